Source: an optimization exercise on an open RTL-to-GDS flow (aim: small area). Production flows keep margins and buffers that such runs may drop.
RTL that was checked went through simulation tests only; none was proved equivalent to the original.
Order is by start time. A run may have started before the one above it ended, and the first run may already hold edits.
Some runs may be left out. An edit can pass the tests and still lose a function that they never use.
No functional check of the RTL was part of runs 3 and 4.
No activity file was given, so power comes from the tool's default toggle rates.

[flow/run.sh]
#!/bin/bash
# synth_recipe.tcl (not shown) runs the flow's synth.tcl, then flattens the netlist and writes it again
# the make line also repeats each setting of config.mk as NAME=value (left out here)
make -C /OpenROAD-flow-scripts/flow DESIGN_CONFIG=/design/flow/config.mk WORK_HOME=/design/flow/orfs CLKGATE_MAP_FILE= SYNTH_SCRIPT=/design/flow/synth_recipe.tcl finish
[flow/config.mk]
export PLATFORM = sky130hd
export DESIGN_NAME = axi_lite_pwm_motor
export DESIGN_NICKNAME = axi_lite_pwm_motor
export VERILOG_FILES = /design/flow/design.v
export SDC_FILE = /design/flow/constraint.sdc
export NUM_CORES = 4
export LEC_CHECK = 0
export CAP_MARGIN = 20
export CORE_MARGIN = 2
export CORE_UTILIZATION = 40
export SLEW_MARGIN = 20
[flow/constraint.sdc]
create_clock -name core_clock -period 12.0 [get_ports {clk}]
set_input_delay 2.4000 -clock core_clock [delete_from_list [all_inputs] [get_ports {clk}]]
set_output_delay 2.4000 -clock core_clock [all_outputs]
set_load 0.01 [all_outputs]
[flow/design.v]
module pwm_compare #(
	parameter int unsigned CNT_WIDTH = 32
	)
	(
	input	logic							enable,
	input		logic	[CNT_WIDTH-1:0]	cnt,
	input		logic	[CNT_WIDTH-1:0]	period_cycles_eff,
	input		logic	[CNT_WIDTH-1:0]	duty_cycles,
	output	logic							pwm_o);
	logic	[CNT_WIDTH-1:0] duty_eff;
	assign duty_eff = (duty_cycles >= period_cycles_eff) ? period_cycles_eff : duty_cycles;
	assign pwm_o = (!enable) ? 1'b0 : (cnt < duty_eff);
endmodule
module pwm_timebase #(
	parameter	int	unsigned					CNT_WIDTH					=	32,
	parameter	logic		[CNT_WIDTH-1:0]	DEFAULT_PERIOD_CYCLES	=	5_000,
	parameter	int								RST_CNT_WHEN_DISABLED	=	1'b1
	)
	(
	input		logic clk,
	input		logic rst_n,
	input		logic	enable,
	input		logic	[CNT_WIDTH-1:0]	period_cycles,
	output		logic	[CNT_WIDTH-1:0]	cnt,
	output		logic					period_start,
	output		logic					period_end,
	output		logic	[CNT_WIDTH-1:0]	period_cycles_eff
	);
	logic [CNT_WIDTH-1:0] period_cycles_candidate;
	assign period_cycles_candidate		=	(period_cycles == '0)			? DEFAULT_PERIOD_CYCLES		:	period_cycles;
	assign period_cycles_eff			=	(period_cycles_candidate < CNT_WIDTH'(2)) ? CNT_WIDTH'(2)	:	period_cycles_candidate;
	assign period_start	=	enable && (cnt == 0);
	assign period_end	= 	enable && (cnt == (period_cycles_eff - CNT_WIDTH'(1)));
	always_ff @(posedge clk or negedge rst_n)
	begin
		if(!rst_n)
			cnt	<= '0;
		else
		begin
			if(!enable)
				begin
					if(RST_CNT_WHEN_DISABLED)
						cnt <= '0;
					else
						cnt <= cnt;
				end
			else
				begin
					if(cnt >= (period_cycles_eff - CNT_WIDTH'(1)))
						cnt <= '0;
					else
						cnt <= cnt + 1'b1;
				end
		end
	end
endmodule
module pwm_core_ip #(
    parameter int unsigned CNT_WIDTH                =   32,
    parameter int unsigned CHANNELS                 =   4,
    parameter int unsigned DEFAULT_PERIOD_CYCLES    =   32'd5_000)
(
   input    logic               clk,
   input    logic               rst_n,
   input    logic               enable,
   input    logic   [CHANNELS-1:0]  ch_enable_i,
   input    logic   [CNT_WIDTH-1:0] period_cycles_i,
   input    logic   [CHANNELS-1:0][CNT_WIDTH-1:0] duty_cycles_i,
   output   logic   [CNT_WIDTH-1:0] cnt,
   output   logic                   period_end,
   output   logic   [CHANNELS-1:0]  pwm_o);
logic   [CNT_WIDTH-1:0] period_active;
logic   [CNT_WIDTH-1:0] period_cycles_eff;
logic   [CHANNELS-1:0]  ch_enable_eff;
assign  period_active   = (period_cycles_i == '0)
                        ? CNT_WIDTH'(DEFAULT_PERIOD_CYCLES)
                        : period_cycles_i;
assign  ch_enable_eff   =   {CHANNELS{enable}}  & ch_enable_i;
pwm_timebase    #(
        .CNT_WIDTH(CNT_WIDTH),
        .DEFAULT_PERIOD_CYCLES(CNT_WIDTH'(DEFAULT_PERIOD_CYCLES)),
        .RST_CNT_WHEN_DISABLED(1)
    )
    u_timebase(
        .clk(clk),
        .rst_n(rst_n),
        .enable(enable),
        .period_cycles(period_active),
        .cnt(cnt),
        .period_start(),
        .period_end(period_end),
        .period_cycles_eff(period_cycles_eff)
    );
genvar  i;
generate
    for(i=0; i<CHANNELS; i++)
    begin   :   g_pwm_compare
        pwm_compare     #(
            .CNT_WIDTH(CNT_WIDTH)
        )
        u_pwmcompare(
            .enable(ch_enable_eff[i]),
            .cnt(cnt),
            .period_cycles_eff(period_cycles_eff),
            .duty_cycles(duty_cycles_i[i]),
            .pwm_o(pwm_o[i])
        );
    end
endgenerate
endmodule
module pwm_hbridge_adapter (
    input   logic   direction_i,
    input   logic   brake_i,
    input   logic   coast_i,
    input   logic   pwm_i,
    output  logic   pwm_o,
    output  logic   in1_o,
    output  logic   in2_o);
    always_comb
    begin
        pwm_o = pwm_i;
        in1_o = direction_i;
        in2_o = ~direction_i;
        if(brake_i)
        begin
            pwm_o = 1'b1;
            in1_o = 1'b1;
            in2_o = 1'b1;
        end
        else if(coast_i)
        begin
            pwm_o = 1'b1;
            in1_o = 1'b0;
            in2_o = 1'b0;
        end
    end
endmodule
module pwm_regs_common #(
    parameter   int unsigned    ADDR_W      =   12,
    parameter   int unsigned    DATA_W      =   32,
    parameter   int unsigned    CNT_W       =   32,
    parameter   int unsigned    CHANNELS    =   4,
    parameter   bit APPLY_ON_PERIOD_END =   1'b1)
(
    input   logic                       clk,
    input   logic                       rst_n,
    input   logic                       req_valid,
    output  logic                       req_ready,
    input   logic                       req_write,       
    input   logic   [ADDR_W-1:0]        req_addr,        
    input   logic   [DATA_W-1:0]        req_wdata,
    input   logic   [(DATA_W/8)-1:0]    req_wstrb,
    output  logic                       rsp_valid,
    input   logic                       rsp_ready,
    output  logic   [DATA_W-1:0]        rsp_rdata,
    output  logic                       rsp_err,         
    input   logic                       period_end_i,    
    input   logic   [CNT_W-1:0]         cnt_i,           
    output  logic                       enable_o,
    output  logic   [CHANNELS-1:0]      ch_enable_o,
    output  logic   [CNT_W-1:0]         period_cycles_o,
    output  logic   [CHANNELS-1:0][CNT_W-1:0] duty_cycles_o,
    output logic apply_commit_o);
    initial 
    begin
        if (CHANNELS > DATA_W)
        begin
            $error("pwm_regs_common: CHANNELS (%0d) must be <= DATA_W (%0d)", CHANNELS, DATA_W);
        end
    end
    localparam  logic   [ADDR_W-1:0]    REG_CTRL        =   'h00;
    localparam  logic   [ADDR_W-1:0]    REG_PERIOD      =   'h04;
    localparam  logic   [ADDR_W-1:0]    REG_APPLY       =   'h08;
    localparam  logic   [ADDR_W-1:0]    REG_CH_ENABLE   =   'h0C;
    localparam  logic   [ADDR_W-1:0]    REG_STATUS      =   'h10;
    localparam  logic   [ADDR_W-1:0]    REG_CNT         =   'h14;
    localparam  logic   [ADDR_W-1:0]    REG_DUTY_BASE   =   'h20;
	logic   [DATA_W-1:0]    ctrl_shadow;
    logic   [CNT_W-1:0]     period_shadow;
    logic   [CNT_W-1:0]     duty_shadow[CHANNELS];
    logic   [CHANNELS-1:0]  ch_enable_shadow;
	logic   [DATA_W-1:0]    ctrl_active;
    logic   [CNT_W-1:0]     period_active;
    logic   [CNT_W-1:0]     duty_active[CHANNELS];
    logic   [CHANNELS-1:0]  ch_enable_active;
    logic                   apply_pulse;          
    logic                   apply_pending;        
    logic                   safe_to_delay_apply;  
    logic                   apply_commit_now;     
    logic                   req_fire;
    logic   [DATA_W-1:0]    rdata_next;
    logic                   err_next;
    logic                   rsp_fire;
    logic           duty_addr_hit;  
    int unsigned    duty_idx;        
    assign  rsp_fire    =   rsp_valid && rsp_ready;
    assign  req_ready   =   (!rsp_valid) || (rsp_fire);
    assign  req_fire    =   req_valid && req_ready;
    logic   [DATA_W-1:0]    ch_enable_merged;
    function automatic logic [DATA_W-1:0] merge_wstrb(
        input   logic   [DATA_W-1:0]        old_val,
        input   logic   [DATA_W-1:0]        new_val,
        input   logic   [(DATA_W/8)-1:0]    strb);
        logic [DATA_W-1:0] write_mask;
        begin
            write_mask = {
                {8{strb[3]}},
                {8{strb[2]}},
                {8{strb[1]}},
                {8{strb[0]}}
            };
            merge_wstrb = (old_val & ~write_mask) | (new_val & write_mask);
        end
    endfunction
    always_comb
    begin
        duty_addr_hit   =   1'b0;
        duty_idx        =   0;
        if( (req_addr >= REG_DUTY_BASE) &&
            (req_addr <  (REG_DUTY_BASE + CHANNELS*4)) &&
            (req_addr[1:0]  ==  2'b00))
        begin
            duty_addr_hit   =   1'b1;
            duty_idx        =   (req_addr   -   REG_DUTY_BASE) >> 2;
        end
    end
    always_comb 
	begin
        rdata_next = '0;
        err_next   = 1'b0;
        if(duty_addr_hit)
        begin
            rdata_next  =   duty_shadow[duty_idx];
        end
        else
        begin
            unique case (req_addr)
                REG_CTRL:
                begin
                    rdata_next = ctrl_shadow;  
                end
                REG_PERIOD:
                begin
                    rdata_next = period_shadow;
                end
                REG_CH_ENABLE:
                begin
                    rdata_next  =   '0;  
                    rdata_next[CHANNELS-1:0]    =   ch_enable_shadow;
                end
                REG_APPLY:
                begin
                    rdata_next = '0;
                end
                REG_STATUS:
                begin
                    rdata_next[0] = period_end_i;
                    rdata_next[1] = apply_pending;
                    rdata_next[2] = ctrl_active[0];  
                end
                REG_CNT:
                begin
                    rdata_next = cnt_i;
                end
                default:
                begin
                    rdata_next = '0;
                    err_next   = 1'b1;
                end
            endcase
        end
    end
    always_comb
	begin
        apply_pulse = 1'b0;
        if(req_fire && req_write && (req_addr == REG_APPLY))
		begin
            if(req_wstrb[0] && req_wdata[0])
                apply_pulse = 1'b1;
        end
    end
    always_comb
	begin
        safe_to_delay_apply = ctrl_active[0] && (period_active != '0);
        apply_commit_now = 1'b0;
        if(APPLY_ON_PERIOD_END)
		begin
            if(apply_pulse || apply_pending)
			begin
                if(!safe_to_delay_apply)
                    apply_commit_now = 1'b1;    
                else if(period_end_i)
                    apply_commit_now = 1'b1;    
            end
        end
        else
		begin
            apply_commit_now = apply_pulse;     
        end
    end
    always_comb
    begin
        ch_enable_merged    = merge_wstrb(
            {{(DATA_W-CHANNELS){1'b0}},ch_enable_shadow},
            req_wdata,
            req_wstrb);
    end
    integer k;
    always_ff @(posedge clk or negedge rst_n)
	begin
        if(!rst_n)
		begin
            ctrl_shadow		    <=  '0;
            ch_enable_shadow    <=  '0;
            period_shadow	    <=  '0;
            for(k=0; k<CHANNELS; k++)
            begin
                duty_shadow[k]  <=  '0;
                duty_active[k]  <=  '0;
            end
            ctrl_active		    <=  '0;
            ch_enable_active    <=  '0;
            period_active	    <=  '0;
            apply_pending	<=  1'b0;
            rsp_valid		<=  1'b0;
            rsp_rdata		<=  '0;
            rsp_err			<=  1'b0;
        end
        else
		begin
            if (rsp_fire)
            begin
                rsp_valid <= 1'b0;
            end
            if(apply_commit_now)
			begin
                ctrl_active		    <=  ctrl_shadow;
                ch_enable_active    <=  ch_enable_shadow;
                period_active	    <=  period_shadow;
                for(k=0;k<CHANNELS;k++)
                begin
                    duty_active[k] <= duty_shadow[k];
                end
                apply_pending	    <=  1'b0;
            end
            else if(apply_pulse && APPLY_ON_PERIOD_END && safe_to_delay_apply)
            begin
                apply_pending   <=   1'b1;
            end
            if (req_fire)
			begin
                rsp_valid <= 1'b1;
                rsp_err   <= err_next;
                rsp_rdata <= rdata_next;
                if (req_write)
				begin
                    if(duty_addr_hit)
                    begin
                        duty_shadow[duty_idx]   <=  merge_wstrb(
                            duty_shadow[duty_idx],
                            req_wdata,
                            req_wstrb);
                    end
                    else
                    begin
                        unique case (req_addr)
                            REG_CTRL:
                            begin
                                ctrl_shadow <= merge_wstrb(ctrl_shadow, req_wdata, req_wstrb);
                            end
                            REG_PERIOD:
                            begin
                                period_shadow <= merge_wstrb(period_shadow, req_wdata, req_wstrb);
                            end
                            REG_CH_ENABLE:
                            begin
                                ch_enable_shadow    <=  ch_enable_merged[CHANNELS-1:0];
                            end
                            REG_APPLY:
                            begin
                            end
                            default:
                            begin
                            end
                        endcase
                    end
                end
            end
        end
    end
    assign  enable_o            =   ctrl_active[0];  
    assign  ch_enable_o         =   ch_enable_active;
    assign  period_cycles_o     =   period_active;
    assign apply_commit_o       =   apply_commit_now;
    genvar idx;
    generate
        for(idx=0; idx<CHANNELS;idx++) begin : g_duty_out
            assign  duty_cycles_o[idx]  =   duty_active[idx];
        end
    endgenerate
endmodule
module pwm_regs_hbridge_ext #(
    parameter int unsigned ADDR_W   = 12,
    parameter int unsigned DATA_W   = 32,
    parameter int unsigned CHANNELS = 4)
    (
    input  logic                    clk,
    input  logic                    rst_n,
    input  logic                    wr_en,
    input  logic [ADDR_W-1:0]       addr,
    input  logic [DATA_W-1:0]       wdata,
    input  logic [(DATA_W/8)-1:0]   wstrb,
    input  logic                    apply_commit_i,
    output logic                    reg_hit_o,
    output logic [DATA_W-1:0]       rdata_o,
    output logic [CHANNELS-1:0]     dir_mask_o,
    output logic [CHANNELS-1:0]     brake_mask_o,
    output logic [CHANNELS-1:0]     coast_mask_o);
        initial
        begin
            if (CHANNELS > DATA_W) begin
                $error("pwm_regs_hbridge_ext: CHANNELS (%0d) must be <= DATA_W (%0d)",
                    CHANNELS, DATA_W);
        end
    end
    localparam logic [ADDR_W-1:0] REG_DIR_MASK   = 'h40;
    localparam logic [ADDR_W-1:0] REG_BRAKE_MASK = 'h44;
    localparam logic [ADDR_W-1:0] REG_COAST_MASK = 'h48;
    logic [CHANNELS-1:0] dir_shadow;
    logic [CHANNELS-1:0] brake_shadow;
    logic [CHANNELS-1:0] coast_shadow;
    logic [CHANNELS-1:0] dir_active;
    logic [CHANNELS-1:0] brake_active;
    logic [CHANNELS-1:0] coast_active;
    logic [DATA_W-1:0] dir_merged;
    logic [DATA_W-1:0] brake_merged;
    logic [DATA_W-1:0] coast_merged;
    function automatic logic [DATA_W-1:0] merge_wstrb(
        input logic [DATA_W-1:0]        old_val,
        input logic [DATA_W-1:0]        new_val,
        input logic [(DATA_W/8)-1:0]    strb
    );
        logic [DATA_W-1:0] write_mask;
        begin
            write_mask = {
                {8{strb[3]}},
                {8{strb[2]}},
                {8{strb[1]}},
                {8{strb[0]}}
            };
            merge_wstrb = (old_val & ~write_mask) | (new_val & write_mask);
        end
    endfunction
    always_comb
    begin
        dir_merged = merge_wstrb(
            {{(DATA_W-CHANNELS){1'b0}}, dir_shadow},
            wdata,
            wstrb
        );
        brake_merged = merge_wstrb(
            {{(DATA_W-CHANNELS){1'b0}}, brake_shadow},
            wdata,
            wstrb
        );
        coast_merged = merge_wstrb(
            {{(DATA_W-CHANNELS){1'b0}}, coast_shadow},
            wdata,
            wstrb
        );
    end
    always_comb
    begin
        reg_hit_o = 1'b0;
        rdata_o   = '0;
        unique case (addr)
            REG_DIR_MASK:
            begin
                reg_hit_o = 1'b1;
                rdata_o   = '0;
                rdata_o[CHANNELS-1:0] = dir_shadow;
            end
            REG_BRAKE_MASK:
            begin
                reg_hit_o = 1'b1;
                rdata_o   = '0;
                rdata_o[CHANNELS-1:0] = brake_shadow;
            end
            REG_COAST_MASK:
            begin
                reg_hit_o = 1'b1;
                rdata_o   = '0;
                rdata_o[CHANNELS-1:0] = coast_shadow;
            end
            default:
            begin
                reg_hit_o = 1'b0;
                rdata_o   = '0;
            end
        endcase
    end
    always_ff @(posedge clk or negedge rst_n)
    begin
        if (!rst_n)
        begin
            dir_shadow   <= '0;
            brake_shadow <= '0;
            coast_shadow <= '0;
            dir_active   <= '0;
            brake_active <= '0;
            coast_active <= '0;
        end
        else
        begin
            if (apply_commit_i)
            begin
                dir_active   <= dir_shadow;
                brake_active <= brake_shadow;
                coast_active <= coast_shadow;
            end
            if (wr_en && reg_hit_o)
            begin
                unique case (addr)
                    REG_DIR_MASK:
                    begin
                        dir_shadow <= dir_merged[CHANNELS-1:0];
                    end
                    REG_BRAKE_MASK:
                    begin
                        brake_shadow <= brake_merged[CHANNELS-1:0];
                    end
                    REG_COAST_MASK:
                    begin
                        coast_shadow <= coast_merged[CHANNELS-1:0];
                    end
                    default:
                    begin
                    end
                endcase
            end
        end
    end
    assign  dir_mask_o      =   dir_active;
    assign  brake_mask_o    =   brake_active;
    assign  coast_mask_o    =   coast_active;
endmodule
module pwm_subsystem_motor #(
    parameter int unsigned ADDR_W       = 12,
    parameter int unsigned DATA_W       = 32,
    parameter int unsigned CNT_W        = 32,
    parameter int unsigned CHANNELS     = 4,
    parameter bit APPLY_ON_PERIOD_END   = 1'b1)
    (
    input   logic                       clk,
    input   logic                       rst_n,
    input   logic                       req_valid,
    output  logic                       req_ready,
    input   logic                       req_write,
    input   logic   [ADDR_W-1:0]        req_addr,
    input   logic   [DATA_W-1:0]        req_wdata,
    input   logic   [(DATA_W/8)-1:0]    req_wstrb,
    output  logic                       rsp_valid,
    input   logic                       rsp_ready,
    output  logic   [DATA_W-1:0]        rsp_rdata,
    output  logic                       rsp_err,
    output  logic   [CNT_W-1:0]         cnt,
    output  logic                       period_end,
    output  logic   [CHANNELS-1:0]      pwm_o,
    output  logic   [CHANNELS-1:0]      in1_o,
    output  logic   [CHANNELS-1:0]      in2_o
);
    logic                               enable;
    logic   [CHANNELS-1:0]              ch_enable;
    logic   [CNT_W-1:0]                 period_cycles;
    logic   [CHANNELS-1:0][CNT_W-1:0]   duty_cycles;
    logic                               apply_commit;
    logic   [CHANNELS-1:0]              dir_mask;
    logic   [CHANNELS-1:0]              brake_mask;
    logic   [CHANNELS-1:0]              coast_mask;
    logic   [CHANNELS-1:0]              pwm_raw;
    logic                               common_req_valid;
    logic                               common_req_ready;
    logic                               common_rsp_valid;
    logic                               common_rsp_ready;
    logic   [DATA_W-1:0]                common_rsp_rdata;
    logic                               common_rsp_err;
    logic                               ext_wr_en;
    logic                               ext_reg_hit;
    logic   [DATA_W-1:0]                ext_rdata;
    logic                               pending_common;
    logic                               ext_rsp_valid_reg;
    logic   [DATA_W-1:0]                ext_rsp_rdata_reg;
    logic                               ext_rsp_err_reg;
    logic                               idle;
    logic                               route_to_ext;
    logic                               req_fire;
    assign  idle         = !pending_common && !ext_rsp_valid_reg;
    assign route_to_ext = ext_reg_hit;
    assign req_ready = idle && (route_to_ext ? 1'b1 : common_req_ready);
    assign req_fire  = req_valid && req_ready;
    assign common_req_valid = req_valid && idle && !route_to_ext;
    assign common_rsp_ready = pending_common && rsp_ready;
    assign ext_wr_en = req_fire && route_to_ext && req_write;
    pwm_regs_common #(
        .ADDR_W(ADDR_W),
        .DATA_W(DATA_W),
        .CNT_W(CNT_W),
        .CHANNELS(CHANNELS),
        .APPLY_ON_PERIOD_END(APPLY_ON_PERIOD_END))
    u_pwm_regs_common(
        .clk(clk),
        .rst_n(rst_n),
        .req_valid(common_req_valid),
        .req_ready(common_req_ready),
        .req_write(req_write),
        .req_addr(req_addr),
        .req_wdata(req_wdata),
        .req_wstrb(req_wstrb),
        .rsp_valid(common_rsp_valid),
        .rsp_ready(common_rsp_ready),
        .rsp_rdata(common_rsp_rdata),
        .rsp_err(common_rsp_err),
        .period_end_i(period_end),
        .cnt_i(cnt),
        .enable_o(enable),
        .ch_enable_o(ch_enable),
        .period_cycles_o(period_cycles),
        .duty_cycles_o(duty_cycles),
        .apply_commit_o(apply_commit)
    );
    pwm_regs_hbridge_ext #(
        .ADDR_W(ADDR_W),
        .DATA_W(DATA_W),
        .CHANNELS(CHANNELS))
    u_pwm_regs_hbridge_ext(
        .clk(clk),
        .rst_n(rst_n),
        .wr_en(ext_wr_en),
        .addr(req_addr),
        .wdata(req_wdata),
        .wstrb(req_wstrb),
        .apply_commit_i(apply_commit),
        .reg_hit_o(ext_reg_hit),
        .rdata_o(ext_rdata),
        .dir_mask_o(dir_mask),
        .brake_mask_o(brake_mask),
        .coast_mask_o(coast_mask)
    );
    pwm_core_ip #(
        .CNT_WIDTH(CNT_W),
        .CHANNELS(CHANNELS)
    ) u_pwm_core_ip (
        .clk(clk),
        .rst_n(rst_n),
        .enable(enable),
        .ch_enable_i(ch_enable),
        .period_cycles_i(period_cycles),
        .duty_cycles_i(duty_cycles),
        .cnt(cnt),
        .period_end(period_end),
        .pwm_o(pwm_raw)
    );
    genvar i;
    generate
        for (i = 0; i < CHANNELS; i++)
        begin : g_hbridge
            pwm_hbridge_adapter u_pwm_hbridge_adapter
            (
                .direction_i(dir_mask[i]),
                .brake_i(brake_mask[i]),
                .coast_i(coast_mask[i]),
                .pwm_i(pwm_raw[i]),
                .pwm_o(pwm_o[i]),
                .in1_o(in1_o[i]),
                .in2_o(in2_o[i])
            );
        end
    endgenerate
    always_ff @(posedge clk or negedge rst_n)
    begin
        if (!rst_n)
        begin
            pending_common      <= 1'b0;
            ext_rsp_valid_reg   <= 1'b0;
            ext_rsp_rdata_reg   <= '0;
            ext_rsp_err_reg     <= 1'b0;
        end
        else
        begin
            if (ext_rsp_valid_reg && rsp_ready && !pending_common)
            begin
                ext_rsp_valid_reg <= 1'b0;
            end
            if (req_fire && !route_to_ext)
            begin
                pending_common <= 1'b1;
            end
            else if (pending_common && common_rsp_valid && rsp_ready)
            begin
                pending_common <= 1'b0;
            end
            if (req_fire && route_to_ext)
            begin
                ext_rsp_valid_reg <= 1'b1;
                ext_rsp_rdata_reg <= ext_rdata;
                ext_rsp_err_reg   <= 1'b0;
            end
        end
    end
    assign rsp_valid = pending_common ? common_rsp_valid : ext_rsp_valid_reg;
    assign rsp_rdata = pending_common ? common_rsp_rdata : ext_rsp_rdata_reg;
    assign rsp_err   = pending_common ? common_rsp_err   : ext_rsp_err_reg;
endmodule
module  axi_lite_pwm_motor    #(
    parameter   int unsigned    AXI_ADDR_W              =   12,
    parameter   int unsigned    AXI_DATA_W              =   32,
    parameter   int unsigned    CNT_W                   =   32,
    parameter   int unsigned    CHANNELS                =   4,
    parameter   bit             APPLY_ON_PERIOD_END     =   1'b1)
    (
    input   logic                   clk,
    input   logic                   rst_n,
    input   logic   [AXI_ADDR_W-1:0]            s_axil_awaddr,
    input   logic                               s_axil_awvalid,
    output  logic                               s_axil_awready,
    input   logic   [AXI_DATA_W-1:0]            s_axil_wdata,
    input   logic   [(AXI_DATA_W/8)-1:0]        s_axil_wstrb,
    input   logic                               s_axil_wvalid,
    output  logic                               s_axil_wready,
    output  logic   [1:0]                       s_axil_bresp,
    output  logic                               s_axil_bvalid,
    input   logic                               s_axil_bready,
    input   logic   [AXI_ADDR_W-1:0]            s_axil_araddr,
    input   logic                               s_axil_arvalid,
    output  logic                               s_axil_arready,
    output  logic   [AXI_DATA_W-1:0]            s_axil_rdata,
    output  logic   [1:0]                       s_axil_rresp,
    output  logic                               s_axil_rvalid,
    input   logic                               s_axil_rready,
    output  logic   [CNT_W-1:0]                 cnt,
    output  logic                               period_end,
    output  logic   [CHANNELS-1:0]              pwm_o,
    output  logic   [CHANNELS-1:0]              in1_o,
    output  logic   [CHANNELS-1:0]              in2_o);
    localparam  logic   [1:0]   AXI_RESP_OKAY       =   2'b00;
    localparam  logic   [1:0]   AXI_RESP_SLVERR     =   2'b10;
    logic                           req_valid;
    logic                           req_ready;
    logic                           req_write;
    logic   [AXI_ADDR_W-1:0]        req_addr;
    logic   [AXI_DATA_W-1:0]        req_wdata;
    logic   [(AXI_DATA_W/8)-1:0]    req_wstrb;
    logic                           rsp_valid;
    logic                           rsp_ready;
    logic   [AXI_DATA_W-1:0]        rsp_rdata;
    logic                           rsp_err;   
    typedef enum logic  [3:0]
    {
        IDLE,
        WR_WAIT_DATA,
        WR_WAIT_ADDR,
        WR_ISSUE,
        WR_WAIT_RSP,
        WR_SEND_B,
        RD_ISSUE,
        RD_WAIT_RSP,
        RD_SEND_R
    }   state_t;
    state_t current_state, next_state;
    logic   [AXI_ADDR_W-1:0]        awaddr_reg;
    logic   [AXI_DATA_W-1:0]        wdata_reg;
    logic   [(AXI_DATA_W/8)-1:0]    wstrb_reg;
    logic   [AXI_ADDR_W-1:0]        araddr_reg;
    logic   [1:0]                   bresp_reg;
    logic   [AXI_DATA_W-1:0]        rdata_reg;
    logic   [1:0]                   rresp_reg;
    logic aw_fire, w_fire, ar_fire, b_fire, r_fire;
    assign  aw_fire =   s_axil_awvalid  &&  s_axil_awready;
    assign  w_fire  =   s_axil_wvalid   &&  s_axil_wready;
    assign  ar_fire =   s_axil_arvalid  &&  s_axil_arready;
    assign  b_fire  =   s_axil_bvalid   &&  s_axil_bready;
    assign  r_fire  =   s_axil_rvalid   &&  s_axil_rready;
    logic   req_fire,   rsp_fire;
    assign  req_fire    =   req_valid   &&  req_ready;
    assign  rsp_fire    =   rsp_valid   &&  rsp_ready;
    pwm_subsystem_motor #(
        .ADDR_W(AXI_ADDR_W),
        .DATA_W(AXI_DATA_W),
        .CNT_W(CNT_W),
        .CHANNELS(CHANNELS),
        .APPLY_ON_PERIOD_END(APPLY_ON_PERIOD_END))
        u_pwm_subsystem (
        .clk(clk),
        .rst_n(rst_n),
        .req_valid(req_valid),
        .req_ready(req_ready),
        .req_write(req_write),
        .req_addr(req_addr),
        .req_wdata(req_wdata),
        .req_wstrb(req_wstrb),
        .rsp_valid(rsp_valid),
        .rsp_ready(rsp_ready),
        .rsp_rdata(rsp_rdata),
        .rsp_err(rsp_err),
        .cnt(cnt),
        .period_end(period_end),
        .pwm_o(pwm_o),
        .in1_o(in1_o),
        .in2_o(in2_o));  
    always_ff   @(posedge clk or negedge rst_n)
    begin
        if(!rst_n)
            current_state   <=  IDLE;
        else
            current_state   <=  next_state;
    end
    always_ff   @(posedge   clk or  negedge rst_n)
    begin
        if(!rst_n)
        begin
            awaddr_reg  <=  '0;
            wdata_reg   <=  '0;
            wstrb_reg   <=  '0;
            araddr_reg  <=  '0;
            bresp_reg   <=  AXI_RESP_OKAY;
            rdata_reg   <=  '0;
            rresp_reg   <=  AXI_RESP_OKAY;
        end
        else
        begin
            if(aw_fire)
            begin
                awaddr_reg  <=  s_axil_awaddr;
            end
            if(w_fire)
            begin
                wdata_reg   <=  s_axil_wdata;
                wstrb_reg   <=  s_axil_wstrb;
            end
            if(ar_fire)
            begin
                araddr_reg  <=  s_axil_araddr;
            end
            if((current_state   ==  WR_WAIT_RSP) && rsp_fire)
            begin
                bresp_reg   <=  rsp_err ?   AXI_RESP_SLVERR :   AXI_RESP_OKAY;
            end
            if((current_state   ==  RD_WAIT_RSP)    &&  rsp_fire)
            begin
                rdata_reg   <=  rsp_rdata;
                rresp_reg   <=  rsp_err ?   AXI_RESP_SLVERR :   AXI_RESP_OKAY;
            end
        end
    end
    always_comb
    begin
        next_state  =   current_state;
        unique  case    (current_state)
            IDLE:
            begin
                if(aw_fire  && w_fire)
                    next_state  =   WR_ISSUE;
                else if(aw_fire)
                    next_state  =   WR_WAIT_DATA;
                else if(w_fire)
                    next_state  =   WR_WAIT_ADDR;
                else if(ar_fire)
                    next_state  =   RD_ISSUE;
            end
            WR_WAIT_DATA:
            begin
                if(w_fire)
                    next_state  =   WR_ISSUE;
            end
            WR_WAIT_ADDR:
            begin
                if(aw_fire)
                    next_state  =   WR_ISSUE;
            end
            WR_ISSUE:
            begin
                if(req_fire)
                    next_state  =   WR_WAIT_RSP;
            end
            WR_WAIT_RSP:
            begin
                if(rsp_fire)
                    next_state  =   WR_SEND_B;
            end
            WR_SEND_B:
            begin
                if(b_fire)
                    next_state  =   IDLE;
            end
            RD_ISSUE:
            begin
                if(req_fire)
                    next_state  =   RD_WAIT_RSP;
            end
            RD_WAIT_RSP:
            begin
                if(rsp_fire)
                    next_state  =   RD_SEND_R;
            end
            RD_SEND_R:
            begin
                if(r_fire)
                    next_state  =   IDLE;
            end
            default:
            begin
                next_state  =   IDLE;
            end
        endcase
    end
    always_comb
    begin
        s_axil_awready  =   1'b0;
        s_axil_wready   =   1'b0;
        s_axil_arready  =   1'b0;
        s_axil_bvalid   =   1'b0;
        s_axil_bresp    =   bresp_reg;
        s_axil_rvalid   =   1'b0;
        s_axil_rdata    =   rdata_reg;
        s_axil_rresp    =   rresp_reg;
        req_valid       =   1'b0;
        req_write       =   1'b0;
        req_addr        =   '0;
        req_wdata       =   '0;
        req_wstrb       =   '0;
        rsp_ready       =   1'b0;
        unique case (current_state)
            IDLE: 
            begin
                s_axil_awready  =   1'b1;
                s_axil_wready   =   1'b1;
                s_axil_arready  =   1'b1;
            end
            WR_WAIT_DATA:
            begin
                s_axil_wready   =   1'b1;
            end
            WR_WAIT_ADDR:
            begin
                s_axil_awready  =   1'b1;
            end
            WR_ISSUE:
            begin
                req_valid   =   1'b1;
                req_write   =   1'b1;
                req_addr    =   awaddr_reg;
                req_wdata   =   wdata_reg;
                req_wstrb   =   wstrb_reg;
            end
            WR_WAIT_RSP:
            begin
                rsp_ready   =   1'b1;
            end
            WR_SEND_B:
            begin
                s_axil_bvalid   =   1'b1;
                s_axil_bresp    =   bresp_reg;
            end
            RD_ISSUE:
            begin
                req_valid   =   1'b1;
                req_write   =   1'b0;
                req_addr    =   araddr_reg;
            end
            RD_WAIT_RSP:
            begin
                rsp_ready   =   1'b1;
            end
            RD_SEND_R:
            begin
                s_axil_rvalid   =   1'b1;
                s_axil_rdata    =   rdata_reg;
                s_axil_rresp    =   rresp_reg;
            end
            default:
            begin
            end
        endcase
    end
endmodule
==> results of run 1 <==
[power groups by stage]
stage / registers [mW] / logic (mW) / clock network (mW)
2_1_floorplan: 2.08 / 0.519 / 0
3_3_place_gp: 2.14 / 0.794 / 0
3_5_place_dp: 2.15 / 0.808 / 0
4_1_cts: 2.11 / 0.811 / 1.98
5_1_grt: 2.13 / 0.878 / 2.07
6_report: 2.11 / 0.821 / 1.96
[per-stage QoR]
step / std cells / util (%) / setup slack, ns
floorplan: 2993 / - / 3.56
global placement: 4072 / 43.4 / 1.68
detailed placement: 4072 / 43.4 / 1.59
CTS: 4178 / 46.0 / 0.864
global route: 4179 / 46.0 / 0.390
finish: 4180 / 46.0 / 0.841
[worst max path at each step]
stage / start / cells after the start / to / slack [ns]
after detailed placement: flip-flop / 21 / pwm_o[3] / 1.59
final: flip-flop / 21 / pwm_o[3] / 0.84
after global placement: flip-flop / 21 / pwm_o[3] / 1.68
after CTS: flip-flop / 21 / pwm_o[3] / 0.86
after global routing: flip-flop / 21 / pwm_o[3] / 0.39
after floorplan: flip-flop / 26 / pwm_o[2] / 3.56
[routing by layer]
layer,GRT usage [%],up-vias,wire [µm]
li1,-,11183,-
met1,40.4,13002,52900
met2,41.2,927,49600
met3,4.32,147,8290
met4,6.22,0,2340
met5,0,-,0
[kinds of logic after synthesis]
kind of cell               Yosys count  synth area share (%)
and+or+nand+nor                    781                  11.7
DFF                                556                  42.8
muxes                              545                  18.5
AOI/OAI and AO/OA                  537                  11.0
adders and majority gates          286                  11.0
buffers and inverters              229                  3.34
xor gates and xnor gates            57                  1.54
other                                1                0.0115
[worst max-delay path: cells and delay by family, from the launching register on]
family	cells	cell delay, ns
compound gates	11	3.90
simple gates	4	1.39
buf+inv	3	1.34
fa+ha+maj	2	0.62
flops	1	0.54
mux	1	0.30
[cell usage in the layout (no fill, tap or decap), types with 76 or more instances in the layout]
master | synthesis | routed
a21oi_1 | 118 | 116
clkdlybuf4s50_1 | 0 | 149
dfrtp_1 | 556 | 556
ha_1 | 286 | 286
mux2_1 | 120 | 120
mux2_2 | 286 | 286
mux2i_1 | 129 | 129
nand2_1 | 326 | 326
nor2_1 | 112 | 108
nor3_1 | 78 | 76
o21ai_0 | 118 | 118
[cell type report]
cell class	count	area (µm²)
Fill cell	7422	43400
Multi-Input combinational cell	2208	17600
Sequential cell	556	13900
Timing Repair Buffer	194	1850
Clock buffer	88	1820
Tap cell	1060	1330
Clock inverter	18	262
Inverter	55	206
Antenna cell	1	2.50
==> summary.txt, run 1 <==
Status: complete, no violations
Final Setup Violations: 0
Fmax: 0.0896 GHz
CTS root buf: clkbuf_16
Combinational group share of total power: 16.8%
Layout net count: 3429
R2r setup slk: 3.20 ns
Port Buf Inserts: 150
Row Count: 104
RSZ-0062 raised after global routing: no
Setup TNS: 0 ns
Vias in the first global route: 25484
Synth top area share: 42.8%
Most frequent cell after synthesis: dfrtp_1
Pin slew with the least headroom to its limit: 1.10 ns
Worst Reg-to-Reg Cells: 18
P per Cell Area: 132 nW/µm²
Minimum clock period: 11.16 ns
WP data required: 9.60 ns
H-Tree Depth: 2
Resized Gates After CTS: 0
Max clock buf depth: 3
Pint: 3.42 mW
Area Growth Syn to Fin: 14.0%
Largest net degree at the start of global routing: 167
Crit-path cells: nor4_1, nand4_1, o41ai_2, inv_1, ha_1, nand2b_1, a2111o_1, a21oi_1, o211ai_1, a21oi_4, buf_4, mux2i_1, ha_1, a21o_1, a21o_1, a21oi_1, o21ai_0, o2111ai_1, nand4_1, a221oi_1, clkdlybuf4s50_1
Max-cap violations: 0
Sequential power share: 43.2%
Clock share of power: 40.0%
Post-synthesis average cell area: 10.9 µm²
Top_reg_cell synth: dfrtp_1
I/O pins: 153
Hold WS: 0.470 ns
Vias per std cell: 6.04
Sw Pwr: 1.48 mW
Mapped Cells: 2992
CTS tree: built
Max-slew headroom: 25.8%
Die Wd: 289 µm
Die H: 289 µm
Post-DRT Antenna Nets: 0
Yosys warnings: 8
Seq/Total Area, Yosys: 42.8%
Slowest stage delay, CP: 0.87 ns
Die ar.: 83500 µm²
Top cell type by total area after synthesis: dfrtp_1
Initial drt markers: 2700
Synth unique cells: 86
Critical-path cell with the highest stage delay: o41ai_2
Post-synth top cells: dfrtp_1, nand2_1, ha_1, mux2_2, mux2i_1
Proportion of layout cells with a drive suffix above 1: 15.6%
GR Overflow Total: 0
Worst setup EP type: output port
Clk Latency, worst-skew pair: 0.66 ns
Post-Route WL: 113000 µm
Synth async-reset ratio: 100%
CP Launch Type: flip-flop
CTS clk-pin slew, worst paths: 0.06 ns
Postcts setup bufs: 0
GPL Wtd Cong: 0.965
Post-DP Area: 34900 µm²
First-pass GRT wire length: 170000 µm
Synth area leaders: dfrtp_1, ha_1, mux2_2
Initial antenna violation count: 0
DRC viols: 0
Core ar.: 80400 µm²
Final instance area: 37000 µm²
Setup CP Type: flip-flop to output port
Crit share post-route: 93.0%
CTS buffer count: 61
PnR Total Power: 4.89 mW
Hold path startpoint: rdata_reg[13]
Fin Clk Skew: 0.0247 ns
Mapped Area: 32500 µm²
HP Class: flip-flop to flip-flop
Leak Pwr: 17.9 nW
DP Wirelength: 84500 µm
VDD IR max: 154 µV
Post-CTS Hold Buffers: 0
CP Max Fanout: 18
WHS Path Cells: 2
Post-synth EDFFs: 0
Total GRT Usage: 27.1%
Hold EP: rdata_reg[13]
Worst EP arrival: 8.76 ns
Initial Util: 40.4%
Flops & latches, synth: 556
CTS sink count: 556
Final number of hold-violating endpoints: 0
Fin. max-slew vios: 0
Routed len/inst: 27.1 µm
Drt first pass iters: 9
Via count: 25259
Switching part of the total power: 30.2%
==> run 2, diff against run 1 <==
==> flow/design.v (replaced) <==
module axi_lite_pwm_motor #(
    parameter int unsigned AXI_ADDR_W          = 12,
    parameter int unsigned AXI_DATA_W          = 32,
    parameter int unsigned CNT_W               = 32,
    parameter int unsigned CHANNELS            = 4,
    parameter bit          APPLY_ON_PERIOD_END = 1'b1)
    (
    input   logic                           clk,
    input   logic                           rst_n,
    input   logic   [AXI_ADDR_W-1:0]        s_axil_awaddr,
    input   logic                           s_axil_awvalid,
    output  logic                           s_axil_awready,
    input   logic   [AXI_DATA_W-1:0]        s_axil_wdata,
    input   logic   [(AXI_DATA_W/8)-1:0]    s_axil_wstrb,
    input   logic                           s_axil_wvalid,
    output  logic                           s_axil_wready,
    output  logic   [1:0]                   s_axil_bresp,
    output  logic                           s_axil_bvalid,
    input   logic                           s_axil_bready,
    input   logic   [AXI_ADDR_W-1:0]        s_axil_araddr,
    input   logic                           s_axil_arvalid,
    output  logic                           s_axil_arready,
    output  logic   [AXI_DATA_W-1:0]        s_axil_rdata,
    output  logic   [1:0]                   s_axil_rresp,
    output  logic                           s_axil_rvalid,
    input   logic                           s_axil_rready,
    output  logic   [CNT_W-1:0]             cnt,
    output  logic                           period_end,
    output  logic   [CHANNELS-1:0]          pwm_o,
    output  logic   [CHANNELS-1:0]          in1_o,
    output  logic   [CHANNELS-1:0]          in2_o);
    typedef enum logic [3:0] {
        IDLE      = 4'd0,
        WAIT_DATA = 4'd1,
        WAIT_ADDR = 4'd2,
        WR_ISSUE  = 4'd3,
        WR_RSP    = 4'd4,
        WR_B      = 4'd5,
        RD_ISSUE  = 4'd6,
        RD_RSP    = 4'd7,
        RD_R      = 4'd8
    } state_t;
    state_t state, state_d;
    logic [4:0]  widx;
    logic [31:0] dreg;
    logic [3:0]  sreg;
    function automatic logic [4:0] enc_addr(input logic [11:0] a);
        if (a[11:7] == 5'd0 && a[1:0] == 2'd0)
            enc_addr = a[6:2];
        else
            enc_addr = 5'd7;
    endfunction
    logic [31:0] ctrl_sh, period_sh;
    logic [31:0] duty_sh [4];
    logic [3:0]  chen_sh, dir_sh, brake_sh, coast_sh;
    logic        en_a;
    logic [31:0] period_a;
    logic [31:0] duty_a [4];
    logic [3:0]  chen_a, dir_a, brake_a, coast_a;
    logic        pending;
    logic sel_ctrl, sel_period, sel_apply, sel_chen, sel_status, sel_cnt;
    logic sel_dir, sel_brake, sel_coast;
    logic [3:0] sel_duty;
    logic err;
    always_comb begin
        sel_ctrl   = (widx == 5'd0);
        sel_period = (widx == 5'd1);
        sel_apply  = (widx == 5'd2);
        sel_chen   = (widx == 5'd3);
        sel_status = (widx == 5'd4);
        sel_cnt    = (widx == 5'd5);
        for (int i = 0; i < 4; i++)
            sel_duty[i] = (widx == 5'(8 + i));
        sel_dir    = (widx == 5'd16);
        sel_brake  = (widx == 5'd17);
        sel_coast  = (widx == 5'd18);
        err = !(sel_ctrl | sel_period | sel_apply | sel_chen | sel_status | sel_cnt |
                (|sel_duty) | sel_dir | sel_brake | sel_coast);
    end
    logic wr, rd;
    assign wr = (state == WR_ISSUE);
    assign rd = (state == RD_ISSUE);
    logic        pzero;
    logic [31:0] peff;       
    logic [31:0] cnt_inc;
    logic        at_end, wrap;
    assign pzero   = (period_a == 32'd0);
    assign peff    = pzero ? 32'd5000 : ((period_a == 32'd1) ? 32'd2 : period_a);
    assign cnt_inc = cnt + 32'd1;
    assign at_end  = (cnt_inc == peff);
    assign wrap    = (cnt_inc >= peff);
    assign period_end = en_a && at_end;
    logic apply_pulse, safe, commit;
    assign apply_pulse = wr && sel_apply && sreg[0] && dreg[0];
    assign safe        = en_a && !pzero;
    assign commit      = (apply_pulse || pending) && (!safe || period_end);
    always_ff @(posedge clk or negedge rst_n) begin
        if (!rst_n)
            cnt <= '0;
        else if (!en_a || wrap)
            cnt <= '0;
        else
            cnt <= cnt_inc;
    end
    always_comb begin
        state_d = state;
        case (state)
            IDLE:
                if (s_axil_awvalid && s_axil_wvalid) state_d = WR_ISSUE;
                else if (s_axil_awvalid)             state_d = WAIT_DATA;
                else if (s_axil_wvalid)              state_d = WAIT_ADDR;
                else if (s_axil_arvalid)             state_d = RD_ISSUE;
            WAIT_DATA: if (s_axil_wvalid)  state_d = WR_ISSUE;
            WAIT_ADDR: if (s_axil_awvalid) state_d = WR_ISSUE;
            WR_ISSUE:  state_d = WR_RSP;
            WR_RSP:    state_d = WR_B;
            WR_B:      if (s_axil_bready) state_d = IDLE;
            RD_ISSUE:  state_d = RD_RSP;
            RD_RSP:    state_d = RD_R;
            RD_R:      if (s_axil_rready) state_d = IDLE;
            default:   state_d = IDLE;
        endcase
    end
    always_ff @(posedge clk or negedge rst_n) begin
        if (!rst_n)
            state <= IDLE;
        else
            state <= state_d;
    end
    assign s_axil_awready = (state == IDLE) || (state == WAIT_ADDR);
    assign s_axil_wready  = (state == IDLE) || (state == WAIT_DATA);
    assign s_axil_arready = (state == IDLE);
    assign s_axil_bvalid  = (state == WR_B);
    assign s_axil_rvalid  = (state == RD_R);
    assign s_axil_bresp   = {err, 1'b0};
    assign s_axil_rresp   = {err, 1'b0};
    assign s_axil_rdata   = dreg;
    logic [31:0] rmux;
    always_comb begin
        rmux = '0;
        for (int b = 0; b < 32; b++) begin
            rmux[b] = (sel_ctrl & ctrl_sh[b]) | (sel_period & period_sh[b]) | (sel_cnt & cnt[b]) |
                      (sel_duty[0] & duty_sh[0][b]) | (sel_duty[1] & duty_sh[1][b]) |
                      (sel_duty[2] & duty_sh[2][b]) | (sel_duty[3] & duty_sh[3][b]);
        end
        for (int b = 0; b < 4; b++) begin
            rmux[b] = rmux[b] | (sel_chen & chen_sh[b]) | (sel_dir & dir_sh[b]) |
                      (sel_brake & brake_sh[b]) | (sel_coast & coast_sh[b]);
        end
        rmux[0] = rmux[0] | (sel_status & period_end);
        rmux[1] = rmux[1] | (sel_status & pending);
        rmux[2] = rmux[2] | (sel_status & en_a);
    end
    always_ff @(posedge clk) begin
        if (s_axil_awready)
            widx <= s_axil_awvalid ? enc_addr(s_axil_awaddr) : enc_addr(s_axil_araddr);
        if (s_axil_wready) begin
            dreg <= s_axil_wdata;
            sreg <= s_axil_wstrb;
        end else if (rd) begin
            dreg <= rmux;
        end
    end
    function automatic logic [31:0] merge(input logic [31:0] o, input logic [31:0] n, input logic [3:0] s);
        for (int b = 0; b < 4; b++)
            merge[8*b +: 8] = s[b] ? n[8*b +: 8] : o[8*b +: 8];
    endfunction
    always_ff @(posedge clk or negedge rst_n) begin
        if (!rst_n) begin
            ctrl_sh   <= '0;
            period_sh <= '0;
            chen_sh   <= '0;
            dir_sh    <= '0;
            brake_sh  <= '0;
            coast_sh  <= '0;
            for (int i = 0; i < 4; i++)
                duty_sh[i] <= '0;
        end else if (wr) begin
            if (sel_ctrl)   ctrl_sh   <= merge(ctrl_sh, dreg, sreg);
            if (sel_period) period_sh <= merge(period_sh, dreg, sreg);
            if (sel_chen && sreg[0])  chen_sh  <= dreg[3:0];
            if (sel_dir && sreg[0])   dir_sh   <= dreg[3:0];
            if (sel_brake && sreg[0]) brake_sh <= dreg[3:0];
            if (sel_coast && sreg[0]) coast_sh <= dreg[3:0];
            for (int i = 0; i < 4; i++)
                if (sel_duty[i]) duty_sh[i] <= merge(duty_sh[i], dreg, sreg);
        end
    end
    always_ff @(posedge clk or negedge rst_n) begin
        if (!rst_n) begin
            en_a    <= 1'b0;
            dir_a   <= '0;
            brake_a <= '0;
            coast_a <= '0;
            pending <= 1'b0;
        end else begin
            if (commit) begin
                en_a    <= ctrl_sh[0];
                dir_a   <= dir_sh;
                brake_a <= brake_sh;
                coast_a <= coast_sh;
                pending <= 1'b0;
            end else if (apply_pulse && safe) begin
                pending <= 1'b1;
            end
        end
    end
    always_ff @(posedge clk) begin
        if (commit) begin
            period_a <= period_sh;
            chen_a   <= chen_sh;
            for (int i = 0; i < 4; i++)
                duty_a[i] <= duty_sh[i];
        end
    end
    logic below_p;
    assign below_p = !wrap || at_end;    
    always_comb begin
        for (int i = 0; i < 4; i++) begin
            logic raw;
            raw      = en_a && chen_a[i] && below_p && (cnt < duty_a[i]);
            pwm_o[i] = brake_a[i] | coast_a[i] | raw;
            in1_o[i] = brake_a[i] | (!coast_a[i] & dir_a[i]);
            in2_o[i] = brake_a[i] | (!coast_a[i] & !dir_a[i]);
        end
    end
endmodule
==> summary.txt, run 2 <==
Status: complete, no violations
Post-synth EDFFs: 205 (+205)
WHS Path Cells: 0 (-2)
Final instance area: 26300 µm² (-29%)
CTS root buf: clkbuf_16
Hold EP: duty_a[0][0]
Fmax: 0.126 GHz (+40%)
Synth async-reset ratio: 55.7% (-44 points)
Row Count: 86 (-17%)
Multiplexer share of the synthesized area: 11.3% (-7.2 points)
Post-synth top cells: dfrtp_1, mux2_2, edfxtp_1, inv_1, ha_1
Ant diodes: 0 (-1)
PnR Total Power: 3.99 mW (-18%)
Most frequent cell after synthesis: dfrtp_1
Mapped Area: 22300 µm² (-31%)
CP Max Fanout: 10 (-8)
Fin. max-slew vios: 0 (unchanged)
Most frequent cells in the layout: dfrtp_1, mux2_2, edfxtp_1, inv_1, ha_1
Mapped Cells: 1738 (-42%)
Area Growth Syn to Fin: 18.2%
Final Setup Violations: 0 (unchanged)
Synth unique cells: 73 (-15%)
Pin slew with the least headroom to its limit: 1.00 ns (-0.0980 ns)
Worst setup EP type: output port
Hold path startpoint: duty_sh[0][0]
# fillers: 4967 (-33%)
HP Class: flip-flop to flip-flop
Core ar.: 55100 µm² (-31%)
XOR/XNOR share of the synthesized area: 1.25% (-0.29 points)
Top Registers: duty_a: 128 flops, duty_sh: 128 flops
Post-DP Area: 24600 µm² (-29%)
H-Tree Depth: 2 (unchanged)
Crit share post-route: 66.3% (-27 points)
Top cell type by total area after synthesis: dfrtp_1
Top_reg_cell synth: dfrtp_1
Postcts setup bufs: 0 (unchanged)
Routed len/inst: 23.6 µm (-13%)
Worst EP arrival: 5.56 ns (-3.20 ns)
Seq/Total Area, Yosys: 56.6% (+14 points)
WP data required: 9.60 ns (about the same)
CTS buffer count: 50 (-18%)
Clk Latency, worst-skew pair: 0.60 ns (-0.06 ns)
RSZ-0062 raised after global routing: no
RR Startpoint: cnt[0]
Synth top area share: 29.0% (-14 points)
Max-cap violations: 0 (unchanged)
Post-Synth Simple-Gate Area: 8.42% (-3.3 points)
Max clock buf depth: 3 (unchanged)
Largest family of logic cells by synthesized area: multiplexers
Vias per std cell: 5.58 (-7.6%)
Max-slew headroom: 32.5% (+6.7 points)
Initial drt markers: 1242 (-54%)
Adder-Cell Fraction of Synth Area: 8.82% (-2.2 points)
Vias in the first global route: 15493 (-39%)
I/O pins: 153 (unchanged)
CTS clk-pin slew, worst paths: 0.06 ns (about the same)
Total GRT Usage: 22.6% (-4.5 points)
Most common cell after layout, fill and taps aside: dfrtp_1
Proportion of layout cells with a drive suffix above 1: 17.1% (+1.4 points)
Die ar.: 57600 µm² (-31%)
CP Launch Type: flip-flop
Worst Reg-to-Reg Cells: 14 (-4)
Layout net count: 2129 (-38%)
Fin Clk Skew: 0.0242 ns (-0.000490 ns)
Drt first pass iters: 6 (-3)
Synth area leaders: dfrtp_1, edfxtp_1, mux2_2
P per Cell Area: 152 nW/µm² (+15%)
Leak Pwr: 11.5 nW (-36%)
CTS tree: built
Die H: 240 µm (-17%)
Setup TNS: 0 ns (unchanged)
Post-CTS Hold Buffers: 0 (unchanged)
Post-DRT Antenna Nets: 0 (unchanged)
R2r setup slk: 6.26 ns (+3.06 ns)
Layout Utilization: 47.8% (+1.8 points)
Post-Route WL: 63600 µm (-44%)
Resized Gates After CTS: 0 (unchanged)
DRC viols: 0 (unchanged)
Die Wd: 240 µm (-17%)
GR Overflow Total: 0 (unchanged)
DP Wirelength: 43600 µm (-48%)
GPL Wtd Cong: 0.847 (-12%)
VDD IR max: 95.4 µV (-38%)
Largest net degree at the start of global routing: 95 (-43%)
Minimum clock period: 7.96 ns (-3.20 ns)
Post-synthesis compound-gate area fraction: 9.69% (-1.4 points)
CTS sink count: 463 (-17%)
Flops & latches, synth: 463 (-17%)
Hold WS: 0.464 ns (-0.00542 ns)
Reg-to-Reg End: duty_a[3][14]
Port Buf Inserts: 150 (unchanged)
Setup CP Type: flip-flop to output port
Yosys warnings: 3 (-5)
First-pass GRT wire length: 97000 µm (-43%)
Via count: 15048 (-40%)
Initial Util: 40.4% (+0.047 points)
Post-synthesis average cell area: 12.8 µm² (+18%)
Final number of hold-violating endpoints: 0 (unchanged)
Initial antenna violation count: 0 (unchanged)
[run 2: changes by cell type in the layout (fill, tap and decap cells not counted), moves of 49 or more]
cell | previous run | this run
nor3_1 | 76 | 17
mux2i_1 | 129 | 1
ha_1 | 286 | 157
nand2_1 | 326 | 79
edfxtp_1 | 0 | 205
dfrtp_1 | 556 | 258
inv_1 | 55 | 162
mux2_2 | 286 | 207
a21o_1 | 61 | 12
o21ai_0 | 118 | 32
mux2_1 | 120 | 15
a21oi_1 | 116 | 52
[run 2: cell type report]
cell class / count / area (µm²) / share of cell area (%)
flip-flops and latches: 463 / 12600 / 47.9
multi-input cells: 1058 / 8840 / 33.6
repair buffers: 169 / 1670 / 6.34
clock buffers: 67 / 1360 / 5.15
well taps: 748 / 936 / 3.56
inverters: 163 / 617 / 2.34
clock inverters: 27 / 297 / 1.13
[run 2: stage by stage]
| step | worst slack, ns | instances |
|---|---|---|
| final | 4.04 | 2695 |
| after global routing | 3.56 | 2695 |
| after CTS | 3.99 | 2694 |
| after detailed placement | 4.64 | 2600 |
| after global placement | 4.77 | 2600 |
| after floorplan | 4.99 | 1739 |
[run 2: critical path, stage by stage, from the launching register on]
cell             delay, ns
dfrtp_1               0.54
ha_1                  0.27
nand2_1               0.13
nor4_1                0.71
and4_1                0.45
nand3_1               0.13
xnor2_1               0.18
ha_1                  0.34
nand4_1               0.19
nor2_1                0.13
nor4b_1               0.40
nand3_1               0.14
a32oi_1               0.56
a311o_1               0.27
clkdlybuf4s50_1       0.54
[run 2: worst max path at each step]
stage,start,to,slack [ns],cells past startpoint
final,cnt[0],pwm_o[0],4.04,14
after global routing,cnt[0],pwm_o[0],3.56,14
after CTS,cnt[0],pwm_o[0],3.99,14
after detailed placement,cnt[0],pwm_o[2],4.64,14
after global placement,cnt[0],pwm_o[0],4.77,14
after floorplan,cnt[3],chen_a[0],4.99,13
[run 2: routing by layer]
metal | vias up | track usage (%) | part of all wire, % | wire length [µm]
met5 | - | 0 | 0 | 0
met4 | 0 | 7.34 | 2.9 | 1850
met3 | 104 | 3.47 | 5.2 | 3290
met2 | 430 | 38.6 | 50 | 31700
met1 | 7680 | 29.3 | 42 | 26800
li1 | 6834 | - | - | -
[run 2: cells by family after synthesis]
logic type / after synthesis
flip-flops: 463
AND/OR/NAND/NOR: 351
AO/OA/AOI/OAI: 295
multiplexers: 223
buffers and inverters: 218
adder cells (fa/ha/maj): 157
XOR/XNOR: 30
other: 1
[run 2: power breakdown]
| group | leakage, nW | internal [mW] | switching [mW] |
|---|---|---|---|
| sequential | 5.87 | 1.78 | 0.165 |
| combinational | 4.80 | 0.204 | 0.282 |
| clock | 0.800 | 0.922 | 0.638 |
==> run 3, diff against run 2 <==
--- a/flow/design.v
+++ b/flow/design.v
@@ -82,7 +82,22 @@
     assign rd = (state == RD_ISSUE);
-    logic        pzero;
+    function automatic logic lt32(input logic [31:0] a, input logic [31:0] b);
+        logic c;
+        c = 1'b0;
+        for (int i = 0; i < 32; i++)
+            c = (~a[i] & b[i]) | ((~a[i] | b[i]) & c);
+        lt32 = c;
+    endfunction
+    function automatic logic lt13(input logic [12:0] a, input logic [12:0] b);
+        logic c;
+        c = 1'b0;
+        for (int i = 0; i < 13; i++)
+            c = (~a[i] & b[i]) | ((~a[i] | b[i]) & c);
+        lt13 = c;
+    endfunction
+    logic        pzero, phigh;
     logic [31:0] peff;       
     logic [31:0] cnt_inc;
-    logic        at_end, wrap;
-    assign pzero   = (period_a == 32'd0);
+    logic        at_end, over, wrap;
+    assign phigh   = (period_a[31:13] != 19'd0);
+    assign pzero   = !phigh && (period_a[12:0] == 13'd0);
     assign peff    = pzero ? 32'd5000 : ((period_a == 32'd1) ? 32'd2 : period_a);
@@ -90,3 +105,4 @@
     assign at_end  = (cnt_inc == peff);
-    assign wrap    = (cnt_inc >= peff);
+    assign over    = !phigh && !lt13(cnt[12:0], peff[12:0]);    
+    assign wrap    = at_end || over;
     assign period_end = en_a && at_end;
@@ -215,4 +231,2 @@
     end
-    logic below_p;
-    assign below_p = !wrap || at_end;    
     always_comb begin
@@ -220,3 +234,3 @@
             logic raw;
-            raw      = en_a && chen_a[i] && below_p && (cnt < duty_a[i]);
+            raw      = en_a && chen_a[i] && !over && lt32(cnt, duty_a[i]);
             pwm_o[i] = brake_a[i] | coast_a[i] | raw;
--- a/flow/config.mk
+++ b/flow/config.mk
@@ -7,2 +7,3 @@
 export LEC_CHECK = 0
+export ABC_AREA = 1
 export CAP_MARGIN = 20
@@ -10,2 +11,3 @@
 export CORE_UTILIZATION = 40
+export CTS_BUF_LIST = sky130_fd_sc_hd__clkbuf_4
 export SLEW_MARGIN = 20
==> summary.txt, run 3 <==
Status: complete, no violations
Worst EP arrival: 5.41 ns (-0.15 ns)
Crit share post-route: 65.1% (-1.2 points)
Leak Pwr: 10.6 nW (-7.8%)
DRC viols: 0 (unchanged)
Port Buf Inserts: 150 (unchanged)
Layout net count: 2551 (+20%)
P per Cell Area: 158 nW/µm² (+4.4%)
Resized Gates After CTS: 0 (unchanged)
CP Launch Type: flip-flop
Routed len/inst: 19.6 µm (-17%)
Synth unique cells: 54 (-26%)
Worst setup EP type: output port
H-Tree Depth: 3 (+1)
Synth top area share: 30.5% (+1.5 points)
Setup CP Type: flip-flop to output port
GR Overflow Total: 0 (unchanged)
Post-synth EDFFs: 205 (unchanged)
GPL Wtd Cong: 0.890 (+5.0%)
Postcts setup bufs: 0 (unchanged)
WP data required: 9.60 ns (about the same)
Max-cap violations: 0 (unchanged)
Row Count: 84 (-2.3%)
RSZ-0062 raised after global routing: no
Crit-path cells: ha_1, nand2_1, nor2_2, nand3_1, nor2_2, inv_2, nor2_2, nand4_1, nor4_1, nand3_1, nor3_1, nand2_1, nor3_2, nand3_1, xor2_1, clkinv_1, nand2_1, and3_1, nand4_1, nor2_1, clkdlybuf4s50_1
Initial antenna violation count: 1 (+1)
HP Class: flip-flop to flip-flop
Top_reg_cell synth: dfrtp_1
Die Wd: 234 µm (-2.5%)
DP Wirelength: 42700 µm (-2.1%)
CTS tree: built
Most frequent cells in the layout: nand2_1, o21ai_0, dfrtp_1, inv_1, clkbuf_4
Final Setup Violations: 0 (unchanged)
Drt first pass iters: 5 (-1)
Max-slew headroom: 33.0% (+0.49 points)
Pin slew with the least headroom to its limit: 1.00 ns (+0.000417 ns)
Mapped Area: 21200 µm² (-4.9%)
Vias per std cell: 5.32 (-4.6%)
WP buf/inv: 3 (+2)
CTS buffer count: 120 (+140%)
Post-synthesis average cell area: 9.33 µm² (-27%)
Total GRT Usage: 23.7% (+1.2 points)
Final instance area: 25100 µm² (-4.8%)
CTS root buf: clkbuf_4
Fin Clk Skew: 0.0464 ns (+0.0222 ns)
Synth area leaders: dfrtp_1, edfxtp_1, nand2_1
Post-CTS Hold Buffers: 0 (unchanged)
Largest net degree at the start of global routing: 121 (+27%)
Post-Route WL: 64100 µm (+0.74%)
Top cell type by total area after synthesis: dfrtp_1
Clk Latency, worst-skew pair: 0.89 ns (+0.29 ns)
CP Max Fanout: 9 (-1)
Max clock buf depth: 3 (unchanged)
Vias in the first global route: 17178 (+11%)
Initial drt markers: 1420 (+14%)
Post-synth top cells: nand2_1, o21ai_0, dfrtp_1, inv_1, edfxtp_1
Core ar.: 52400 µm² (-4.8%)
Setup TNS: 0 ns (unchanged)
Proportion of layout cells with a drive suffix above 1: 12.2% (-4.8 points)
Fmax: 0.128 GHz (+1.9%)
CTS sink count: 463 (unchanged)
Synth async-reset ratio: 55.7% (unchanged)
Post-DRT Antenna Nets: 0 (unchanged)
Mapped Cells: 2268 (+30%)
Fin. max-slew vios: 0 (unchanged)
First-pass GRT wire length: 98800 µm (+1.8%)
Flops & latches, synth: 463 (unchanged)
Critical-path cell with the highest stage delay: clkdlybuf4s50_1
Initial Util: 40.4% (-0.061 points)
CTS clk-pin slew, worst paths: 0.06 ns (about the same)
Slowest stage delay, CP: 0.60 ns (-0.11 ns)
Final number of hold-violating endpoints: 0 (unchanged)
# fillers: 4999 (+0.64%)
Top Registers: duty_a: 128 flops, duty_sh: 128 flops
Via count: 17453 (+16%)
Area Growth Syn to Fin: 18.4%
Most frequent cell after synthesis: nand2_1
Yosys warnings: 3 (unchanged)
Critical path's top delay family: simple AND/OR/NAND/NOR gates
I/O pins: 153 (unchanged)
Seq/Total Area, Yosys: 59.6% (+2.9 points)
Most common cell after layout, fill and taps aside: nand2_1
Die ar.: 54800 µm² (-4.9%)
Layout Utilization: 47.8% (about the same)
Post-DP Area: 23300 µm² (-5.3%)
Minimum clock period: 7.81 ns (-0.146 ns)
VDD IR max: 136 µV (+42%)
Die H: 234 µm (-2.5%)
-- run 3: changes by cell type after synthesis, sizes merged, moves of 28 or more --
cell and change:
nor2 +90, o21ai +248, inv +65, mux2 -222
o22ai +43, nor2b -43, or2 +28, nand3 +29
ha -155, a221oi +45, a222oi -28, nand2 +549
clkbuf +28, a22oi -53
-- run 3: per-layer routing --
layer,routed length [µm],vias to the layer above,GRT usage (%)
met1,28300,8443,32.8
met5,0,-,0
li1,-,8193,-
met2,29500,695,37.4
met4,1550,0,8.50
met3,4740,122,4.55
-- run 3: worst reg2reg max path: stages, from the launching register on --
cell      delay (ns)
dfrtp_1         0.50
ha_1            0.25
nand2_1         0.08
nor2_2          0.14
nand3_1         0.22
nor2_2          0.21
inv_2           0.06
nor2_2          0.14
nand4_1         0.16
nor4_1          0.33
nand3_1         0.17
nor3_1          0.24
nand2_1         0.14
nor3_2          0.22
nand3_1         0.14
xor2_1          0.17
clkinv_1        0.12
nand2_1         0.08
nand2_1         0.05
nor2_1          0.11
nand4_1         0.10
nor3_2          0.16
nand3_1         0.21
nand2_2         0.15
nand2_2         0.17
clkinv_4        0.62
buf_4           0.78
-- run 3: cell families after synthesis --
kind of cell	after synthesis	synth area share (%)
xor gates and xnor gates	39	1.61
adders and majority gates	2	0.118
AOI/OAI and AO/OA	483	13.6
other	1	0.0177
buffers and inverters	318	6.12
DFF	463	59.6
and+or+nand+nor	962	19.0
-- run 3: area by class of cell --
| cell class | instances | area, µm² | share of cell area [%] |
|---|---|---|---|
| sequential | 463 | 12600 | 50.3 |
| multi-input combinational | 1488 | 7320 | 29.2 |
| timing repair buffer | 167 | 1650 | 6.60 |
| clock buffer | 207 | 1550 | 6.20 |
| inverter | 242 | 916 | 3.65 |
| tap | 688 | 861 | 3.43 |
| clock inverter | 22 | 140 | 0.559 |
| antenna | 1 | 2.50 | 0.00999 |
-- run 3: stage by stage --
step / setup slack, ns / power [mW] / hold slack, ns / cells
global route: 3.77 / 4.14 / 0.475 / 3278
finish: 4.19 / 3.97 / 0.442 / 3278
CTS: 4.09 / 4.00 / 0.435 / 3276
global placement: 5.10 / 2.52 / 0.454 / 3047
floorplan: 6.56 / 2.14 / 0.447 / 2269
detailed placement: 5.05 / 2.52 / 0.457 / 3047
-- run 3: where the power goes --
group	switching, mW	total [mW]	internal (mW)
Combinational	0.437	0.657	0.220
Clock	0.663	1.47	0.812
Sequential	0.0586	1.84	1.78
-- run 3: final timing paths --
check                           cells past startpoint              to  slack, ns     startpoint
worst max register to register                     26    period_a[12]       5.87         cnt[1]
max in group asynchronous                           2  duty_sh[1][21]       8.76          rst_n
worst max-delay path                               21      period_end       4.19         cnt[1]
worst min register to register                      0    period_a[28]       0.44  period_sh[28]
min in group asynchronous                           1  duty_sh[0][27]       1.63          rst_n
worst min-delay path                                0    period_a[28]       0.44  period_sh[28]
==> run 4, diff against run 3 <==
--- a/flow/design.v
+++ b/flow/design.v
@@ -59,2 +59,5 @@
     logic [3:0]  chen_a, dir_a, brake_a, coast_a;
+    logic [3:0]  va_duty;
+    logic        v_ctrl;
+    logic [3:0]  v_duty;
     logic        pending;
@@ -154,2 +157,6 @@
     logic [31:0] rmux;
+    logic        rd_ctrl;
+    logic [3:0]  rd_duty;
+    assign rd_ctrl = sel_ctrl & v_ctrl;
+    assign rd_duty = sel_duty & v_duty;
     always_comb begin
@@ -157,5 +164,5 @@
         for (int b = 0; b < 32; b++) begin
-            rmux[b] = (sel_ctrl & ctrl_sh[b]) | (sel_period & period_sh[b]) | (sel_cnt & cnt[b]) |
-                      (sel_duty[0] & duty_sh[0][b]) | (sel_duty[1] & duty_sh[1][b]) |
-                      (sel_duty[2] & duty_sh[2][b]) | (sel_duty[3] & duty_sh[3][b]);
+            rmux[b] = (rd_ctrl & ctrl_sh[b]) | (sel_period & period_sh[b]) | (sel_cnt & cnt[b]) |
+                      (rd_duty[0] & duty_sh[0][b]) | (rd_duty[1] & duty_sh[1][b]) |
+                      (rd_duty[2] & duty_sh[2][b]) | (rd_duty[3] & duty_sh[3][b]);
         end
@@ -183,5 +190,25 @@
     endfunction
+    logic [31:0] dm;
+    assign dm = dreg & {{8{sreg[3]}}, {8{sreg[2]}}, {8{sreg[1]}}, {8{sreg[0]}}};
     always_ff @(posedge clk or negedge rst_n) begin
         if (!rst_n) begin
-            ctrl_sh   <= '0;
+            v_ctrl <= 1'b0;
+            v_duty <= '0;
+        end else if (wr) begin
+            if (sel_ctrl) v_ctrl <= 1'b1;
+            for (int i = 0; i < 4; i++)
+                if (sel_duty[i]) v_duty[i] <= 1'b1;
+        end
+    end
+    always_ff @(posedge clk) begin
+        for (int b = 0; b < 4; b++) begin
+            if (wr && sel_ctrl && (sreg[b] || !v_ctrl))
+                ctrl_sh[8*b +: 8] <= dm[8*b +: 8];
+            for (int i = 0; i < 4; i++)
+                if (wr && sel_duty[i] && (sreg[b] || !v_duty[i]))
+                    duty_sh[i][8*b +: 8] <= dm[8*b +: 8];
+        end
+    end
+    always_ff @(posedge clk or negedge rst_n) begin
+        if (!rst_n) begin
             period_sh <= '0;
@@ -191,6 +218,3 @@
             coast_sh  <= '0;
-            for (int i = 0; i < 4; i++)
-                duty_sh[i] <= '0;
         end else if (wr) begin
-            if (sel_ctrl)   ctrl_sh   <= merge(ctrl_sh, dreg, sreg);
             if (sel_period) period_sh <= merge(period_sh, dreg, sreg);
@@ -200,4 +224,2 @@
             if (sel_coast && sreg[0]) coast_sh <= dreg[3:0];
-            for (int i = 0; i < 4; i++)
-                if (sel_duty[i]) duty_sh[i] <= merge(duty_sh[i], dreg, sreg);
         end
@@ -213,3 +235,3 @@
             if (commit) begin
-                en_a    <= ctrl_sh[0];
+                en_a    <= v_ctrl & ctrl_sh[0];
                 dir_a   <= dir_sh;
@@ -227,2 +249,3 @@
             chen_a   <= chen_sh;
+            va_duty  <= v_duty;
             for (int i = 0; i < 4; i++)
@@ -234,3 +257,3 @@
             logic raw;
-            raw      = en_a && chen_a[i] && !over && lt32(cnt, duty_a[i]);
+            raw      = en_a && chen_a[i] && va_duty[i] && !over && lt32(cnt, duty_a[i]);
             pwm_o[i] = brake_a[i] | coast_a[i] | raw;
==> flow/flow/run.sh (new file) <==
#!/bin/bash
# Standard ORFS layout, with two changes to how it is built:
#  - port buffers use the smallest buffer (sky130_fd_sc_hd__buf_1)
#  - CTS builds fewer, larger sink clusters and inserts no dummy loads
# Each make run's full output goes to its own log file here.
set -euo pipefail
bash standard.sh \
  BUFFER_PORTS_ARGS="-buffer_cell sky130_fd_sc_hd__buf_1" \
  CTS_ARGS="-sink_clustering_enable -repair_clock_nets -dont_use_dummy_load -buf_list sky130_fd_sc_hd__clkbuf_16 -sink_clustering_size 30 -sink_clustering_max_diameter 100" \
  finish > flow_make.log 2>&1
==> flow/standard.sh (new file) <==
#!/bin/bash
# synth_recipe.tcl (not shown) runs the flow's synth.tcl, then flattens the netlist and writes it again
# the make line also repeats each setting of config.mk as NAME=value (left out here)
make -C /OpenROAD-flow-scripts/flow DESIGN_CONFIG=/design/flow/config.mk WORK_HOME=/design/flow/orfs CLKGATE_MAP_FILE= SYNTH_SCRIPT=/design/flow/synth_recipe.tcl "${@:-finish}"
--- a/flow/config.mk
+++ b/flow/config.mk
@@ -11,3 +11,2 @@
 export CORE_UTILIZATION = 40
-export CTS_BUF_LIST = sky130_fd_sc_hd__clkbuf_4
 export SLEW_MARGIN = 20
removed: flow/run.sh
==> summary.txt, run 4 <==
Setup TNS: 0 ns (unchanged)
Fin. max-slew vios: 0 (unchanged)
Worst Reg-to-Reg Cells: 17 (-35%)
Worst setup EP type: output port
Synth unique cells: 52 (-3.7%)
Status: complete, no violations
WP buf/inv: 3 (unchanged)
Flops & latches, synth: 472 (+1.9%)
Post-synth top cells: nand2_1, edfxtp_1, inv_1, nor2_1, dfrtp_1
Setup ws final: 4.84 ns (+0.645 ns)
Via count: 14774 (-15%)
Crit-path cells: inv_1, nand3_1, or3_1, nor3_1, nor2_1, inv_1, o21bai_1, nor4_1, nand2_1, nor2_1, nand2_1, nor4_1, nand2_1, nor4_2, nand4_2, nor2_1, buf_1
Setup CP Type: flip-flop to output port
Postcts setup bufs: 0 (unchanged)
Minimum clock period: 7.16 ns (-0.645 ns)
Yosys warnings: 3 (unchanged)
Slowest stage delay, CP: 0.82 ns (+0.22 ns)
Die H: 232 µm (-0.73%)
Top_reg_cell synth: edfxtp_1
Max-slew headroom: 10.6% (-22 points)
Critical-path cell with the highest stage delay: nor3_1
Drt first pass iters: 5 (unchanged)
Worst EP arrival: 4.76 ns (-0.65 ns)
VDD IR max: 124 µV (-8.4%)
CTS tree: built
RSZ-0062 raised after global routing: no
DRC viols: 0 (unchanged)
Port Buf Inserts: 150 (unchanged)
GPL Wtd Cong: 0.856 (-3.8%)
Seq/Total Area, Yosys: 65.5% (+5.9 points)
Initial drt markers: 1430 (+0.70%)
HP Class: flip-flop to flip-flop
Critical path's top delay family: simple AND/OR/NAND/NOR gates
CTS root buf: clkbuf_16
PnR Total Power: 3.30 mW (-17%)
Post-Route WL: 58400 µm (-8.8%)
CP Max Fanout: 6 (-3)
Most frequent cells in the layout: nand2_1, edfxtp_1, inv_1, buf_1, nor2_1
Synth top area share: 53.1% (+23 points)
P per Cell Area: 145 nW/µm² (-8.5%)
Post-synthesis average cell area: 10.7 µm² (+14%)
Post-CTS Hold Buffers: 0 (unchanged)
Final Setup Violations: 0 (unchanged)
Layout net count: 2164 (-15%)
Hold path startpoint: duty_sh[1][8]
Vias in the first global route: 14361 (-16%)
Ant diodes: 0 (-1)
Row Count: 83 (-1.2%)
DP Wirelength: 39800 µm (-6.8%)
Routed len/inst: 21.1 µm (+7.8%)
Proportion of layout cells with a drive suffix above 1: 5.78% (-6.4 points)
Post-DP Area: 22300 µm² (-4.6%)
Area Growth Syn to Fin: 9.33%
Clk Latency, worst-skew pair: 0.57 ns (-0.32 ns)
Hold EP: duty_a[1][8]
Final number of hold-violating endpoints: 0 (unchanged)
Most common cell after layout, fill and taps aside: nand2_1
WP data required: 9.60 ns (about the same)
GR Overflow Total: 0 (unchanged)
I/O pins: 153 (unchanged)
Largest net degree at the start of global routing: 191 (+58%)
Top Registers: duty_a: 128 flops, duty_sh: 128 flops
Synth area leaders: edfxtp_1, dfrtp_1, nand2_1
CTS buffer count: 21 (-83%)
WHS Path Cells: 0 (unchanged)
CTS sink count: 472 (+1.9%)
Core ar.: 51400 µm² (-2.0%)
Post-DRT Antenna Nets: 0 (unchanged)
R2r setup slk: 6.58 ns (+0.71 ns)
Layout Utilization: 44.4% (-3.4 points)
Die ar.: 54000 µm² (-1.5%)
Fmax: 0.140 GHz (+9.0%)
CP Launch Type: flip-flop
Synth async-reset ratio: 21.8% (-34 points)
Post-synth EDFFs: 369 (+80%)
Crit share post-route: 59.7% (-5.4 points)
First-pass GRT wire length: 88300 µm (-11%)
Most frequent cell after synthesis: nand2_1
Total GRT Usage: 21.6% (-2.1 points)
RR Startpoint: period_a[11]
Final Non-Filler Cells: 2773 (-15%)
Max clock buf depth: 3 (unchanged)
Initial antenna violation count: 0 (-1)
Fin Clk Skew: 0.0476 ns (+0.00118 ns)
Mapped Cells: 1952 (-14%)
Hold WS: 0.442 ns (+0.0000710 ns)
Top cell type by total area after synthesis: edfxtp_1
Final instance area: 22800 µm² (-9.0%)
CTS clk-pin slew, worst paths: 0.11 ns (+0.05 ns)
Resized Gates After CTS: 0 (unchanged)
Reg-to-Reg End: period_a[21]
Mapped Area: 20900 µm² (-1.5%)
Max-cap violations: 0 (unchanged)
Number of cells after detailed placement: 2752 (-9.7%)
H-Tree Depth: 1 (-2)
Initial Util: 40.6% (+0.20 points)
Dpl ws: 5.44 ns (+0.397 ns)
Pin slew with the least headroom to its limit: 1.34 ns (+0.337 ns)
Leak Pwr: 9.04 nW (-15%)
Vias per std cell: 5.33 (about the same)
Die Wd: 232 µm (-0.73%)
==> run 4: cell types whose count changed after synthesis, moves of 11 or more <==
cell,previous run,this run
inv_1,221,262
dfrtp_1,258,103
edfxtp_1,205,369
o2111ai_1,1,19
a41oi_1,15,4
clkbuf_1,56,39
nor2_1,143,130
mux2_2,0,28
or2_2,29,12
nand3_1,56,44
o21ai_0,272,89
nand2_1,637,528
nor2_2,24,3
==> run 4: power breakdown <==
| part | internal (mW) | switching (mW) |
|---|---|---|
| clock | 0.316 | 0.496 |
| combinational | 0.105 | 0.349 |
| sequential | 1.93 | 0.105 |
==> run 4: cell families after synthesis <==
kind of cell,Yosys count,synth area share (%)
fa+ha+maj,2,0.120
buf+inv,332,6.26
flops,472,65.5
xor+xnor,41,1.72
other cells,1,0.0180
simple gates,774,15.3
mux,28,1.51
compound gates,302,9.55
==> run 4: final cells by class <==
type	count	area (µm²)
Clock buffer	21	526
Fill cell	4794	28600
Inverter	279	1050
Multi-Input combinational cell	1149	5970
Sequential cell	472	13700
Tap cell	680	851
Timing Repair Buffer	172	748
==> run 4: worst max path at each step <==
stage / from / to / slack (ns) / cells past startpoint
finish: period_a[11] / period_end / 4.84 / 17
detailed placement: period_a[11] / period_end / 5.44 / 17
global route: period_a[11] / period_end / 4.48 / 17
global placement: period_a[11] / period_end / 5.50 / 17
floorplan: cnt[1] / period_end / 6.68 / 16
CTS: period_a[11] / period_end / 4.81 / 17
==> run 4: metal layers <==
metal | wire length (µm) | global-route usage (%) | up-vias
met1 | 26000 | 31.0 | 7271
met5 | 0 | 0 | -
met3 | 3980 | 2.74 | 56
met2 | 27500 | 35.4 | 515
li1 | - | - | 6932
met4 | 934 | 4.37 | 0
==> run 5, diff against run 4 <==
--- a/flow/design.v
+++ b/flow/design.v
@@ -159,4 +159,12 @@
     logic [3:0]  rd_duty;
-    assign rd_ctrl = sel_ctrl & v_ctrl;
-    assign rd_duty = sel_duty & v_duty;
+    logic        rd_period, rd_cnt, rd_chen, rd_dir, rd_brake, rd_coast, rd_status;
+    assign rd_ctrl   = rd & sel_ctrl & v_ctrl;
+    assign rd_duty   = {4{rd}} & sel_duty & v_duty;
+    assign rd_period = rd & sel_period;
+    assign rd_cnt    = rd & sel_cnt;
+    assign rd_chen   = rd & sel_chen;
+    assign rd_dir    = rd & sel_dir;
+    assign rd_brake  = rd & sel_brake;
+    assign rd_coast  = rd & sel_coast;
+    assign rd_status = rd & sel_status;
     always_comb begin
@@ -164,3 +172,3 @@
         for (int b = 0; b < 32; b++) begin
-            rmux[b] = (rd_ctrl & ctrl_sh[b]) | (sel_period & period_sh[b]) | (sel_cnt & cnt[b]) |
+            rmux[b] = (rd_ctrl & ctrl_sh[b]) | (rd_period & period_sh[b]) | (rd_cnt & cnt[b]) |
                       (rd_duty[0] & duty_sh[0][b]) | (rd_duty[1] & duty_sh[1][b]) |
@@ -169,9 +177,11 @@
         for (int b = 0; b < 4; b++) begin
-            rmux[b] = rmux[b] | (sel_chen & chen_sh[b]) | (sel_dir & dir_sh[b]) |
-                      (sel_brake & brake_sh[b]) | (sel_coast & coast_sh[b]);
-        end
-        rmux[0] = rmux[0] | (sel_status & period_end);
-        rmux[1] = rmux[1] | (sel_status & pending);
-        rmux[2] = rmux[2] | (sel_status & en_a);
-    end
+            rmux[b] = rmux[b] | (rd_chen & chen_sh[b]) | (rd_dir & dir_sh[b]) |
+                      (rd_brake & brake_sh[b]) | (rd_coast & coast_sh[b]);
+        end
+        rmux[0] = rmux[0] | (rd_status & period_end);
+        rmux[1] = rmux[1] | (rd_status & pending);
+        rmux[2] = rmux[2] | (rd_status & en_a);
+    end
+    logic [31:0] wmask;
+    assign wmask = {{8{s_axil_wstrb[3]}}, {8{s_axil_wstrb[2]}}, {8{s_axil_wstrb[1]}}, {8{s_axil_wstrb[0]}}};
     always_ff @(posedge clk) begin
@@ -179,8 +189,6 @@
             widx <= s_axil_awvalid ? enc_addr(s_axil_awaddr) : enc_addr(s_axil_araddr);
-        if (s_axil_wready) begin
-            dreg <= s_axil_wdata;
+        if (s_axil_wready)
             sreg <= s_axil_wstrb;
-        end else if (rd) begin
-            dreg <= rmux;
-        end
+        if (s_axil_wready || rd)
+            dreg <= ({32{s_axil_wready}} & s_axil_wdata & wmask) | rmux;
     end
@@ -191,3 +199,3 @@
     logic [31:0] dm;
-    assign dm = dreg & {{8{sreg[3]}}, {8{sreg[2]}}, {8{sreg[1]}}, {8{sreg[0]}}};
+    assign dm = dreg;
     always_ff @(posedge clk or negedge rst_n) begin
==> flow/flow/run.sh (replaced) <==
#!/bin/bash
# Layout flow: the standard ORFS flow (standard.sh) with these changes to
# how the layout is made (the design, constraints and registers are unchanged):
#  - synthesis maps the logic with an area-oriented ABC script (flow/abc_area.script)
#    in place of ORFS's; everything else in synthesis is the standard script
#  - port buffers use the smallest buffer (sky130_fd_sc_hd__buf_1)
#  - CTS builds fewer, larger sink clusters and inserts no dummy loads
# The make output goes to flow_make.log here; ORFS keeps each step's log in orfs/logs.
set -euo pipefail
WORK=$PWD
rm -rf "$WORK/scripts_local"
cp -r "$FLOW_HOME/scripts" "$WORK/scripts_local"
cp "$WORK/flow/abc_area.script" "$WORK/scripts_local/abc_area.script"
bash standard.sh \
  SCRIPTS_DIR="$WORK/scripts_local" \
  ABC_AREA=1 \
  BUFFER_PORTS_ARGS="-buffer_cell sky130_fd_sc_hd__buf_1" \
  CTS_ARGS="-sink_clustering_enable -repair_clock_nets -dont_use_dummy_load -buf_list sky130_fd_sc_hd__clkbuf_16 -sink_clustering_size 30 -sink_clustering_max_diameter 100" \
  finish > "$WORK/flow_make.log" 2>&1
==> flow/flow/abc_area.script (new file) <==
strash
&get -n
&fraig -x
&put
scorr
dc2
strash
&get -n
&dch -f
&nf -R 1000
&put
topo
dnsize -c
==> summary.txt, run 5 <==
Yosys warnings: 3 (unchanged)
Pin slew with the least headroom to its limit: 1.11 ns (-0.230 ns)
Vias per std cell: 6.00 (+13%)
Post-synthesis average cell area: 14.8 µm² (+39%)
Pint: 2.31 mW (-1.8%)
Die ar.: 49400 µm² (-8.4%)
# fillers: 4269 (-11%)
Hold path startpoint: duty_sh[2][31]
VDD IR max: 96.9 µV (-22%)
Crit path from: cnt[1]
HP Class: flip-flop to flip-flop
Port Buf Inserts: 150 (unchanged)
Fin Clk Skew: 0.0512 ns (+0.00362 ns)
Post-Route WL: 52700 µm (-9.8%)
Post-CTS Hold Buffers: 0 (unchanged)
Minimum clock period: 8.80 ns (+1.64 ns)
WP data required: 9.60 ns (about the same)
CTS tree: built
Setup TNS: 0 ns (unchanged)
Combinational group share of total power: 9.8% (-3.9 points)
Sw Pwr: 0.823 mW (-13%)
Largest net degree at the start of global routing: 86 (-55%)
Top cell type by total area after synthesis: edfxtp_1
Via count: 12528 (-15%)
Ant diodes: 0 (unchanged)
Most common cell after layout, fill and taps aside: edfxtp_1
Postcts setup bufs: 0 (unchanged)
CP Launch Type: flip-flop
Synth async-reset ratio: 21.8% (unchanged)
Post-DRT Antenna Nets: 0 (unchanged)
Top Registers: duty_a: 128 flops, duty_sh: 128 flops
Most frequent cells in the layout: edfxtp_1, buf_1, dfrtp_1, nor2_1, a21oi_1
Resized Gates After CTS: 0 (unchanged)
Crit share post-route: 73.4% (+14 points)
Synth area leaders: edfxtp_1, dfrtp_1, mux2_1
Status: complete, no violations
Layout net count: 1544 (-29%)
Critical-path cell with the highest stage delay: dfrtp_1
Initial Util: 40.3% (-0.30 points)
Drt first pass iters: 6 (+1)
Synth top area share: 58.1% (+5.0 points)
Mapped Cells: 1284 (-34%)
Worst EP arrival: 6.40 ns (+1.64 ns)
Post-synth EDFFs: 369 (unchanged)
Most frequent cell after synthesis: edfxtp_1
First-pass GRT wire length: 78700 µm (-11%)
Area Growth Syn to Fin: 10.5%
Vias in the first global route: 12343 (-14%)
Final number of hold-violating endpoints: 0 (unchanged)
Die Wd: 222 µm (-4.3%)
Post-synth top cells: edfxtp_1, dfrtp_1, a21oi_1, nor2_1, a22oi_1
Initial antenna violation count: 0 (unchanged)
Seq/Total Area, Yosys: 71.6% (+6.1 points)
Core ar.: 47300 µm² (-7.9%)
Fin. max-slew vios: 0 (unchanged)
Leak Pwr: 7.26 nW (-20%)
Die H: 222 µm (-4.3%)
Total GRT Usage: 21.0% (-0.60 points)
Clock share of power: 24.2% (-0.4 points)
Routed len/inst: 25.2 µm (+20%)
DRC viols: 0 (unchanged)
Mapped Area: 19100 µm² (-8.6%)
RSZ-0062 raised after global routing: no
Max clock buf depth: 3 (unchanged)
Setup CP Type: flip-flop to output port
Flops & latches, synth: 472 (unchanged)
H-Tree Depth: 1 (unchanged)
Synth unique cells: 50 (-3.8%)
GR Overflow Total: 0 (unchanged)
Slowest stage delay, CP: 0.48 ns (-0.34 ns)
Clk Latency, worst-skew pair: 0.57 ns (about the same)
CTS sink count: 472 (unchanged)
CTS buffer count: 19 (-9.5%)
Switching part of the total power: 26.3% (-2.5 points)
DP Wirelength: 36600 µm (-8.2%)
P per Cell Area: 149 nW/µm² (+2.6%)
Final Setup Violations: 0 (unchanged)
Row Count: 80 (-3.6%)
CTS clk-pin slew, worst paths: 0.12 ns (about the same)
Max-cap violations: 0 (unchanged)
Initial drt markers: 1469 (+2.7%)
I/O pins: 153 (unchanged)
Max-slew headroom: 25.9% (+15 points)
Top_reg_cell synth: edfxtp_1
Proportion of layout cells with a drive suffix above 1: 3.60% (-2.2 points)
Sequential power share: 66.0% (+4.3 points)
Dpl ws: 3.81 ns (-1.64 ns)
CP Max Fanout: 6 (unchanged)
CTS root buf: clkbuf_16
RR Startpoint: period_a[21]
Fmax: 0.114 GHz (-19%)
GPL Wtd Cong: 0.871 (+1.7%)
Setup ws final: 3.20 ns (-1.64 ns)
Worst setup EP type: output port
==> run 5: changes by cell type after synthesis, sizes merged, moves of 30 or more <==
| cell | before | now |
|---|---|---|
| a21oi | 44 | 74 |
| a221oi | 46 | 10 |
| a222oi | 0 | 50 |
| a22oi | 18 | 60 |
| clkbuf | 39 | 0 |
| clkinv | 15 | 54 |
| inv | 264 | 0 |
| nand2 | 528 | 57 |
| nor2 | 133 | 72 |
| o21ai | 90 | 25 |
| xnor2 | 5 | 39 |
| xor2 | 36 | 5 |
==> run 5: per-layer routing <==
layer  vias to the layer above  GRT usage [%]  share of wire, %  wire [µm]
li1                       5554              -                 -          -
met3                        63           3.04               7.1       3760
met5                         -              0                 0          0
met4                         0           5.06               2.0       1070
met2                       513           34.4                48      25100
met1                      6398           29.8                43      22800
==> run 5: kinds of logic (layout without fill, tap and decap cells) <==
| group | count (synthesis) | after routing | synth area share, % |
|---|---|---|---|
| DFF | 472 | 472 | 71.6 |
| AOI/OAI and AO/OA | 356 | 356 | 13.7 |
| and+or+nand+nor | 279 | 279 | 7.17 |
| buffers and inverters | 58 | 246 | 1.22 |
| muxes | 56 | 56 | 3.31 |
| xor gates and xnor gates | 44 | 44 | 2.02 |
| adders and majority gates | 18 | 18 | 0.971 |
| other | 1 | 2 | 0.0197 |
==> run 5: power by group through the flow <==
stage | registers, mW | logic, mW | clock network [mW]
2_1_floorplan | 2.08 | 0.125 | 0
3_3_place_gp | 2.10 | 0.301 | 0
3_5_place_dp | 2.10 | 0.306 | 0
4_1_cts | 2.07 | 0.308 | 0.773
5_1_grt | 2.09 | 0.329 | 0.827
6_report | 2.07 | 0.305 | 0.758
==> run 5: area by class of cell <==
type                    count  area (µm²)  area share (%)
clock buffers              19         475            2.26
inverters                  54         203           0.962
flip-flops and latches    472       13700            64.8
well taps                 615         769            3.65
multi-input cells         755        5230            24.8
repair buffers            173         739            3.51
==> run 5: through the flow <==
step / util, % / power (mW) / hold WS (ns) / instances / area [µm²]
after global routing: 44.5 / 3.25 / 0.455 / 2088 / 21100
after global placement: 43.4 / 2.40 / 0.430 / 2066 / 20600
after CTS: 44.5 / 3.15 / 0.453 / 2087 / 21100
after detailed placement: 43.5 / 2.41 / 0.433 / 2068 / 20600
final: 44.5 / 3.13 / 0.450 / 2088 / 21100
after floorplan: - / 2.20 / 0.425 / 1285 / 19100
==> run 5: final timing paths <==
check	endpoint	slack, ns	cells after the start
min in group asynchronous	cnt[11]	1.87	1
setup reg to reg	brake_a[1]	4.56	24
max in group asynchronous	period_sh[26]	8.72	2
hold reg to reg	duty_a[2][31]	0.45	0
setup / recovery	pwm_o[2]	3.20	29
hold / removal	duty_a[2][31]	0.45	0
==> run 5: critical path, delay by kind of cell (launching register included) <==
kind,cells,cell delay (ns)
buf+inv,2,0.39
simple gates,1,0.07
fa+ha+maj,5,1.88
flops,1,0.48
compound gates,21,3.03
==> run 6, diff against run 5 <==
==> flow/flow/abc_area.script (replaced) <==
strash
&get -n
&fraig -x
&put
scorr
dc2
strash
&get -n
&dc2
&dch -f
&nf -R 1000 -C 32 -F 8
&put
topo
dnsize -c
--- a/flow/config.mk
+++ b/flow/config.mk
@@ -8,5 +8,5 @@
 export ABC_AREA = 1
-export CAP_MARGIN = 20
+export CAP_MARGIN = 0
 export CORE_MARGIN = 2
 export CORE_UTILIZATION = 40
-export SLEW_MARGIN = 20
+export SLEW_MARGIN = 0
==> summary.txt, run 6 <==
I/O pins: 153 (unchanged)
Pin slew with the least headroom to its limit: 1.41 ns (+0.303 ns)
Final number of hold-violating endpoints: 0 (unchanged)
DP Wirelength: 36300 µm (-0.64%)
Total GRT Usage: 21.1% (+0.039 points)
Area Growth Syn to Fin: 10.4%
Die H: 221 µm (-0.41%)
Leak Pwr: 7.09 nW (-2.4%)
Top Registers: duty_a: 128 flops, duty_sh: 128 flops
Seq/Total Area, Yosys: 72.2% (+0.60 points)
Proportion of layout cells with a drive suffix above 1: 3.10% (-0.50 points)
Max-slew headroom: 5.69% (-20 points)
Multi-input logic area: 5050 µm² (-3.5%)
RSZ-0062 raised after global routing: no
Most frequent cells in the layout: edfxtp_1, buf_1, dfrtp_1, nor2_1, a222oi_1
Die Wd: 221 µm (-0.41%)
VDD IR max: 96.5 µV (-0.36%)
Ant diodes: 0 (unchanged)
DRC viols: 0 (unchanged)
CTS sink count: 472 (unchanged)
GPL Wtd Cong: 0.942 (+8.2%)
Crit path from: period_a[21]
First-pass GRT wire length: 78800 µm (+0.14%)
Flops & latches, synth: 472 (unchanged)
Row Count: 79 (-1.3%)
Initial antenna violation count: 0 (unchanged)
Mapped Cells: 1266 (-1.4%)
Yosys warnings: 3 (unchanged)
Fin Clk Skew: 0.0456 ns (-0.00564 ns)
Most common cell after layout, fill and taps aside: edfxtp_1
CTS root buf: clkbuf_16
Top_reg_cell synth: edfxtp_1
Port Buf Inserts: 150 (unchanged)
RR Startpoint: period_a[21]
H-Tree Depth: 1 (unchanged)
Initial drt markers: 1595 (+8.6%)
Setup TNS: 0 ns (unchanged)
HP Class: flip-flop to flip-flop
Routed len/inst: 25.6 µm (+1.5%)
Resized Gates After CTS: 0 (unchanged)
Most frequent cell after synthesis: edfxtp_1
Final Setup Violations: 0 (unchanged)
Post-CTS Hold Buffers: 0 (unchanged)
Post-DP Area: 20400 µm² (-1.0%)
Worst setup EP type: output port
Post-Route WL: 52700 µm (about the same)
Max-cap violations: 0 (unchanged)
Crit share post-route: 75.3% (+1.9 points)
Synth async-reset ratio: 21.8% (unchanged)
WP data required: 9.60 ns (about the same)
Minimum clock period: 9.03 ns (+0.226 ns)
Synth top area share: 58.6% (+0.48 points)
Synth area leaders: edfxtp_1, dfrtp_1, a222oi_1
CP Launch Type: flip-flop
Hold path startpoint: duty_sh[1][3]
CTS buffer count: 19 (unchanged)
Core ar.: 46600 µm² (-1.7%)
GR Overflow Total: 0 (unchanged)
Initial Util: 40.6% (+0.34 points)
Vias per std cell: 6.11 (+1.8%)
Postcts setup bufs: 0 (unchanged)
Post-DRT Antenna Nets: 0 (unchanged)
CTS clk-pin slew, worst paths: 0.11 ns (about the same)
Storage cell area: 13700 µm² (unchanged)
# fillers: 4146 (-2.9%)
CTS tree: built
Largest net degree at the start of global routing: 74 (-14%)
Post-synth top cells: edfxtp_1, dfrtp_1, nor2_1, a222oi_1
Clk Latency, worst-skew pair: 0.56 ns (about the same)
Max clock buf depth: 3 (unchanged)
Post-synth EDFFs: 369 (unchanged)
P per Cell Area: 150 nW/µm² (+0.98%)
Fmax: 0.111 GHz (-2.5%)
Synth unique cells: 45 (-10%)
Drt first pass iters: 7 (+1)
Setup CP Type: flip-flop to output port
CP Max Fanout: 5 (-1)
Post-synthesis average cell area: 14.9 µm² (+0.58%)
Layout net count: 1523 (-1.4%)
Final instance area: 20900 µm² (-0.99%)
Die ar.: 49000 µm² (-0.81%)
Top cell type by total area after synthesis: edfxtp_1
Via count: 12572 (+0.35%)
Mapped Area: 18900 µm² (-0.83%)
Worst EP arrival: 6.63 ns (+0.23 ns)
Status: complete, no violations
Fin. max-slew vios: 0 (unchanged)
Vias in the first global route: 12170 (-1.4%)
==> run 6: critical path: stages, from the launching register on <==
cell,delay (ns)
edfxtp_1,0.46
nor4_1,0.45
nand2_1,0.12
nor4_1,0.32
nand3_1,0.26
or3_1,0.41
and2_0,0.18
ha_1,0.27
a21oi_1,0.11
o21ai_0,0.12
a21oi_1,0.13
o21ai_0,0.09
a21oi_1,0.16
o21ai_0,0.10
a21oi_1,0.14
nand4_1,0.15
nor4_1,0.41
nand4_1,0.17
nor4_1,0.29
nand4_1,0.15
nor4_1,0.31
nand4_1,0.16
nor3_1,0.20
nand4_1,0.36
nor2_1,0.36
buf_1,0.19
==> run 6: cell families after synthesis <==
| group | Yosys count | synth area share [%] |
|---|---|---|
| AO/OA/AOI/OAI | 356 | 13.7 |
| XOR/XNOR | 53 | 2.46 |
| adder cells (fa/ha/maj) | 5 | 0.291 |
| buffers and inverters | 60 | 1.27 |
| flip-flops | 472 | 72.2 |
| multiplexers | 56 | 3.34 |
| other | 1 | 0.0198 |
| AND/OR/NAND/NOR | 263 | 6.70 |
==> run 6: worst paths after layout <==
check | to | cells after the start | slack [ns]
max | period_end | 25 | 2.97
min | duty_a[1][3] | 0 | 0.44
max reg2reg | duty_a[2][18] | 26 | 4.27
min reg2reg | duty_a[1][3] | 0 | 0.44
max in group asynchronous | period_sh[27] | 2 | 8.73
min in group asynchronous | state[0] | 1 | 1.89
==> run 6: layout make-up <==
type | instances | share of cell area (%)
Clock buffer | 19 | 2.28
Inverter | 56 | 1.01
Multi-Input combinational cell | 735 | 24.2
Sequential cell | 472 | 65.5
Tap cell | 607 | 3.64
Timing Repair Buffer | 170 | 3.44
==> run 6: power by group <==
group,internal (mW),switching (mW)
sequential,1.94,0.135
combinational,0.0798,0.216
clock,0.288,0.471
total,2.31,0.823
==> run 6: metrics by stage <==
stage	std cells	utilization [%]	setup WS, ns	total power, mW	hold WS [ns]
after floorplan	1267	-	2.13	2.20	0.425
after global routing	2059	44.8	2.38	3.25	0.464
final	2059	44.8	2.97	3.13	0.436
after global placement	2039	43.8	3.57	2.40	0.426
after CTS	2058	44.8	2.93	3.15	0.436
after detailed placement	2039	43.8	3.58	2.41	0.434
==> run 6: layer usage <==
layer	global-route usage (%)	wire length, µm	share of wire (%)
met2	34.3	25000	47
met3	2.48	4010	7.6
met1	30.5	22700	43
met5	0	0	0
met4	4.80	1010	1.9
==> run 7, diff against run 6 <==
--- a/flow/design.v
+++ b/flow/design.v
@@ -58,4 +58,4 @@
     logic [31:0] duty_a [4];
-    logic [3:0]  chen_a, dir_a, brake_a, coast_a;
-    logic [3:0]  va_duty;
+    logic [3:0]  chen_a;
+    logic [3:0]  mode_a, dir1_a;     
     logic        v_ctrl;
@@ -237,5 +237,4 @@
             en_a    <= 1'b0;
-            dir_a   <= '0;
-            brake_a <= '0;
-            coast_a <= '0;
+            mode_a  <= '0;
+            dir1_a  <= '0;
             pending <= 1'b0;
@@ -244,5 +243,4 @@
                 en_a    <= v_ctrl & ctrl_sh[0];
-                dir_a   <= dir_sh;
-                brake_a <= brake_sh;
-                coast_a <= coast_sh;
+                mode_a  <= brake_sh | coast_sh;
+                dir1_a  <= brake_sh | (~coast_sh & dir_sh);
                 pending <= 1'b0;
@@ -256,4 +254,3 @@
             period_a <= period_sh;
-            chen_a   <= chen_sh;
-            va_duty  <= v_duty;
+            chen_a   <= chen_sh & v_duty;    
             for (int i = 0; i < 4; i++)
@@ -265,6 +262,6 @@
             logic raw;
-            raw      = en_a && chen_a[i] && va_duty[i] && !over && lt32(cnt, duty_a[i]);
-            pwm_o[i] = brake_a[i] | coast_a[i] | raw;
-            in1_o[i] = brake_a[i] | (!coast_a[i] & dir_a[i]);
-            in2_o[i] = brake_a[i] | (!coast_a[i] & !dir_a[i]);
+            raw      = en_a && chen_a[i] && !over && lt32(cnt, duty_a[i]);
+            pwm_o[i] = mode_a[i] | raw;
+            in1_o[i] = dir1_a[i];
+            in2_o[i] = !(mode_a[i] ^ dir1_a[i]);
         end
==> summary.txt, run 7 <==
Fin. max-slew vios: 0 (unchanged)
Total GRT Usage: 21.0% (-0.082 points)
GR Overflow Total: 0 (unchanged)
Via count: 12473 (-0.79%)
CTS root buf: clkbuf_16
Critical Path Most Common Cell: nor4_1
Critical-path cell with the highest stage delay: nor4_1
H-Tree Depth: 1 (unchanged)
Synth async-reset ratio: 21.3% (-0.49 points)
Vias per std cell: 6.02 (-1.4%)
Critical path's top delay family: simple AND/OR/NAND/NOR gates
Initial antenna violation count: 0 (unchanged)
P per Cell Area: 150 nW/µm² (-0.22%)
Post-CTS Hold Buffers: 0 (unchanged)
Ant diodes: 0 (unchanged)
CTS clk-pin slew, worst paths: 0.12 ns (about the same)
DP Wirelength: 35600 µm (-2.1%)
Most common cell after layout, fill and taps aside: edfxtp_1
Proportion of layout cells with a drive suffix above 1: 2.87% (-0.23 points)
Fin Clk Skew: 0.0515 ns (+0.00589 ns)
Post-DRT Antenna Nets: 0 (unchanged)
Slowest stage delay, CP: 0.61 ns (+0.15 ns)
Mapped Area: 18700 µm² (-1.3%)
Die ar.: 48400 µm² (-1.2%)
Synth area leaders: edfxtp_1, dfrtp_1, a222oi_1
Pin slew with the least headroom to its limit: 1.23 ns (-0.189 ns)
CTS tree: built
Sw Pwr: 0.808 mW (-1.8%)
Mapped Cells: 1280 (+1.1%)
Most frequent cells in the layout: edfxtp_1, buf_1, dfrtp_1, a21oi_1, nor2_1
CTS buffer count: 19 (unchanged)
HP Class: flip-flop to flip-flop
RSZ-0062 raised after global routing: no
Minimum clock period: 9.05 ns (+0.0149 ns)
Most frequent cell after synthesis: edfxtp_1
Vias in the first global route: 11965 (-1.7%)
Max-slew headroom: 18.3% (+13 points)
I/O pins: 153 (unchanged)
CP Max Fanout: 4 (-1)
Flops & latches, synth: 464 (-1.7%)
Area Growth Syn to Fin: 10.4% (about the same)
RR Startpoint: period_a[25]
Final Setup Violations: 0 (unchanged)
Pint: 2.28 mW (-1.4%)
Row Count: 79 (unchanged)
Max-cap violations: 0 (unchanged)
DRC viols: 0 (unchanged)
Post-Route WL: 51400 µm (-2.5%)
CP Launch Type: flip-flop
Yosys warnings: 3 (unchanged)
WP buf/inv: 1 (unchanged)
Sequential power share: 66.2% (about the same)
Post-synthesis average cell area: 14.6 µm² (-2.3%)
Max clock buf depth: 3 (unchanged)
Combinational group share of total power: 9.5% (about the same)
Synth unique cells: 50 (+11%)
Top cell type by total area after synthesis: edfxtp_1
Worst EP arrival: 6.65 ns (+0.02 ns)
Layout net count: 1536 (+0.85%)
Die Wd: 220 µm (-0.62%)
First-pass GRT wire length: 76100 µm (-3.5%)
Post-synth top cells: edfxtp_1, dfrtp_1, a21oi_1, nor2_1, nand2_1
Switching part of the total power: 26.2% (-0.090 points)
Final Non-Filler Cells: 2072 (+0.63%)
Postcts setup bufs: 0 (unchanged)
Hold path startpoint: duty_sh[1][3]
Clk Latency, worst-skew pair: 0.55 ns (about the same)
Worst setup EP type: output port
Crit path from: period_a[25]
Status: complete, no violations
R2r setup slk: 3.97 ns (-0.30 ns)
Resized Gates After CTS: 0 (unchanged)
Clock share of power: 24.3% (about the same)
Core ar.: 46400 µm² (-0.42%)
Final number of hold-violating endpoints: 0 (unchanged)
Fmax: 0.111 GHz (-0.17%)
Initial drt markers: 1458 (-8.6%)
Drt first pass iters: 6 (-1)
Leak Pwr: 6.98 nW (-1.6%)
Largest net degree at the start of global routing: 72 (-2.7%)
Top Registers: duty_a: 128 flops, duty_sh: 128 flops
Initial Util: 40.3% (-0.34 points)
VDD IR max: 89.4 µV (-7.4%)
Seq/Total Area, Yosys: 72.0% (-0.26 points)
Crit share post-route: 75.4% (+0.12 points)
Setup CP Type: flip-flop to output port
Routed len/inst: 24.8 µm (-3.2%)
Setup TNS: 0 ns (unchanged)
Top_reg_cell synth: edfxtp_1
WP data required: 9.60 ns (about the same)
Post-synth EDFFs: 365 (-1.1%)
GPL Wtd Cong: 0.946 (+0.35%)
Synth top area share: 58.7% (+0.10 points)
CTS sink count: 464 (-1.7%)
Die H: 220 µm (-0.62%)
Number of cells after detailed placement: 2053 (+0.69%)
Port Buf Inserts: 150 (unchanged)
[run 7: logic make-up after synthesis]
| group | synth area share, % |
|---|---|
| buffers and inverters | 1.27 |
| adder cells (fa/ha/maj) | 0.348 |
| AO/OA/AOI/OAI | 14.4 |
| XOR/XNOR | 2.06 |
| multiplexers | 2.65 |
| other | 0.0201 |
| AND/OR/NAND/NOR | 7.32 |
| flip-flops | 72.0 |
[run 7: stage by stage]
step	util [%]	cell area (µm²)	setup slack [ns]	hold slack (ns)	power (mW)
2_1_floorplan	-	18700	2.70	0.425	2.17
3_3_place_gp	43.4	20100	3.58	0.428	2.36
3_5_place_dp	43.4	20100	3.42	0.434	2.37
4_1_cts	44.4	20600	2.80	0.414	3.10
5_1_grt	44.4	20600	2.35	0.434	3.19
6_report	44.4	20600	2.95	0.410	3.08
[run 7: final cells by class]
class | instances | area [µm²]
Clock buffer | 19 | 475
Fill cell | 4092 | 25800
Inverter | 55 | 206
Multi-Input combinational cell | 758 | 5010
Sequential cell | 464 | 13400
Tap cell | 607 | 759
Timing Repair Buffer | 169 | 709
[run 7: final timing paths]
| path | to | depth (start not counted) |
|---|---|---|
| max | period_end | 25 |
| min | duty_a[1][3] | 0 |
| max reg2reg | period_a[19] | 27 |
| min reg2reg | duty_a[1][3] | 0 |
| max in group asynchronous | period_sh[4] | 2 |
| min in group asynchronous | period_sh[24] | 1 |
[run 7: worst register-to-register path, cell delays in order, from the launching register on]
cell       delay (ns)
edfxtp_1         0.43
nor4_1           0.32
nand2_1          0.08
nor4_1           0.42
and3_1           0.31
a21boi_0         0.13
ha_1             0.29
a21oi_1          0.11
o21ai_0          0.09
a21oi_1          0.12
o211ai_1         0.10
nor4_1           0.29
nand3_1          0.12
nor3_1           0.17
nand4_1          0.14
a2111oi_0        0.49
o2111ai_1        0.24
nor3_1           0.19
o2111ai_1        0.12
a2111oi_0        0.37
o2111ai_1        0.18
nor3_1           0.20
nand3_1          0.09
nor4_1           0.61
nor3b_1          0.24
nor2_4           0.17
buf_4            0.67
buf_4            0.94
[run 7: power groups by stage]
stage	registers (mW)	logic (mW)	clock network, mW
2_1_floorplan	2.05	0.119	0
3_3_place_gp	2.07	0.294	0
3_5_place_dp	2.07	0.296	0
4_1_cts	2.04	0.298	0.765
5_1_grt	2.06	0.318	0.812
6_report	2.04	0.294	0.749
[run 7: layer usage]
layer  share of wire (%)  global-route usage (%)  up-vias
li1                    -                       -     5527
met5                   0                       0        -
met3                 6.6                    1.71       50
met4                 1.9                    4.54        0
met1                  44                    30.6     6352
met2                  48                    34.4      544
==> run 8, diff against run 7 <==
--- a/flow/config.mk
+++ b/flow/config.mk
@@ -10,3 +10,4 @@
 export CORE_MARGIN = 2
-export CORE_UTILIZATION = 40
+export CORE_UTILIZATION = 55
+export PLACE_DENSITY = 0.85
 export SLEW_MARGIN = 0
==> summary.txt, run 8 <==
Minimum clock period: 9.06 ns (+0.0121 ns)
Multi-input logic area: 5020 µm² (+0.12%)
Setup ws final: 2.94 ns (-0.0121 ns)
Max-slew headroom: 9.54% (-8.7 points)
Synth area leaders: edfxtp_1, dfrtp_1, a222oi_1
Max clock buf depth: 3 (unchanged)
Final number of hold-violating endpoints: 0 (unchanged)
Layout net count: 1523 (-0.85%)
Proportion of layout cells with a drive suffix above 1: 2.34% (-0.53 points)
Final Setup Violations: 0 (unchanged)
RSZ-0062 raised after global routing: no
Core ar.: 33400 µm² (-28%)
Storage cell area: 13400 µm² (unchanged)
Post-DRT Antenna Nets: 0 (unchanged)
Synth top area share: 58.7% (unchanged)
Initial antenna violation count: 0 (unchanged)
CP Max Fanout: 4 (unchanged)
Critical-path cell with the highest stage delay: nor4_1
Number of cells after detailed placement: 1881 (-8.4%)
Die Wd: 188 µm (-14%)
Fin Clk Skew: 0.0437 ns (-0.00777 ns)
Total GRT Usage: 26.8% (+5.9 points)
CTS root buf: clkbuf_16
GR Overflow Total: 0 (unchanged)
Setup CP Type: flip-flop to output port
WP data required: 9.60 ns (about the same)
Initial Util: 55.8% (+16 points)
Resized Gates After CTS: 0 (unchanged)
GPL Wtd Cong: 0.992 (+4.9%)
Top_reg_cell synth: edfxtp_1
Synth unique cells: 50 (unchanged)
VDD IR max: 123 µV (+37%)
Drt first pass iters: 12 (+6)
Most common cell after layout, fill and taps aside: edfxtp_1
Post-CTS Hold Buffers: 0 (unchanged)
# fillers: 2361 (-42%)
Final Non-Filler Cells: 1900 (-8.3%)
I/O pins: 153 (unchanged)
Setup TNS: 0 ns (unchanged)
Largest net degree at the start of global routing: 166 (+130%)
Post-Route WL: 48100 µm (-6.5%)
Worst setup EP type: output port
Pin slew with the least headroom to its limit: 1.35 ns (+0.121 ns)
Vias per std cell: 6.78 (+13%)
Die H: 188 µm (-14%)
Die ar.: 35400 µm² (-27%)
Row Count: 67 (-15%)
DRC viols: 0 (unchanged)
CP Launch Type: flip-flop
Via count: 12874 (+3.2%)
First-pass GRT wire length: 72800 µm (-4.3%)
Most frequent cell after synthesis: edfxtp_1
Top Registers: duty_a: 128 flops, duty_sh: 128 flops
Ant diodes: 0 (unchanged)
CTS buffer count: 19 (unchanged)
Status: complete, no violations
Post-synthesis average cell area: 14.6 µm² (unchanged)
DP Wirelength: 32600 µm (-8.3%)
Critical Path Most Common Cell: nor4_1
Postcts setup bufs: 0 (unchanged)
HP Class: flip-flop to flip-flop
Most frequent cells in the layout: edfxtp_1, buf_1, dfrtp_1, a21oi_1, nor2_1
CTS clk-pin slew, worst paths: 0.10 ns (-0.02 ns)
Mapped Area: 18700 µm² (unchanged)
H-Tree Depth: 1 (unchanged)
Clk Latency, worst-skew pair: 0.55 ns (about the same)
Post-synth EDFFs: 365 (unchanged)
Area Growth Syn to Fin: 8.87%
Dpl ws: 3.56 ns (+0.140 ns)
Slowest stage delay, CP: 0.66 ns (+0.05 ns)
Yosys warnings: 3 (unchanged)
Routed len/inst: 25.3 µm (+2.0%)
CTS sink count: 464 (unchanged)
Top cell type by total area after synthesis: edfxtp_1
Vias in the first global route: 12568 (+5.0%)
Fin. max-slew vios: 0 (unchanged)
Synth async-reset ratio: 21.3% (unchanged)
Initial drt markers: 2092 (+43%)
Mapped Cells: 1280 (unchanged)
Port Buf Inserts: 150 (unchanged)
Seq/Total Area, Yosys: 72.0% (unchanged)
Fmax: 0.110 GHz (-0.13%)
Post-synth top cells: edfxtp_1, dfrtp_1, a21oi_1, nor2_1, nand2_1
Max-cap violations: 0 (unchanged)
Flops & latches, synth: 464 (unchanged)
P per Cell Area: 151 nW/µm² (+0.72%)
Leak Pwr: 6.91 nW (-1.0%)
Crit share post-route: 75.5% (+0.10 points)
Worst EP arrival: 6.66 ns (about the same)
CTS tree: built
[run 8: cell counts after synthesis]
Identical to the previous run, type by type.
[run 8: report_power, final]
group,internal [mW],switching (mW)
sequential,1.91,0.134
clock,0.287,0.453
combinational,0.0759,0.204
total,2.27,0.791
[run 8: final timing paths]
path | start | end | slack, ns | cells past startpoint
setup reg to reg | period_a[22] | duty_a[1][19] | 4.47 | 26
setup / recovery | period_a[22] | period_end | 2.94 | 25
hold reg to reg | duty_sh[2][5] | duty_a[2][5] | 0.42 | 0
min in group asynchronous | rst_n | dir_sh[1] | 1.84 | 1
hold / removal | duty_sh[2][5] | duty_a[2][5] | 0.42 | 0
max in group asynchronous | rst_n | period_sh[17] | 8.85 | 2
[run 8: metal layers]
layer / share of wire (%) / vias up / GRT usage [%]
li1: - / 5514 / -
met1: 37 / 6276 / 35.9
met2: 48 / 936 / 44.1
met3: 10 / 148 / 3.86
met4: 4.8 / 0 / 12.4
met5: 0 / - / 0
[run 8: cell type report]
cell class,instances,area share (%)
Sequential cell,464,66.1
Timing Repair Buffer,156,3.07
Tap cell,448,2.76
Clock buffer,19,2.34
Inverter,55,1.02
Multi-Input combinational cell,758,24.7
[run 8: stage by stage]
stage	hold WS (ns)	total power, mW	util [%]	instance area (µm²)
5_1_grt	0.441	3.15	60.8	20300
4_1_cts	0.420	3.06	60.8	20300
6_report	0.425	3.06	60.8	20300
3_3_place_gp	0.429	2.33	59.3	19900
2_1_floorplan	0.425	2.17	-	18700
3_5_place_dp	0.434	2.35	59.3	19900
[run 8: logic make-up after synthesis]
| kind of cell | after synthesis | synth area share (%) |
|---|---|---|
| buf+inv | 59 | 1.27 |
| simple gates | 285 | 7.32 |
| compound gates | 377 | 14.4 |
| flops | 464 | 72.0 |
| other cells | 1 | 0.0201 |
| mux | 44 | 2.65 |
| fa+ha+maj | 6 | 0.348 |
| xor+xnor | 44 | 2.06 |
[run 8: worst max-delay path, delay by kind of cell, from the launching register on]
kind            cells  cell delay (ns)
simple gates       13             3.26
flops               1             0.44
compound gates     10             1.97
buf+inv             1             0.18
fa+ha+maj           1             0.29
==> run 9, diff against run 8 <==
--- a/flow/flow/run.sh
+++ b/flow/flow/run.sh
@@ -17,3 +17,3 @@
   BUFFER_PORTS_ARGS="-buffer_cell sky130_fd_sc_hd__buf_1" \
-  CTS_ARGS="-sink_clustering_enable -repair_clock_nets -dont_use_dummy_load -buf_list sky130_fd_sc_hd__clkbuf_16 -sink_clustering_size 30 -sink_clustering_max_diameter 100" \
+  CTS_ARGS="-sink_clustering_enable -repair_clock_nets -dont_use_dummy_load -buf_list sky130_fd_sc_hd__clkbuf_16 -sink_clustering_size 30 -sink_clustering_max_diameter 100 -root_buf sky130_fd_sc_hd__clkbuf_8" \
   finish > "$WORK/flow_make.log" 2>&1
--- a/flow/flow/abc_area.script
+++ b/flow/flow/abc_area.script
@@ -9,2 +9,6 @@
 &dc2
+&if -K 4
+&mfs
+&st
+&dc2
 &dch -f
==> summary.txt, run 9 <==
Status: complete, no violations
Core ar.: 33400 µm² (unchanged)
Top_reg_cell synth: edfxtp_1
Most common cell after layout, fill and taps aside: edfxtp_1
Vias per std cell: 6.77 (about the same)
H-Tree Depth: 1 (unchanged)
Die ar.: 35300 µm² (-0.34%)
VDD IR max: 109 µV (-11%)
Mapped Cells: 1271 (-0.70%)
Initial Util: 55.6% (-0.19 points)
Dpl ws: 3.56 ns (-0.00310 ns)
P per Cell Area: 149 nW/µm² (-1.0%)
Max-cap violations: 0 (unchanged)
Post-synth top cells: edfxtp_1, dfrtp_1, a21oi_1, nand2_1, nor2_1
Vias in the first global route: 12537 (-0.25%)
Pint: 2.24 mW (-1.3%)
Hold WS: 0.420 ns (-0.00492 ns)
Yosys warnings: 3 (unchanged)
Setup ws final: 2.76 ns (-0.183 ns)
Post-synth EDFFs: 365 (unchanged)
Largest net degree at the start of global routing: 86 (-48%)
Final Setup Violations: 0 (unchanged)
Resized Gates After CTS: 0 (unchanged)
Final number of hold-violating endpoints: 0 (unchanged)
Critical Path Most Common Cell: nor3_1
Via count: 12833 (-0.32%)
CP Launch Type: flip-flop
Row Count: 67 (unchanged)
DRC viols: 0 (unchanged)
R2r setup slk: 3.81 ns (-0.66 ns)
HP Class: flip-flop to flip-flop
Setup CP Type: flip-flop to output port
Total GRT Usage: 27.0% (+0.19 points)
Die Wd: 188 µm (-0.17%)
Combinational group share of total power: 9.3% (+0.2 points)
Top cell type by total area after synthesis: edfxtp_1
Critical-path cell with the highest stage delay: nor4_1
Seq/Total Area, Yosys: 72.2% (+0.25 points)
CTS root buf: clkbuf_8
First-pass GRT wire length: 72900 µm (+0.10%)
Fin Clk Skew: 0.0474 ns (+0.00368 ns)
Post-Route WL: 48400 µm (+0.68%)
CP Max Fanout: 10 (+6)
Max clock buf depth: 3 (unchanged)
Proportion of layout cells with a drive suffix above 1: 2.56% (+0.22 points)
Top Registers: duty_a: 128 flops, duty_sh: 128 flops
Worst setup EP type: output port
Sequential power share: 67.4% (+0.7 points)
Synth area leaders: edfxtp_1, dfrtp_1, a222oi_1
WP data required: 9.60 ns (about the same)
Clock share of power: 23.3% (-0.9 points)
Crit-path cells: clkinv_1, nor4_1, nand4_1, nor3_1, nand2_1, nor3_1, nand3_1, or3_1, nor3_1, nand3_1, xnor2_1, xnor2_1, a2111oi_0, o211ai_1, a2111oi_0, o21ai_0, nor4_1, o2111ai_1, nor2_1, buf_1
Fin. max-slew vios: 0 (unchanged)
Area Growth Syn to Fin: 8.83% (about the same)
Port Buf Inserts: 150 (unchanged)
Slowest stage delay, CP: 0.59 ns (-0.07 ns)
GR Overflow Total: 0 (unchanged)
CTS clk-pin slew, worst paths: 0.11 ns (about the same)
Max-slew headroom: 10.4% (+0.90 points)
Synth top area share: 58.9% (+0.21 points)
Worst EP arrival: 6.84 ns (+0.18 ns)
Synth async-reset ratio: 21.3% (unchanged)
CTS tree: built
Crit share post-route: 77.0% (+1.5 points)
Fmax: 0.108 GHz (-2.0%)
Initial drt markers: 2265 (+8.3%)
Clk Latency, worst-skew pair: 0.61 ns (+0.06 ns)
# fillers: 2392 (+1.3%)
DP Wirelength: 33200 µm (+1.8%)
Post-synthesis average cell area: 14.6 µm² (+0.36%)
Routed len/inst: 25.5 µm (+0.94%)
Synth unique cells: 53 (+6.0%)
Minimum clock period: 9.24 ns (+0.183 ns)
Most frequent cells in the layout: edfxtp_1, buf_1, dfrtp_1, a21oi_1, nand2_1
Die H: 188 µm (-0.17%)
CTS buffer count: 19 (unchanged)
CTS sink count: 464 (unchanged)
Flops & latches, synth: 464 (unchanged)
I/O pins: 153 (unchanged)
Most frequent cell after synthesis: edfxtp_1
GPL Wtd Cong: 0.910 (-8.2%)
Leak Pwr: 6.83 nW (-1.2%)
Drt first pass iters: 9 (-3)
Pin slew with the least headroom to its limit: 1.34 ns (-0.00321 ns)
Setup TNS: 0 ns (unchanged)
Sw Pwr: 0.777 mW (-1.8%)
Layout net count: 1518 (-0.33%)
Postcts setup bufs: 0 (unchanged)
Mapped Area: 18600 µm² (-0.35%)
Ant diodes: 0 (unchanged)
Switching part of the total power: 25.7% (-0.10 points)
Post-DRT Antenna Nets: 0 (unchanged)
Initial antenna violation count: 0 (unchanged)
RSZ-0062 raised after global routing: no
Post-CTS Hold Buffers: 0 (unchanged)
-- run 9: cell count changes in the layout (fill, tap and decap cells not counted), moves of 6 or more --
cell     change
or3_1        +7
a21oi_1     -16
nand4_1      -9
nand2_1      +9
nor2_1      -12
o21ai_0     +14
a22oi_1      -6
nor2b_1      -6
-- run 9: critical path: cells and delay by family, from the launching register on --
kind | cells | cell delay, ns
simple gates | 11 | 3.21
compound gates | 5 | 1.60
flops | 1 | 0.53
buf+inv | 2 | 0.50
xor+xnor | 2 | 0.37
-- run 9: routing by layer --
| metal | routed length [µm] | track usage, % |
|---|---|---|
| met4 | 2130 | 11.8 |
| met3 | 5570 | 4.32 |
| met1 | 17500 | 36.2 |
| met5 | 0 | 0 |
| met2 | 23200 | 44.2 |
-- run 9: worst paths after layout --
path,cells after the start,end,start
setup / recovery,20,period_end,cnt[2]
hold / removal,0,duty_a[0][4],duty_sh[0][4]
setup reg to reg,23,duty_a[1][3],cnt[2]
hold reg to reg,0,duty_a[0][4],duty_sh[0][4]
max in group asynchronous,2,period_sh[27],rst_n
min in group asynchronous,1,cnt[4],rst_n
-- run 9: kinds of logic (layout without fill, tap and decap cells) --
family                     count (synthesis)  count (layout)  synth area share [%]
AOI/OAI and AO/OA                        382             382                  14.7
and+or+nand+nor                          278             278                  7.13
other                                      1               2                0.0202
DFF                                      464             464                  72.2
muxes                                     40              40                  2.42
adders and majority gates                  4               4                 0.242
buffers and inverters                     62             237                  1.33
xor gates and xnor gates                  40              40                  1.88
-- run 9: layout make-up --
| class | instances | area, µm² | share of cell area [%] |
|---|---|---|---|
| clock buffer | 19 | 442 | 2.18 |
| timing repair buffer | 160 | 642 | 3.17 |
| sequential | 464 | 13400 | 66.4 |
| inverter | 58 | 223 | 1.10 |
| tap | 448 | 561 | 2.77 |
| multi-input combinational | 746 | 4940 | 24.4 |
-- run 9: power groups by stage --
stage	registers [mW]	logic, mW	clock network (mW)
floorplan	2.05	0.117	0
global placement	2.06	0.271	0
detailed placement	2.07	0.277	0
CTS	2.03	0.279	0.704
global route	2.05	0.300	0.759
finish	2.04	0.280	0.704
-- run 9: stage by stage --
step	power [mW]	instances	cell area [µm²]	util (%)
6_report	3.02	1895	20200	60.5
4_1_cts	3.02	1895	20200	60.5
2_1_floorplan	2.16	1272	18600	-
3_3_place_gp	2.33	1876	19800	59.2
3_5_place_dp	2.34	1876	19800	59.2
5_1_grt	3.11	1895	20200	60.5

-- port drivers added, routing unchanged --
Ports are ideal in the flow. The routed layouts listed here were re-timed in OpenROAD. Step 1 assumes that a clkbuf_16 drives the clock port and a buf_2 every other input. Step 2 moves the port delays by t, midway between the first and last clock arrival at a register: inputs arrive t later, outputs are due t later. That takes back most of the time a late clock gives input paths. a / b / c = ideal ports / drivers / drivers and shift; a / b = the first two.
| run | shift t [ns] | setup slack, ns | worst hold slack (ns) | clock arrival spread, ns |
|---|---|---|---|---|
| run 1 | 0.712 | 0.841 / 0.772 / 1.485 | 0.470 / 0.470 / 0.470 | 0.025 / 0.025 |
| run 2 | 0.648 | 4.044 / 3.986 / 4.634 | 0.464 / 0.464 / 0.464 | 0.024 / 0.024 |
| run 3 | 0.918 | 4.190 / 4.138 / 5.056 | 0.442 / 0.442 / 0.442 | 0.050 / 0.050 |
| run 4 | 0.599 | 4.836 / 4.783 / 5.382 | 0.442 / 0.442 / 0.442 | 0.048 / 0.048 |
| run 5 | 0.595 | 3.195 / 3.140 / 3.736 | 0.450 / 0.450 / 0.450 | 0.052 / 0.053 |
| run 6 | 0.585 | 2.969 / 2.919 / 3.505 | 0.436 / 0.436 / 0.436 | 0.046 / 0.045 |
| run 7 | 0.580 | 2.955 / 2.904 / 3.484 | 0.410 / 0.410 / 0.410 | 0.052 / 0.052 |
| run 8 | 0.580 | 2.942 / 2.892 / 3.471 | 0.425 / 0.425 / 0.425 | 0.046 / 0.045 |
| run 9 | 0.635 | 2.760 / 2.715 / 3.350 | 0.420 / 0.420 / 0.420 | 0.048 / 0.048 |
After both steps every run listed still meets setup and hold.
